Context: an optimization exercise on an open-source flow, tuned for a short achievable clock period and few clock cycles. The choices shown serve that exercise and are no tape-out recipe.
Where RTL was checked, it was by simulation tests only, not by an equivalence proof against the original.
The runs stand in the order in which they began. Some may have run side by side, so a run need not build on the results above it, and the first need not be the original design.
The series may have gaps, and a smaller design here may also do less where the tests do not look.
Function not checked in run 2: the RTL went through the layout flow alone.
No activity file was given, so power comes from the tool's default toggle rates.

**flow/config.mk**
```make
export PLATFORM = sky130hd
export DESIGN_NAME = core
export DESIGN_NICKNAME = core
export VERILOG_FILES = /design/flow/design.v
export SDC_FILE = /design/flow/constraint.sdc
export NUM_CORES = 4
export LEC_CHECK = 0
export CAP_MARGIN = 20
export CORE_MARGIN = 2
export CORE_UTILIZATION = 40
export PLACE_DENSITY = 0.6
export SLEW_MARGIN = 20
```
**flow/constraint.sdc**
```tcl
create_clock -name core_clock -period 7.0 [get_ports {clk}]
set_input_delay 1.4000 -clock core_clock [delete_from_list [all_inputs] [get_ports {clk}]]
set_output_delay 1.4000 -clock core_clock [all_outputs]
set_load 0.01 [all_outputs]
```
**flow/design.v**
```verilog
module if_pp(
	input                            clk      ,
	input                            _rst     ,
	input                            jump_en  ,
	input     [32-1:0] jump_addr,
	output reg[32-1:0] inst_addr,
	input     [32-1:0]      inst_in  ,
	output    [32-1:0]      inst_out ,
	output    [32-1:0] pc       ,
	input                            stall    
);	
	always @(posedge clk) begin
		if (!_rst) begin
			inst_addr <= 32'b0;
		end
		else if (!stall) begin
			inst_addr <= jump_en ? jump_addr : (inst_addr + 32'h4);
		end
	end
	assign inst_out    = inst_in                                                ;
	assign pc          = inst_addr                                              ;
endmodule
module id_pp(
	input                                clk        ,
	input                                _rst       ,
	input [32-1:0]              inst_in    ,
	input [32-1:0]              pc         ,
	output [5-1:0]    rs1_addr   ,
	output [5-1:0]    rs2_addr   ,
	input [32-1:0]              rs1_in     ,
	input [32-1:0]              rs2_in     ,
	output reg[32-1:0]          opd1       ,
	output reg[32-1:0]          opd2       ,
	output reg[32-1:0]          base       ,
	output reg[32-1:0]          offset     ,
	output reg[4:0]                      op         ,
	output reg                           sel_to_me  ,
	output reg                           sel_to_if  ,
	output reg                           sel_mem_res,
	output reg                           jump       ,
	output reg                           cond_jump  ,
	output reg                           reg_w_en   ,
	output    [5-1:0] rd_addr    ,
	output reg                           mem_r_en   ,
	output reg                           mem_w_en   ,
	output reg[2:0]                      mem_sign   ,
	output reg[2:0]                      mem_whb    ,
	output reg[32-1:0]          mem_data   ,	
	input                                flush      ,
	input                                ex_mem_r_en,                           
	input                                ex_reg_w_en,
	input     [5-1:0] ex_rd_addr ,
	input     [32-1:0]          ex_reg_data,
	input                                me_reg_w_en,
	input     [5-1:0] me_rd_addr ,
	input     [32-1:0]          me_reg_data,
	input                                wb_reg_w_en,
	input     [5-1:0] wb_rd_addr ,
	input     [32-1:0]          wb_reg_data,
	output                               insert_nop
);
	reg [32-1:0] inst_q;
	reg [32-1:0] pc_q  ;
	always @(posedge clk) begin
		if (!_rst || flush) begin
			inst_q <= 32'b110011; 
			pc_q   <= 32'b0     ;
		end
		else if (!insert_nop) begin
			inst_q <= inst_in;
			pc_q   <= pc     ;
		end
	end
	wire[6:0] opcode       ;
	wire[2:0] func3        ;
	wire[6:0] func7        ; 
	wire      haz_rs1_ex_rd;
	wire      haz_rs2_ex_rd;
	reg                   opd1_sel   ;
	reg [1:0]             opd2_sel   ;
	reg [1:0]             base_sel   ;
	reg [1:0]             off_sel    ;
	reg [32-1:0] rs1_y      ;
	reg [32-1:0] rs2_y      ;
	reg                   mem_data_en;
	reg                   insert_nop1;
	reg                   insert_nop2;
	reg                   insert_nop3;
	assign opcode        = inst_q[6:0]                            ;
	assign func3         = inst_q[14:12]                          ;
	assign func7         = inst_q[31:25]                          ;
	assign rs1_addr      = inst_q[19:15]                          ;
	assign rs2_addr      = inst_q[24:20]                          ;
	assign rd_addr       = inst_q[11:7]                           ;
	assign insert_nop    = insert_nop1 | insert_nop2 | insert_nop3;
	assign haz_rs1_ex_rd = rs1_addr == ex_rd_addr && ex_reg_w_en  ;
	assign haz_rs2_ex_rd = rs2_addr == ex_rd_addr && ex_reg_w_en  ;
	always @(*) begin
		insert_nop1 = 1'b0;
		case(opd1_sel)
			1'h0:begin
				insert_nop1 = ex_mem_r_en && haz_rs1_ex_rd;
				opd1        = rs1_y                       ;
			end
			1'h1 :opd1 = pc_q  ;
		endcase
	end
	always @(*) begin
		insert_nop2 = 1'b0;
		case(opd2_sel)
			2'h0  :begin
				insert_nop2 = ex_mem_r_en && haz_rs2_ex_rd;
				opd2        = rs2_y                       ;
			end
			2'h1:opd2 = {{20{inst_q[31]}},inst_q[31:25],inst_q[11:7]}                            ;
			2'h2:opd2 = {{11{inst_q[31]}},inst_q[31],inst_q[19:12],inst_q[20],inst_q[30:21],1'b0};
			2'h3:opd2 = {{20{inst_q[31]}},inst_q[31:20]}                                         ;
		endcase
	end
	always @(*) begin
		insert_nop3 = mem_data_en && ex_mem_r_en && haz_rs2_ex_rd;
		mem_data    = rs2_y;
	end
	always @(*) begin
		if (haz_rs1_ex_rd) begin
			rs1_y = ex_reg_data;
		end
		else if (rs1_addr == me_rd_addr && me_reg_w_en ) begin
			rs1_y = me_reg_data;
		end
		else if (rs1_addr == wb_rd_addr && wb_reg_w_en) begin
			rs1_y = wb_reg_data;
		end 
		else begin
			rs1_y = rs1_in;
		end
	end
	always @(*) begin
		if (haz_rs2_ex_rd ) begin
			rs2_y = ex_reg_data;
		end
		else if (rs2_addr == me_rd_addr && me_reg_w_en ) begin
			rs2_y = me_reg_data;
		end
		else if (rs2_addr == wb_rd_addr && wb_reg_w_en ) begin
			rs2_y = wb_reg_data;
		end
		else begin
			rs2_y = rs2_in;
		end
	end
	always @(*) begin
		case(base_sel)
			1'h0: base = pc_q          ;
			1'h1 : base = 32'b0;
			default     : base = 32'b0;
		endcase
	end
	always @(*) begin
		case(off_sel)
			2'h0    : offset = 32'h4                                                         ;
			2'h1: offset = {{19{inst_q[31]}},inst_q[31],inst_q[7],inst_q[30:25],inst_q[11:8],1'b0};
			2'h2: offset = {inst_q[31:12],12'b0}                                                  ;
			default       : offset = 32'h4                                                         ;
		endcase
	end
	always @(*) begin
		op          = 5'h00       ;
		sel_to_me   = 1'b0          ;
		sel_to_if   = 1'b0          ;
		sel_mem_res = 1'b0          ;
		jump        = 1'b0          ;
		cond_jump   = 1'b0          ;
		reg_w_en    = 1'b0          ;
		mem_data_en = 1'b0          ;
		mem_r_en    = 1'b0          ;
		mem_w_en    = 1'b0          ;
		mem_sign    = 3'b000        ;
		mem_whb     = 3'b000        ;
		opd1_sel    = 1'h0 ;
		opd2_sel    = 2'h0 ;
		base_sel    = 1'h0  ;
		off_sel     = 2'h0    ;
		case(opcode)
			7'b0110011:begin
				reg_w_en = 1'b1;
				case(func3)
					3'h0:begin
						case(func7)
							7'h00:op = 5'h00;
							7'h20:op = 5'h01; 
						endcase
					end
					3'h4:op = 5'h02;
					3'h6:op = 5'h03 ;
					3'h7:op = 5'h04;
					3'h1:op = 5'h05;
					3'h5:begin
						case(func7)
							7'h00:op = 5'h06;
							7'h20:op = 5'h07;
						endcase
					end
					3'h2:op = 5'h08 ;
					3'h3:op = 5'h09; 
				endcase
			end
			7'b1100011:begin        
				off_sel   = 2'h1;                           
				cond_jump = 1'b1          ;
				case(func3)
					3'h0:op = 5'h11 ;
					3'h1:op = 5'h12 ;
					3'h4:op = 5'h13 ;
					3'h5:op = 5'h14 ;
					3'h6:op = 5'h15;
					3'h7:op = 5'h16;
				endcase
			end
			7'b0010011:begin
				opd2_sel = 2'h3;
				reg_w_en = 1'b1           ;
				case(func3)
					3'h0: op = 5'h00;
					3'h4: op = 5'h02;
					3'h6: op = 5'h03 ;
					3'h7: op = 5'h04;
					3'h1: op = 5'h05;
					3'h5: begin
						case(inst_q[31:25])
							7'h00:op = 5'h06;
							7'h20:op = 5'h07;
						endcase
					end
					3'h2: op = 5'h08 ;
					3'h3: op = 5'h09;
				endcase
			end
			7'b0000011:begin                       
				opd2_sel    = 2'h3;
				mem_r_en    = 1'b1           ;
				reg_w_en    = 1'b1           ;
				sel_mem_res = 1'b1           ;
				case(func3)
					3'h0,3'h4:mem_whb = 3'b001;
					3'h1,3'h5:mem_whb = 3'b010;
					3'h2:     mem_whb = 3'b100;
				endcase
				case(func3)
					3'h0:          mem_sign = 3'b001;
					3'h1:          mem_sign = 3'b010;
					3'h2,3'h4,3'h5:mem_sign = 3'b100;
				endcase
			end
			7'b1100111:begin                         
				opd2_sel    = 2'h3;
				jump        = 1'b1           ;
				reg_w_en    = 1'b1           ;
				sel_to_me   = 1'b1           ;
				sel_to_if   = 1'b1           ;
			end
			7'b1110011:begin
				case(inst_q[31:20])
					12'h0:op = 5'h1B ;
					12'h1:op = 5'h1C;
				endcase
			end
			7'b0100011:begin
				opd2_sel    = 2'h1;
				mem_w_en    = 1'b1           ;
				mem_data_en = 1'b1           ;
				case(func3)
					3'h0,3'h4:mem_whb = 3'b001;
					3'h1,3'h5:mem_whb = 3'b010;
					3'h2:     mem_whb = 3'b100;
				endcase
			end
			7'b0110111:begin
				base_sel  = 1'h1   ;
				off_sel   = 2'h2;
				reg_w_en  = 1'b1          ; 
				sel_to_me = 1'b1          ;
			end
			7'b0010111:begin
				off_sel   = 2'h2;
				reg_w_en  = 1'b1          ;
				sel_to_me = 1'b1          ; 
			end
			7'b1101111:begin
				opd1_sel    = 1'h1   ;
				opd2_sel    = 2'h2;
				jump        = 1'b1           ;
				reg_w_en    = 1'b1           ;
				sel_to_me   = 1'b1           ;
				sel_to_if   = 1'b1           ;
			end
		endcase
		if(rd_addr == 5'b0) begin
			reg_w_en = 1'b0;
		end
	end
endmodule
module ex_pp(
	input                                clk            ,
	input                                _rst           ,
	input     [32-1:0]          opd1           ,
	input     [32-1:0]          opd2           ,
	input     [32-1:0]          base           ,
	input     [32-1:0]          offset         ,
	input     [4:0]                      op             ,
	input                                sel_to_me      ,
	input                                sel_to_if      ,
	input                                sel_mem_res_in ,
	input                                jump           ,
	input                                cond_jump      ,
	input                                reg_w_en_in    ,
	input     [5-1:0] rd_addr_in     ,
	input                                mem_r_en_in    ,
	input                                mem_w_en_in    ,
	input     [2:0]                      mem_sign_in    ,
	input     [2:0]                      mem_whb_in     ,
	input     [32-1:0]          mem_data_in    ,	
	output reg                           reg_w_en_out   ,
	output reg[5-1:0] rd_addr_out    ,
	output reg                           mem_r_en_out   ,
	output reg                           mem_w_en_out   ,
	output reg[2:0]                      mem_sign_out   ,
	output reg[2:0]                      mem_whb_out    , 
	output reg[32-1:0]          mem_data_out   ,	
	output reg                           sel_mem_res_out,   
	output    [32-1:0]          res            ,
	output                               jump_en        ,
	output    [32-1:0]          jump_addr      ,
	input                                flush          ,
	output                               pb_mem_r_en    ,
	output                               pb_reg_w_en    ,
	output    [5-1:0] pb_rd_addr     ,
	output    [32-1:0]          pb_reg_data     
);
	reg [32-1:0]          opd1_q     ;
	reg [32-1:0]          opd2_q     ;
	reg [32-1:0]          base_q     ;
	reg [32-1:0]          offset_q   ;
	reg [32-1:0]          mem_data_q ;
	reg [4:0]                      op_q       ; 
	reg [2:0]                      sel_to_me_q;
	reg                            sel_to_if_q;
	reg                            jump_q     ;
	reg                            cond_jump_q;
	always @(posedge clk) begin
		if (!_rst || flush || jump_en) begin
			opd1_q          <= 32'b0         ; 
			opd2_q          <= 32'b0         ; 
			base_q          <= 32'b0         ; 
			offset_q        <= 32'b0         ; 
			mem_data_out    <= 32'b0         ; 
			rd_addr_out     <= 5'b0;
			op_q            <= 5'h00                ;
			sel_to_me_q     <= 2'h0                   ;
			sel_to_if_q     <= 1'b0                   ;
			sel_mem_res_out <= 1'b0                   ;
			jump_q          <= 1'b0                   ;
			cond_jump_q     <= 1'b0                   ;
			reg_w_en_out    <= 1'b0                   ;
			mem_r_en_out    <= 1'b0                   ;
			mem_w_en_out    <= 1'b0                   ;
			mem_sign_out    <= 3'b0                   ;
			mem_whb_out     <= 3'b0                   ;
		end
		else begin
			opd1_q          <= opd1                   ; 
			opd2_q          <= opd2                   ; 
			base_q          <= base                   ; 
			offset_q        <= offset                 ; 
			mem_data_out    <= mem_data_in            ;
			rd_addr_out     <= rd_addr_in             ;
			op_q            <= op                     ;
			sel_to_me_q     <= sel_to_me              ;
			sel_to_if_q     <= sel_to_if              ;
			sel_mem_res_out <= sel_mem_res_in         ;
			jump_q          <= jump                   ;
			cond_jump_q     <= cond_jump              ;
			reg_w_en_out    <= reg_w_en_in            ;
			mem_r_en_out    <= mem_r_en_in            ;
			mem_w_en_out    <= mem_w_en_in            ;
			mem_sign_out    <= mem_sign_in            ;
			mem_whb_out     <= mem_whb_in             ;
		end
	end
	wire[32-1:0] deputy_res;
	reg [32-1:0] main_res  ;
	reg                   cond      ;
	assign jump_en     = jump_q || cond && cond_jump_q      ;
	assign jump_addr   = sel_to_if_q ? main_res : deputy_res;
	assign res         = sel_to_me_q ? deputy_res: main_res ; 
	assign pb_mem_r_en = mem_r_en_out                       ;
	assign pb_reg_w_en = reg_w_en_out                       ;
	assign pb_rd_addr  = rd_addr_out                        ;
	assign pb_reg_data = res                                ;
	assign deputy_res = base_q + offset_q; 
	always @(*) begin
		main_res = 32'b0;
		cond     = 1'b0          ;
		case(op_q)
			5'h00  :main_res = opd1_q +  opd2_q                                  ;
			5'h01  :main_res = opd1_q -  opd2_q                                  ;
			5'h02  :main_res = opd1_q ^  opd2_q                                  ; 
			5'h03   :main_res = opd1_q |  opd2_q                                  ; 
			5'h04  :main_res = opd1_q &  opd2_q                                  ; 
			5'h05  :main_res = opd1_q << opd2_q[4:0]                             ; 
			5'h06  :main_res = opd1_q >> opd2_q[4:0]                             ;
			5'h07  :main_res = $signed(opd1_q) >>> opd2_q[4:0]                   ;
			5'h08  :main_res = ($signed(opd1_q) < $signed(opd2_q))  ?32'b1 :32'b0;
			5'h09 :main_res = (opd1_q <  opd2_q)                   ?32'b1 :32'b0;
			5'h11  :cond     = (opd1_q == opd2_q)                   ? 1'b1 : 1'b0;
			5'h12  :cond     = (opd1_q != opd2_q)                   ? 1'b1 : 1'b0;
			5'h13  :cond     = ($signed(opd1_q) <  $signed(opd2_q)) ? 1'b1 : 1'b0;
			5'h14  :cond     = ($signed(opd1_q) >= $signed(opd2_q)) ? 1'b1 : 1'b0;
			5'h15 :cond     = (opd1_q <  opd2_q)                   ? 1'b1 : 1'b0;
			5'h16 :cond     = (opd1_q >= opd2_q)                   ? 1'b1 : 1'b0;
		endcase
	end
endmodule
module d_in_ctrl(
	input      [3:0]  sel  ,
	input      [1:0]  addr ,
	input      [31:0] d_in ,
	output  reg[31:0] d_out
	);
	wire[31:0] d;
	assign d = {{8{sel[3]}},{8{sel[2]}},{8{sel[1]}},{8{sel[0]}}} & d_in;
	always @(*) begin
		d_out = 32'b0;
		case(addr)
			2'b00:
				d_out = d;
			2'b01:
				d_out[7:0] = d[15:8];
			2'b10:
				d_out[15:0] = d[31:16];
			2'b11:
				d_out[7:0] = d[31:24];
		endcase
	end	
endmodule
module d_out_ctrl(
	input      [3:0]  sel  ,
	input      [1:0]  addr ,
	input      [31:0] d_in ,
	output     [31:0] d_out
	);
	reg [31:0] d;
	assign d_out = {{8{sel[3]}},{8{sel[2]}},{8{sel[1]}},{8{sel[0]}}} & d;
	always @(*) begin
		d = 32'b0;
		case(addr)
			2'b00:
				d = d_in;
			2'b01:
				d[15:8] = d_in[7:0];
			2'b10:
				d[31:16] = d_in[15:0];
			2'b11:
				d[31:24] = d_in[7:0];
		endcase
	end
endmodule
module me_pp(
	input                                clk           ,
	input                                _rst          ,
	input                                reg_w_en_in   ,
	input    [5-1:0]  rd_addr_in    ,
	input                                mem_r_en_in   ,
	input                                mem_w_en_in   ,
	input    [2:0]                       mem_sign      ,
	input    [2:0]                       mem_whb       ,
	input    [32-1:0]           mem_data_in   ,
	input                                sel_mem_res   ,   
	input    [32-1:0]           res           ,
	output reg                           reg_w_en_out  ,
	output reg[5-1:0] rd_addr_out   ,
	output    [32-1:0]          reg_data      ,   
	output reg                           mem_r_en_out  ,  
	output reg                           mem_w_en_out  ,
	output reg [3:0]                     mem_sel       ,
	output     [32-1:0]    mem_addr_out  ,
	output     [32-1:0]    data_out  ,
	input     [32-1:0]          data_in   ,
	output                               pb_reg_w_en   ,
	output    [5-1:0] pb_rd_addr    ,
	output    [32-1:0]          pb_reg_data     
	);
	reg [2:0]                  mem_sign_q   ;
	reg [2:0]                  mem_whb_q    ;
	reg                        sel_mem_res_q;
	reg [32-1:0]      mem_data_q   ;
	reg [32-1:0]      res_q        ;
	always @(posedge clk) begin
		if (!_rst) begin
			res_q         <= 32'b0    ;
			rd_addr_out   <= 5'b0;
			reg_w_en_out  <= 1'b0                   ;
			mem_r_en_out  <= 1'b0                   ;
			mem_w_en_out  <= 1'b0                   ;
			mem_sign_q    <= 3'b0                   ;
			mem_whb_q     <= 3'b0                   ;
			mem_data_q    <= 32'b0         ;
			sel_mem_res_q <= 1'b0                   ;
		end
		else begin
			res_q         <= res        ;
			rd_addr_out   <= rd_addr_in ;
			reg_w_en_out  <= reg_w_en_in;
			mem_r_en_out  <= mem_r_en_in;
			mem_w_en_out  <= mem_w_en_in;
			mem_sign_q    <= mem_sign   ;
			mem_whb_q     <= mem_whb    ;
			mem_data_q    <= mem_data_in;
			sel_mem_res_q <= sel_mem_res;
		end
	end
	wire [32-1:0] dic_y     ;
	reg  [32-1:0] extend_y  ;
	d_in_ctrl  dic(mem_sel,res_q[1:0],data_in   ,dic_y   );
	d_out_ctrl doc(mem_sel,res_q[1:0],mem_data_q,data_out);
	assign reg_data     = sel_mem_res_q ? extend_y : res_q;
	assign mem_addr_out = res_q                           ;
	assign pb_reg_w_en  = reg_w_en_out                    ;
	assign pb_rd_addr   = rd_addr_out                     ;
	assign pb_reg_data  = reg_data                        ;
 	always @(*) begin
 		mem_sel = 4'b0000;
 		case(mem_whb_q)
 			3'b001:begin
 				case(mem_addr_out[1:0])
 					2'b00:mem_sel = 4'b0001;
 					2'b01:mem_sel = 4'b0010;
 					2'b10:mem_sel = 4'b0100;
 					2'b11:mem_sel = 4'b1000;
 				endcase
 			end
			3'b010:begin
				case(mem_addr_out[1])
					1'b0:mem_sel = 4'b0011;
					1'b1:mem_sel = 4'b1100;
				endcase
			end
			3'b100:begin
				mem_sel = 4'b1111;
			end
 		endcase
 	end 
	always @(*) begin
		extend_y = dic_y;
		case(mem_sign_q)
			3'b001:extend_y = {{24{dic_y[7]}},dic_y[7:0]}  ;
			3'b010:extend_y = {{16{dic_y[15]}},dic_y[15:0]};
			3'b100:extend_y = dic_y                        ;
		endcase
	end	
endmodule
module wb_pp(
	input                                clk           , 
	input                                _rst          , 
	input                                reg_w_en_in   ,
	input    [5-1:0]  rd_addr_in    , 
	input    [32-1:0]           reg_data_in   ,   
	output reg                           reg_w_en_out  ,
	output reg[5-1:0] rd_addr_out   ,
	output reg[32-1:0]          reg_data_out  ,
	output                               pb_reg_w_en   ,
	output    [5-1:0] pb_rd_addr    ,
	output    [32-1:0]          pb_reg_data     
);
	always @(posedge clk) begin
		if (!_rst) begin
			reg_data_out   <= 32'b0         ;
			rd_addr_out    <= 5'b0;
			reg_w_en_out   <= 1'b0                   ;
		end
		else begin
			reg_data_out   <= reg_data_in            ;
			rd_addr_out    <= rd_addr_in             ;
			reg_w_en_out   <= reg_w_en_in            ;
		end
	end
	assign pb_reg_w_en = reg_w_en_out;
	assign pb_rd_addr  = rd_addr_out ;
	assign pb_reg_data = reg_data_out;
endmodule
module reg_file(
	input                                 clk     ,
	input                                 _rst    , 
	input      [5-1:0] rs1_addr,
	input      [5-1:0] rs2_addr,
	output reg [32-1:0]          rs1     ,
	output reg [32-1:0]          rs2     ,
	input                                 w_en    ,
	input      [5-1:0] rd_addr , 
	input      [32-1:0]          w_in    
);
	integer i;
	reg[32-1:0] regs[1:32-1];
	always @(*) begin
		if (rs1_addr == 5'b0) begin
			rs1 = 32'b0;
		end
		else begin
			rs1 = regs[rs1_addr];
		end
	end
	always @(*) begin
		if (rs2_addr == 5'b0) begin
			rs2 = 32'b0;
		end
		else begin
			rs2 = regs[rs2_addr];
		end
	end
	always @(posedge clk ) begin
		if (_rst == 1'b0)begin 
			for(i = 1;i<32;i = i+1)begin
				regs[i] <= 32'b0;
			end	
		end
		else if (w_en && rd_addr != 5'b0) begin
			regs[rd_addr] <= w_in;
		end
	end
endmodule
module core(
	input                            clk      ,
	input                            _rst     ,
	output    [32-1:0] inst_addr,
	input     [32-1:0]      inst     ,
	output                           data_w_en,
	output                           data_r_en,
	output    [3:0]                  data_sel ,
	output    [32-1:0] data_addr,
	output    [32-1:0]      data_out ,
	input     [32-1:0]      data_in
);
	wire [32-1:0]          if_inst     ;
	wire [32-1:0]     if_pc       ;
	wire [5-1:0] id_rs1_addr   ;
	wire [5-1:0] id_rs2_addr   ;
	wire [32-1:0]          id_opd1       ;
	wire [32-1:0]          id_opd2       ;
	wire [32-1:0]          id_base       ;
	wire [32-1:0]          id_offset     ;
	wire [4:0]                      id_op         ;
	wire                            id_sel_to_me  ;
	wire                            id_sel_to_if  ;
	wire                            id_sel_mem_res;
	wire                            id_jump       ;
	wire                            id_cond_jump  ;
	wire [5-1:0] id_rd_addr    ;
	wire                            id_reg_w_en   ;
	wire                            id_mem_r_en   ;
	wire                            id_mem_w_en   ;
	wire [2:0]                      id_mem_sign   ;
	wire [2:0]                      id_mem_whb    ;
	wire [32-1:0]          id_mem_data   ;	
	wire                            id_insert_nop ;
	wire                            ex_reg_w_en   ;
	wire [5-1:0] ex_rd_addr    ;
	wire                            ex_mem_r_en   ;
	wire                            ex_mem_w_en   ;
	wire [2:0]                      ex_mem_sign   ;
	wire [2:0]                      ex_mem_whb    ; 
	wire [32-1:0]          ex_mem_data   ;
	wire                            ex_sel_mem_res;   
	wire [32-1:0]          ex_res        ;
	wire                            ex_pb_mem_r_en;
	wire                            ex_pb_reg_w_en;
	wire [5-1:0] ex_pb_rd_addr ;
	wire [32-1:0]          ex_pb_reg_data;
	wire                            ex_jump_en    ;
	wire [32-1:0]          ex_jump_addr  ;
	wire                            me_reg_w_en    ;
	wire [5-1:0] me_rd_addr     ;
	wire [32-1:0]          me_reg_data    ;   
	wire                            me_mem_r_en    ;  
	wire                            me_mem_w_en    ;
	wire [3:0]                      me_mem_sel     ;
	wire [32-1:0]     me_mem_addr    ;
	wire [32-1:0]     me_mem_data    ;
	wire                            me_pb_reg_w_en ;
	wire [5-1:0] me_pb_rd_addr  ;
	wire [32-1:0]          me_pb_reg_data ;  
	wire                            wb_reg_w_en    ;
	wire [5-1:0] wb_rd_addr     ;
	wire [32-1:0]          wb_reg_data    ;
	wire                            wb_pb_reg_w_en ;
	wire [5-1:0] wb_pb_rd_addr  ;
	wire [32-1:0]          wb_pb_reg_data ;
	wire [32-1:0]          rf_rs1;
	wire [32-1:0]          rf_rs2;
	if_pp if_pp_o(
		.clk      (clk          ),
		._rst     (_rst         ),
		.jump_en  (ex_jump_en   ),
		.jump_addr(ex_jump_addr ),
		.inst_addr(inst_addr ),
		.inst_in  (inst         ),
		.inst_out (if_inst      ),
		.pc       (if_pc        ),
		.stall    (id_insert_nop)
		);
	id_pp id_pp_o(
		.clk        (clk           ),
		._rst       (_rst          ),
		.inst_in    (if_inst       ),
		.pc         (if_pc         ),
		.rs1_addr   (id_rs1_addr   ),
		.rs2_addr   (id_rs2_addr   ),
		.rs1_in     (rf_rs1        ),
		.rs2_in     (rf_rs2        ),
		.opd1       (id_opd1       ),
		.opd2       (id_opd2       ),
		.base       (id_base       ),
		.offset     (id_offset     ),
		.op         (id_op         ),
		.sel_to_me  (id_sel_to_me  ),
		.sel_to_if  (id_sel_to_if  ),
		.sel_mem_res(id_sel_mem_res),
		.jump       (id_jump       ),
		.cond_jump  (id_cond_jump  ),
		.rd_addr    (id_rd_addr    ),
		.reg_w_en   (id_reg_w_en   ),
		.mem_r_en   (id_mem_r_en   ),
		.mem_w_en   (id_mem_w_en   ),
		.mem_sign   (id_mem_sign   ),
		.mem_whb    (id_mem_whb    ),
		.mem_data   (id_mem_data   ),	
		.flush      (ex_jump_en    ),
		.ex_mem_r_en(ex_pb_mem_r_en),                    
		.ex_reg_w_en(ex_pb_reg_w_en),
		.ex_rd_addr (ex_pb_rd_addr ),
		.ex_reg_data(ex_pb_reg_data),
		.me_reg_w_en(me_pb_reg_w_en),
		.me_rd_addr (me_pb_rd_addr ),
		.me_reg_data(me_pb_reg_data),
		.wb_reg_w_en(wb_pb_reg_w_en),
		.wb_rd_addr (wb_pb_rd_addr ),
		.wb_reg_data(wb_pb_reg_data),
		.insert_nop (id_insert_nop )
		);
	ex_pp ex_pp_o(
		.clk            (clk           ),
		._rst           (_rst          ),
		.opd1           (id_opd1       ),
		.opd2           (id_opd2       ),
		.base           (id_base       ),
		.offset         (id_offset     ),
		.op             (id_op         ),
		.sel_to_me      (id_sel_to_me  ),
		.sel_to_if      (id_sel_to_if  ),
		.sel_mem_res_in (id_sel_mem_res),
		.jump           (id_jump       ),
		.cond_jump      (id_cond_jump  ),
		.reg_w_en_in    (id_reg_w_en   ),
		.rd_addr_in     (id_rd_addr    ),
		.mem_r_en_in    (id_mem_r_en   ),
		.mem_w_en_in    (id_mem_w_en   ),
		.mem_sign_in    (id_mem_sign   ),
		.mem_whb_in     (id_mem_whb    ),
		.mem_data_in    (id_mem_data   ),	
		.reg_w_en_out   (ex_reg_w_en   ),
		.rd_addr_out    (ex_rd_addr    ),
		.mem_r_en_out   (ex_mem_r_en   ),
		.mem_w_en_out   (ex_mem_w_en   ),
		.mem_sign_out   (ex_mem_sign   ),
		.mem_whb_out    (ex_mem_whb    ), 
		.mem_data_out   (ex_mem_data   ),
		.sel_mem_res_out(ex_sel_mem_res),   
		.res            (ex_res        ),
		.flush          (id_insert_nop ),
		.pb_mem_r_en    (ex_pb_mem_r_en),
		.pb_reg_w_en    (ex_pb_reg_w_en),
		.pb_rd_addr     (ex_pb_rd_addr ),
		.pb_reg_data    (ex_pb_reg_data),
		.jump_en        (ex_jump_en    ),
		.jump_addr      (ex_jump_addr  )
		);
	me_pp me_pp_o(
		.clk           (clk           ),
		._rst          (_rst          ),
		.reg_w_en_in   (ex_reg_w_en   ),
		.rd_addr_in    (ex_rd_addr    ),
		.mem_r_en_in   (ex_mem_r_en   ),
		.mem_w_en_in   (ex_mem_w_en   ),
		.mem_sign      (ex_mem_sign   ),
		.mem_whb       (ex_mem_whb    ),
		.mem_data_in   (ex_mem_data   ),
		.sel_mem_res   (ex_sel_mem_res),   
		.res           (ex_res        ),
		.reg_w_en_out  (me_reg_w_en   ),
		.rd_addr_out   (me_rd_addr    ),
		.reg_data      (me_reg_data   ),   
		.mem_r_en_out  (data_r_en     ),  
		.mem_w_en_out  (data_w_en     ),
		.mem_sel       (data_sel      ),
		.mem_addr_out  (data_addr     ),
		.data_out      (data_out      ),
		.data_in       (data_in       ),
		.pb_reg_w_en   (me_pb_reg_w_en),
		.pb_rd_addr    (me_pb_rd_addr ),
		.pb_reg_data   (me_pb_reg_data) 
		);
	wb_pp wb_pp_o(
		.clk           (clk           ), 
		._rst          (_rst          ), 
		.reg_w_en_in   (me_reg_w_en   ),
		.rd_addr_in    (me_rd_addr    ), 
		.reg_data_in   (me_reg_data   ),   
		.reg_w_en_out  (wb_reg_w_en   ),
		.rd_addr_out   (wb_rd_addr    ),
		.reg_data_out  (wb_reg_data   ),
		.pb_reg_w_en   (wb_pb_reg_w_en),
		.pb_rd_addr    (wb_pb_rd_addr ),
		.pb_reg_data   (wb_pb_reg_data)  
		);
	reg_file rf(
		.clk     (clk ),
		._rst    (_rst), 
		.rs1_addr(id_rs1_addr),
		.rs2_addr(id_rs2_addr),
		.rs1     (rf_rs1),
		.rs2     (rf_rs2),
		.w_en    (wb_reg_w_en),
		.rd_addr (wb_rd_addr ), 
		.w_in    (wb_reg_data)
		);
endmodule
```
**flow/run.sh**
```bash
#!/bin/bash
# synth_recipe.tcl (not shown) runs the flow's synth.tcl, then flattens the netlist and writes it again
# the make line also repeats each setting of config.mk as NAME=value (left out here)
make -C /OpenROAD-flow-scripts/flow DESIGN_CONFIG=/design/flow/config.mk WORK_HOME=/design/flow/orfs CLKGATE_MAP_FILE= SYNTH_SCRIPT=/design/flow/synth_recipe.tcl finish
```
==> results of run 1 <==
-- kinds of logic (layout without fill, tap and decap cells) --
| group | count (synthesis) | after routing |
|---|---|---|
| xor gates and xnor gates | 69 | 69 |
| other | 1 | 38 |
| and+or+nand+nor | 2373 | 2373 |
| buffers and inverters | 787 | 807 |
| AOI/OAI and AO/OA | 1211 | 1211 |
| adders and majority gates | 133 | 133 |
| muxes | 863 | 863 |
| DFF | 1427 | 1427 |
-- per-stage QoR --
step,cells,util
2_1_floorplan,6895,-
3_3_place_gp,9301,0.427
3_5_place_dp,9305,0.427
4_1_cts,9602,0.453
5_1_grt,9604,0.453
6_report,9609,0.453
-- metal layers --
metal / share of wire / vias up / wire (um) / track usage
li1: - / 25691 / - / -
met1: 0.37 / 31589 / 123000 / 0.389
met2: 0.48 / 3625 / 159000 / 0.511
met3: 0.083 / 874 / 27900 / 0.0562
met4: 0.072 / 10 / 24000 / 0.190
met5: 0.00018 / - / 60 / 0
-- worst paths after layout --
check / endpoint / slack, ns / cells after the start
max: ex_pp_o.opd2_q[31] / 1.42 / 14
min: me_pp_o.mem_whb_q[0] / 0.44 / 1
max reg2reg: ex_pp_o.opd2_q[31] / 1.42 / 14
min reg2reg: me_pp_o.mem_whb_q[0] / 0.44 / 1
-- state kept, by name (all words and copies together), names as in the netlist, 31 cells and up, named ones only --
name	cells
me_pp_o.mem_data_q	32
if_pp_o.inst_addr	32
ex_pp_o.opd2_q	32
id_pp_o.pc_q	32
ex_pp_o.mem_data_out	32
ex_pp_o.base_q	32
rf.regs	1024
me_pp_o.res_q	32
ex_pp_o.opd1_q	32
id_pp_o.inst_q	32
ex_pp_o.offset_q	31
wb_pp_o.reg_data_out	32
-- area by class of cell --
| cell class | count | area, um2 | share of cell area |
|---|---|---|---|
| multi-input combinational | 4681 | 41300 | 0.446 |
| clock buffer | 215 | 4420 | 0.0477 |
| timing repair buffer | 369 | 3400 | 0.0367 |
| sequential | 1427 | 38900 | 0.419 |
| inverter | 141 | 529 | 0.00571 |
| tap | 2688 | 3360 | 0.0363 |
| clock inverter | 82 | 793 | 0.00855 |
| antenna | 6 | 15.0 | 0.000162 |
-- Yosys cell counts (all sizes together) (23+ instances only) --
cell type | number | area (um2)
a22oi | 23 | 173
a21oi | 369 | 1850
mux4 | 706 | 15900
nand2 | 402 | 1510
nand4 | 32 | 200
nor3 | 62 | 315
and2 | 1153 | 7210
and3 | 52 | 325
o21ai | 232 | 1160
nor2 | 433 | 1630
o22ai | 33 | 206
xnor2 | 32 | 280
xor2 | 37 | 324
clkbuf | 524 | 1970
dfxtp | 403 | 8070
edfxtp | 1024 | 30700
nand3 | 72 | 360
o211ai | 65 | 488
buf | 122 | 537
inv | 139 | 522
a31oi | 60 | 375
nor4 | 30 | 188
a221oi | 55 | 482
a211oi | 75 | 568
ha | 130 | 1630
mux2 | 55 | 619
a21o | 29 | 218
o21a | 27 | 203
mux2i | 102 | 1020
-- worst max-delay path, stage by stage (launching register included) --
cell	delay [ns]
dfxtp_1	0.58
inv_1	0.09
ha_1	0.42
nand2b_1	0.24
a221oi_1	0.71
o211ai_1	0.26
buf_4	0.22
a21o_1	0.27
a21oi_1	0.28
or4_1	0.20
o2111ai_2	0.34
a211oi_4	0.65
buf_4	0.47
o21ai_1	0.41
a31oi_1	0.28
-- power groups by stage --
stage / Combinational [W] / Sequential [W] / Clock, W
floorplan: 0.00230 / 0.00974 / 0
global placement: 0.00364 / 0.0101 / 0
detailed placement: 0.00363 / 0.0101 / 0
CTS: 0.00364 / 0.00990 / 0.00859
global route: 0.00386 / 0.00995 / 0.00894
finish: 0.00375 / 0.00992 / 0.00852
==> results.yml, run 1 <==
status:
  outcome: "timing/DRC/antenna clean"
sta:
  rsz0062_at_grt: "no"
  tns_ns: 0
  period_minus_slack_ns: 5.58
  relSlewSlack: 0.202
  fmax_mhz: 179
  final.period_utilization: 0.798
  worst_pin_slew_ns: 1.19
  report.final.slew_viol_count: 0
  setup_viol: 0
  finalHoldViolations: 0
  hold_ws_ns: 0.442
  fin_skew_ns: 0.0344
  setup_ws_ns: 1.42
layout:
  area_growth_pct: 12.7
  num-fill-cells: 18531
  final_cell_mix: "and2_1, edfxtp_1, mux4_2"
  post_route_cells_drive_above_1_share: 0.197
  nNetsFinal: 6980
  design_area_um2: 92700
  final_common_cell: "and2_1"
logic_synthesis:
  synthCells: 6864
  synth_edf_count: 1024
  synth_xor_xnor_area_share: 0.00734
  synth_top_family_by_area: "multiplexers"
  syn_area_um2: 82300
  yosys.area_share.simple: 0.154
  synth_seq_area_share: 0.472
  synth.distinct_cells: 94
  synth_compound_area_frac: 0.0961
  syn_area_per_cell_um2: 12.0
  synth-main-ff-cell: "edfxtp_1"
  synthMuxAreaShare: 0.213
  ys_warn_count: 8
  synthArstFlopShare: 0
  synthAdderAreaFrac: 0.0205
  synth-seq-cells: 1427
floorplan:
  num_rows: 166
  initial_core_util: 0.402
  die_width_um: 458
  dieArea_um2: 209000
  io_pins: 168
  die_h_um: 458
  core_um2: 205000
global_routing:
  antenna_found_initial: 18
  grt_pass1_vias: 60449
  grt_pass1_wl_mm: 469
  grt.total_usage: 0.314
  grt-ovfl-total: 0
  grt_max_degree: 91
place:
  dp_slack_ns: 1.63
  hpwlAfterDp_mm: 232
  place_congestion: 1.03
  port_buffers: 167
  placed_area_um2: 87400
drt:
  drtIter0Drc: 8366
  wl_per_cell_um: 34.8
  vias: 61789
  vias_per_cell: 6.43
  route.detailed.drc: 0
  drt_wl_total_mm: 334
  ant_nets: 0
  firstDrtPassIters: 8
critical_path:
  startpoint: "ex_pp_o.opd1_q[2]"
  regToRegStartpoint: "ex_pp_o.opd1_q[2]"
  worstSetupEndpointType: "flop"
  cp_data_arrival_time_ns: 6.29
  start_kind: "flop"
  worstSetupPathType: "reg -> reg"
  path_max_fanout: 27
  required_ns: 7.71
cts:
  post_cts_buffers: 0
  cts_resized: 0
  holdBufCountCts: 0
  clockRootBuffer: "clkbuf_16"
  clock-sinks: 1427
  cts_buffers: 161
  cts_tree: "done"
  path_clk_slew_ns: 0.06
  cts.path.max_buffers: 3
  clk-insertion-delay-late_ns: 0.82
  htree_levels: 4
power_and_ir_drop:
  finalPower_w: 0.0222
  cellPowerDensity_nw_per_um2: 239
  power_switching_w: 0.00651
  combPwrFrac: 0.169
  seqPwrFrac: 0.447
  switching_share: 0.294
  peakVddDrop_mv: 0.260
  pwr-share-clk: 0.384
  p_leak_nw: 32.4
  power.internal_w: 0.0157
flow_run:
  cap_viol_max_count: 0
min_path:
  hold_class: "reg -> reg"
  worst_hold_startpoint: "ex_pp_o.mem_whb_out[0]"
==> run 2: changes to the inputs <==
==> flow/design.v (replaced) <==
module core(
	input             clk      ,
	input             _rst     ,
	output     [31:0] inst_addr,
	input      [31:0] inst     ,
	output            data_w_en,
	output            data_r_en,
	output     [3:0]  data_sel ,
	output     [31:0] data_addr,
	output     [31:0] data_out ,
	input      [31:0] data_in
);
	reg  [31:0] pc_a, pc_b;
	reg         pc_sel;
	wire [31:0] pc = pc_sel ? pc_b : pc_a;
	reg         x_valid, x_luse;
	reg  [31:0] x_pc, x_cval, x_off, x_op1, x_op2, x_rs2v;
	reg         x_fa_m, x_fb_m, x_fs_m;
	reg  [4:0]  x_rd;
	reg         x_we, x_load, x_store, x_br, x_jal, x_jalr, x_pred;
	reg  [2:0]  x_f3;
	reg         x_c_eq, x_c_ne, x_c_lt, x_c_ge, x_c_ltu, x_c_geu, x_c_jalr;
	reg         x_r_add, x_r_sub, x_r_xor, x_r_or, x_r_and, x_r_sll, x_r_srl, x_r_sra,
	            x_r_slt, x_r_sltu, x_r_pci, x_r_cval;
	reg         m_valid, m_we, m_load;
	reg  [4:0]  m_rd;
	reg  [31:0] m_res;
	reg  [2:0]  m_f3;
	reg  [1:0]  m_a;
	reg         m_w_en, m_r_en;
	reg  [3:0]  m_sel;
	reg  [31:0] m_addr, m_wdata;
	reg  [31:0] rf [1:31];
	reg  [31:0] ld;
	wire [7:0]  ld_b = m_a[1] ? (m_a[0] ? data_in[31:24] : data_in[23:16])
	                          : (m_a[0] ? data_in[15:8]  : data_in[7:0]);
	wire [15:0] ld_h = m_a[1] ? data_in[31:16] : data_in[15:0];
	always @(*) begin
		case (m_f3)
			3'd0:    ld = {{24{ld_b[7]}}, ld_b};
			3'd1:    ld = {{16{ld_h[15]}}, ld_h};
			3'd4:    ld = {24'd0, ld_b};
			3'd5:    ld = {16'd0, ld_h};
			default: ld = data_in;
		endcase
	end
	wire [31:0] wval = m_load ? ld : m_res;
	assign inst_addr = pc;
	wire [4:0] opc = inst[6:2];
	wire [4:0] rd  = inst[11:7];
	wire [2:0] f3  = inst[14:12];
	wire [4:0] rs1 = inst[19:15];
	wire [4:0] rs2 = inst[24:20];
	wire d_lui   = opc == 5'b01101;
	wire d_auipc = opc == 5'b00101;
	wire d_jal   = opc == 5'b11011;
	wire d_jalr  = opc == 5'b11001;
	wire d_br    = opc == 5'b11000;
	wire d_load  = opc == 5'b00000;
	wire d_store = opc == 5'b01000;
	wire d_opi   = opc == 5'b00100;
	wire d_opr   = opc == 5'b01100;
	wire d_alu   = d_opi | d_opr;
	wire d_we    = (d_lui | d_auipc | d_jal | d_jalr | d_load | d_alu) & (rd != 5'd0);
	wire d_use1  = ~(d_lui | d_auipc | d_jal);
	wire d_use2  = d_br | d_store | d_opr;
	wire [31:0] imm_i = {{20{inst[31]}}, inst[31:20]};
	wire [31:0] imm_s = {{20{inst[31]}}, inst[31:25], inst[11:7]};
	wire [31:0] imm_b = {{19{inst[31]}}, inst[31], inst[7], inst[30:25], inst[11:8], 1'b0};
	wire [31:0] imm_u = {inst[31:12], 12'b0};
	wire [31:0] imm_j = {{11{inst[31]}}, inst[31], inst[19:12], inst[20], inst[30:21], 1'b0};
	wire [31:0] pc4 = pc + 32'd4;
	wire        d_pred = d_jal | (d_br & inst[31]);
	wire [31:0] pt_b   = pc + imm_b;
	wire [31:0] pt_j   = pc + imm_j;
	wire [31:0] ptgt   = d_jal ? pt_j : pt_b;
	wire [31:0] rs1v = (rs1 == 5'd0) ? 32'd0 : rf[rs1];
	wire [31:0] rs2v = (rs2 == 5'd0) ? 32'd0 : rf[rs2];
	wire d_b_imm = ~(d_opr | d_br);
	wire d_fa_m = x_valid & x_we & (x_rd == rs1);
	wire d_fa_w = m_valid & m_we & (m_rd == rs1);
	wire d_fb_m = x_valid & x_we & (x_rd == rs2);
	wire d_fb_w = m_valid & m_we & (m_rd == rs2);
	wire d_luse = x_valid & x_load & ((d_fa_m & d_use1) | (d_fb_m & d_use2));
	wire sub_or_sra = inst[30] & d_opr;    
	wire d_r_add  = d_load | d_store | (d_alu & f3 == 3'd0 & ~(inst[30] & d_opr));
	wire d_r_sub  = d_opr & f3 == 3'd0 & inst[30];
	wire d_r_sll  = d_alu & f3 == 3'd1;
	wire d_r_slt  = d_alu & f3 == 3'd2;
	wire d_r_sltu = d_alu & f3 == 3'd3;
	wire d_r_xor  = d_alu & f3 == 3'd4;
	wire d_r_srl  = d_alu & f3 == 3'd5 & ~inst[30];
	wire d_r_sra  = d_alu & f3 == 3'd5 &  inst[30];
	wire d_r_or   = d_alu & f3 == 3'd6;
	wire d_r_and  = d_alu & f3 == 3'd7;
	wire [31:0] ea = x_op1;
	wire [31:0] ob = x_op2;
	wire [31:0] eb = x_rs2v;
	wire [31:0] s_add = ea + ob;
	wire [31:0] s_sub = ~(~ea + ob);           
	wire [31:0] s_pci = x_pc + x_off;
	wire [4:0]  sh    = ob[4:0];
	wire [31:0] s_sll = ea << sh;
	wire [31:0] s_srl = ea >> sh;
	wire [31:0] s_sra = $signed(ea) >>> sh;
	wire [32:0] s_cmp = {1'b0, ob} + {1'b0, ~ea};
	wire        s_ltu = s_cmp[32];
	wire        s_lt  = (ea[31] ^ ob[31]) ? ea[31] : s_ltu;
	wire [31:0] res =
		({32{x_r_add }} & s_add) |
		({32{x_r_sub }} & s_sub) |
		({32{x_r_xor }} & (ea ^ ob)) |
		({32{x_r_or  }} & (ea | ob)) |
		({32{x_r_and }} & (ea & ob)) |
		({32{x_r_sll }} & s_sll) |
		({32{x_r_srl }} & s_srl) |
		({32{x_r_sra }} & s_sra) |
		({32{x_r_slt }} & {31'd0, s_lt }) |
		({32{x_r_sltu}} & {31'd0, s_ltu}) |
		({32{x_r_pci }} & s_pci) |
		({32{x_r_cval}} & x_cval);
	wire b_eq  = ea == ob;
	wire b_lt  = s_lt;
	wire b_ltu = s_ltu;
	wire        hold     = x_valid & x_luse;
	wire        mispred  = x_c_jalr |
	                       (x_c_eq  &  b_eq ) | (x_c_ne  & ~b_eq ) |
	                       (x_c_lt  &  b_lt ) | (x_c_ge  & ~b_lt ) |
	                       (x_c_ltu &  b_ltu) | (x_c_geu & ~b_ltu);
	wire        redirect = x_valid & ~x_luse & mispred;
	wire [31:0] target   = x_jalr ? {s_add[31:1], 1'b0} : x_pred ? x_cval : s_pci;
	assign data_w_en = m_w_en;
	assign data_r_en = m_r_en;
	assign data_sel  = m_sel;
	assign data_addr = m_addr;
	assign data_out  = m_wdata;
	always @(posedge clk) begin
		if (!_rst) begin
			pc_sel <= 1'b0;
			pc_a   <= 32'd0;
		end else begin
			pc_sel <= redirect;
			pc_a   <= hold ? pc : d_pred ? ptgt : pc4;
		end
		pc_b <= target;
	end
	always @(posedge clk) begin
		if (!_rst) begin
			x_valid <= 1'b0;
			x_luse  <= 1'b0;
		end else if (redirect) begin
			x_valid <= 1'b0;
			x_luse  <= 1'b0;
		end else if (hold) begin
			x_luse  <= 1'b0;
		end else begin
			x_valid <= 1'b1;
			x_luse  <= d_luse;
		end
	end
	always @(posedge clk) begin
		if (hold) begin
			if (x_fa_m) x_op1  <= wval;
			if (x_fb_m) x_op2  <= wval;
			if (x_fs_m) x_rs2v <= wval;
			x_fa_m <= 1'b0;
			x_fb_m <= 1'b0;
			x_fs_m <= 1'b0;
		end else begin
			x_pc     <= pc;
			x_cval   <= d_lui ? imm_u : pc4;
			x_off    <= d_br ? imm_b : d_jal ? imm_j : imm_u;
			x_op1    <= d_fa_m ? res : d_fa_w ? wval : rs1v;
			x_op2    <= d_b_imm ? (d_store ? imm_s : imm_i) : d_fb_m ? res : d_fb_w ? wval : rs2v;
			x_rs2v   <= d_fb_m ? res : d_fb_w ? wval : rs2v;
			x_fa_m   <= d_fa_m;
			x_fb_m   <= d_fb_m & ~d_b_imm;
			x_fs_m   <= d_fb_m;
			x_rd     <= rd;
			x_we     <= d_we;
			x_load   <= d_load;
			x_store  <= d_store;
			x_br     <= d_br;
			x_jal    <= d_jal;
			x_jalr   <= d_jalr;
			x_pred   <= d_pred;
			x_f3     <= f3;
			x_c_eq   <= d_br & (d_pred ? f3 == 3'd1 : f3 == 3'd0);
			x_c_ne   <= d_br & (d_pred ? f3 == 3'd0 : f3 == 3'd1);
			x_c_lt   <= d_br & (d_pred ? f3 == 3'd5 : f3 == 3'd4);
			x_c_ge   <= d_br & (d_pred ? f3 == 3'd4 : f3 == 3'd5);
			x_c_ltu  <= d_br & (d_pred ? f3 == 3'd7 : f3 == 3'd6);
			x_c_geu  <= d_br & (d_pred ? f3 == 3'd6 : f3 == 3'd7);
			x_c_jalr <= d_jalr;
			x_r_add  <= d_r_add;
			x_r_sub  <= d_r_sub;
			x_r_xor  <= d_r_xor;
			x_r_or   <= d_r_or;
			x_r_and  <= d_r_and;
			x_r_sll  <= d_r_sll;
			x_r_srl  <= d_r_srl;
			x_r_sra  <= d_r_sra;
			x_r_slt  <= d_r_slt;
			x_r_sltu <= d_r_sltu;
			x_r_pci  <= d_auipc;
			x_r_cval <= d_lui | d_jal | d_jalr;
		end
	end
	wire x_go = x_valid & ~x_luse;
	always @(posedge clk) begin
		if (!_rst) begin
			m_valid <= 1'b0;
			m_w_en  <= 1'b0;
			m_r_en  <= 1'b0;
		end else begin
			m_valid <= x_go;
			m_w_en  <= x_go & x_store;
			m_r_en  <= x_go & x_load;
		end
	end
	always @(posedge clk) begin
		m_we    <= x_we;
		m_load  <= x_load;
		m_rd    <= x_rd;
		m_res   <= res;
		m_f3    <= x_f3;
		m_a     <= s_add[1:0];
		m_addr  <= s_add;
		case (x_f3[1:0])
			2'd0: begin
				m_sel   <= 4'b0001 << s_add[1:0];
				m_wdata <= {4{eb[7:0]}};
			end
			2'd1: begin
				m_sel   <= s_add[1] ? 4'b1100 : 4'b0011;
				m_wdata <= {2{eb[15:0]}};
			end
			default: begin
				m_sel   <= 4'b1111;
				m_wdata <= eb;
			end
		endcase
	end
	integer i;
	always @(posedge clk) begin
		if (!_rst) begin
			for (i = 1; i < 32; i = i + 1) rf[i] <= 32'd0;
		end else if (m_valid & m_we) begin
			rf[m_rd] <= wval;
		end
	end
endmodule
--- a/flow/config.mk
+++ b/flow/config.mk
@@ -7,2 +7,3 @@
 export LEC_CHECK = 0
+export ABC_CLOCK_PERIOD_IN_PS = 3000
 export CAP_MARGIN = 20
@@ -11,2 +12,4 @@
 export PLACE_DENSITY = 0.6
+export SETUP_SLACK_MARGIN = 3.2
 export SLEW_MARGIN = 20
+export TNS_END_PERCENT = 50
==> results.yml, run 2 <==
status:
  outcome: "timing/DRC/antenna clean"
logic_synthesis:
  yosysTopAreaCell: "edfxtp_1"
  synth_top_area_share: 0.458
  synthCells: 6674
  synth_most_common_cell: "nor2_1"
  synth.area.top_cells: "edfxtp_1, mux4_2, nor2_1"
  syn_area_per_cell_um2: 12.2
  synth_commonest_cells: "nor2_1, edfxtp_1, mux4_2"
  synth-seq-cells: 1429
  synth.distinct_cells: 109
  synth_edf_count: 1246
  synthArstFlopShare: 0
  syn_area_um2: 81700
  ys_warn_count: 1
  synth_seq_area_share: 0.503
  synth-main-ff-cell: "edfxtp_1"
drt:
  ant_nets: 0
  vias: 62716
  drtIter0Drc: 8837
  route.detailed.drc: 0
  wl_per_cell_um: 35.2
  firstDrtPassIters: 6
  vias_per_cell: 6.52
  drt_wl_total_mm: 338
flow_run:
  cap_viol_max_count: 0
floorplan:
  initial_core_util: 0.404
  die_width_um: 456
  die_h_um: 456
  core_um2: 203000
  io_pins: 168
  num_rows: 165
  dieArea_um2: 208000
layout:
  largest_reg_flops: 1024
  nNetsFinal: 7041
  largest_register: "rf"
  num-fill-cells: 17898
  final_cells: 9616
  area_growth_pct: 17.8
  final_common_cell: "nor2_1"
  final_cell_mix: "nor2_1, edfxtp_1, mux4_2"
  post_route_cells_drive_above_1_share: 0.265
sta:
  finalHoldViolations: 0
  worst_pin_slew_ns: 1.35
  fmax_mhz: 247
  fin_skew_ns: 0.0603
  setup_ws_ns: 2.96
  rsz0062_at_grt: "yes"
  period_minus_slack_ns: 4.04
  report.final.slew_viol_count: 0
  relSlewSlack: 0.0963
  hold_ws_ns: 0.389
  final.period_utilization: 0.577
  tns_ns: 0
  setup_viol: 0
cts:
  path_clk_slew_ns: 0.06
  clock-sinks: 1429
  cts_tree: "done"
  clockRootBuffer: "clkbuf_16"
  htree_levels: 4
  cts.path.max_buffers: 3
  clk-insertion-delay-late_ns: 0.82
  cts_buffers: 156
global_routing:
  grt_pass1_vias: 60907
  grt_max_degree: 89
  grt.total_usage: 0.316
  grt-ovfl-total: 0
  antenna_found_initial: 8
  grt_pass1_wl_mm: 466
place:
  dp.cells: 9116
  hpwlAfterDp_mm: 220
  port_buffers: 165
  place_congestion: 0.992
  dp_slack_ns: 0.778
min_path:
  min_path_cells: 0
  worst_hold_startpoint: "x_load"
  hold_class: "reg -> reg"
critical_path:
  cp_cell_sequence: "buf_12 -> buf_4 -> buf_12 -> buf_4 -> nor2_1 -> o2111ai_1 -> a31oi_1 -> o211ai_1 -> a221oi_2 -> a21boi_4 -> a221oi_1"
  startpoint: "x_op2[3]"
  worstSetupEndpointType: "flop"
  path_max_fanout: 39
  slowest_delay_ns: 0.58
  regToRegStartpoint: "x_op2[3]"
  start_kind: "flop"
  required_ns: 7.52
  worstSetupPathType: "reg -> reg"
  cp_data_arrival_time_ns: 4.56
  cp_slowest_cell: "a31oi_1"
  rrSetupSlack_ns: 2.96
  reg2reg_depth: 11
power_and_ir_drop:
  p_leak_nw: 34.9
  cellPowerDensity_nw_per_um2: 248
  peakVddDrop_mv: 0.323
run 2: metrics by stage:
step	area [um2]	utilization	power [W]
after global routing	96200	0.475	0.0245
after detailed placement	86500	0.427	0.0149
after floorplan	81700	-	0.0128
after CTS	94600	0.467	0.0235
after global placement	86500	0.427	0.0149
final	96300	0.475	0.0239
run 2: timing repair:
item | CTS | global route
cloned | 20 | 5
hold buffers | 0 | 0
buffers inserted | 129 | 54
pin swaps | 80 | 99
setup endpoints to repair | 255 | 288
resized for setup | 406 | 221
run 2: cell type report:
cell class              instances  area [um2]  area share
clock buffers                 209        4260      0.0442
well taps                    2672        3340      0.0347
inverters                     212         832     0.00864
repair buffers                567        5750      0.0597
multi-input cells            4447       40200       0.418
clock inverters                74         764     0.00794
diodes                          6        15.0    0.000156
flip-flops and latches       1429       41100       0.427
run 2: kinds of logic after synthesis:
kind of cell,synth area share
buffers and inverters,0.0389
DFF,0.503
adders and majority gates,0.0251
AOI/OAI and AO/OA,0.0948
xor gates and xnor gates,0.0148
and+or+nand+nor,0.104
muxes,0.220
run 2: power breakdown:
| part | internal (W) | switching (W) |
|---|---|---|
| registers | 0.00975 | 0.000342 |
| clock network | 0.00464 | 0.00361 |
| logic | 0.00213 | 0.00341 |
| total | 0.0165 | 0.00736 |
run 2: path summary, 6_finish.rpt:
check / end
setup / recovery: x_rs2v[24]
hold / removal: m_load
setup reg to reg: x_rs2v[24]
hold reg to reg: m_load
run 2: worst max-delay path, delay by kind of cell, from the launching register on:
| kind | cells | cell delay [ns] |
|---|---|---|
| flops | 1 | 0.56 |
| simple gates | 1 | 0.38 |
| buf+inv | 4 | 0.72 |
| compound gates | 6 | 2.04 |
run 2: metal layers:
| metal | share of wire | up-vias | GRT usage |
|---|---|---|---|
| met5 | 0.00014 | - | 0 |
| met3 | 0.10 | 940 | 0.0699 |
| met2 | 0.47 | 4167 | 0.504 |
| li1 | - | 25604 | - |
| met1 | 0.36 | 31999 | 0.393 |
| met4 | 0.071 | 6 | 0.190 |
==> run 3: changes to the inputs <==
==> flow/design.v (replaced) <==
module core(
	input             clk      ,
	input             _rst     ,
	output     [31:0] inst_addr,
	input      [31:0] inst     ,
	output            data_w_en,
	output            data_r_en,
	output     [3:0]  data_sel ,
	output     [31:0] data_addr,
	output     [31:0] data_out ,
	input      [31:0] data_in
);
	reg  [31:0] pc_a, pc_b;
	reg         pc_sel;
	reg         x_valid;
	reg  [31:0] x_pc, x_cval, x_off, x_op1, x_op2, x_rs2v;
	reg  [4:0]  x_shamt;
	reg  [4:0]  x_rd;
	reg         x_we, x_load, x_store;
	reg  [2:0]  x_f3;
	reg         x_c_eq, x_c_ne, x_c_lt, x_c_ge, x_c_ltu, x_c_geu, x_c_jalr, x_pred;
	reg         x_r_add, x_r_sub, x_r_xor, x_r_or, x_r_and, x_r_sll, x_r_sr,
	            x_r_slt, x_r_sltu, x_r_pci, x_r_cval;
	reg         x_sra;
	reg         m_valid, m_we, m_load;
	reg  [4:0]  m_rd;
	reg  [31:0] m_res;
	reg  [2:0]  m_f3;
	reg  [1:0]  m_a;
	reg         m_w_en, m_r_en;
	reg  [3:0]  m_sel;
	reg  [31:0] m_addr, m_wdata;
	reg  [31:0] rf [1:31];
	reg         rst_q;
	reg  [31:0] ld;
	wire [7:0]  ld_b = m_a[1] ? (m_a[0] ? data_in[31:24] : data_in[23:16])
	                          : (m_a[0] ? data_in[15:8]  : data_in[7:0]);
	wire [15:0] ld_h = m_a[1] ? data_in[31:16] : data_in[15:0];
	always @(*) begin
		case (m_f3)
			3'd0:    ld = {{24{ld_b[7]}}, ld_b};
			3'd1:    ld = {{16{ld_h[15]}}, ld_h};
			3'd4:    ld = {24'd0, ld_b};
			3'd5:    ld = {16'd0, ld_h};
			default: ld = data_in;
		endcase
	end
	wire [31:0] wval = m_load ? ld : m_res;
	wire        m_wr = m_valid & m_we;
	assign data_w_en = m_w_en;
	assign data_r_en = m_r_en;
	assign data_sel  = m_sel;
	assign data_addr = m_addr;
	assign data_out  = m_wdata;
	wire [31:0] pc = pc_sel ? pc_b : pc_a;
	assign inst_addr = pc;
	wire [4:0] opc = inst[6:2];
	wire [4:0] rd  = inst[11:7];
	wire [2:0] f3  = inst[14:12];
	wire [4:0] rs1 = inst[19:15];
	wire [4:0] rs2 = inst[24:20];
	wire d_lui   = opc == 5'b01101;
	wire d_auipc = opc == 5'b00101;
	wire d_jal   = opc == 5'b11011;
	wire d_jalr  = opc == 5'b11001;
	wire d_br    = opc == 5'b11000;
	wire d_load  = opc == 5'b00000;
	wire d_store = opc == 5'b01000;
	wire d_opi   = opc == 5'b00100;
	wire d_opr   = opc == 5'b01100;
	wire d_alu   = d_opi | d_opr;
	wire d_we    = (d_lui | d_auipc | d_jal | d_jalr | d_load | d_alu) & (rd != 5'd0);
	wire d_use1  = ~(d_lui | d_auipc | d_jal);
	wire d_use2  = d_br | d_store | d_opr;
	wire d_b_imm = ~(d_opr | d_br);
	wire [31:0] imm_i = {{20{inst[31]}}, inst[31:20]};
	wire [31:0] imm_s = {{20{inst[31]}}, inst[31:25], inst[11:7]};
	wire [31:0] imm_b = {{19{inst[31]}}, inst[31], inst[7], inst[30:25], inst[11:8], 1'b0};
	wire [31:0] imm_u = {inst[31:12], 12'b0};
	wire [31:0] imm_j = {{11{inst[31]}}, inst[31], inst[19:12], inst[20], inst[30:21], 1'b0};
	wire [31:0] pc4 = pc + 32'd4;
	wire        d_pred = d_jal | (d_br & inst[31]);
	wire [31:0] pt_b   = pc + imm_b;
	wire [31:0] pt_j   = pc + imm_j;
	wire [31:0] ptgt   = d_jal ? pt_j : pt_b;
	wire [31:0] rs1v = (rs1 == 5'd0) ? 32'd0 : rf[rs1];
	wire [31:0] rs2v = (rs2 == 5'd0) ? 32'd0 : rf[rs2];
	wire d_fa_m = x_valid & x_we & (x_rd == rs1);
	wire d_fa_w = m_wr & (m_rd == rs1);
	wire d_fb_m = x_valid & x_we & (x_rd == rs2);
	wire d_fb_w = m_wr & (m_rd == rs2);
	wire d_luse = x_valid & x_load & ((d_fa_m & d_use1) | (d_fb_m & d_use2));
	wire d_r_add  = d_load | d_store | (d_alu & f3 == 3'd0 & ~(inst[30] & d_opr));
	wire d_r_sub  = d_opr & f3 == 3'd0 & inst[30];
	wire d_r_sll  = d_alu & f3 == 3'd1;
	wire d_r_slt  = d_alu & f3 == 3'd2;
	wire d_r_sltu = d_alu & f3 == 3'd3;
	wire d_r_xor  = d_alu & f3 == 3'd4;
	wire d_r_sr   = d_alu & f3 == 3'd5;
	wire d_r_or   = d_alu & f3 == 3'd6;
	wire d_r_and  = d_alu & f3 == 3'd7;
	wire [31:0] ea = x_op1;
	wire [31:0] ob = x_op2;
	wire [31:0] eb = x_rs2v;
	wire [31:0] s_add = ea + ob;
	wire [31:0] s_sub = ~(~ea + ob);           
	wire [31:0] s_pci = x_pc + x_off;
	wire [31:0] s_sll = ea << x_shamt;
	wire [32:0] s_sr  = $signed({x_sra & ea[31], ea}) >>> x_shamt;
	wire [32:0] s_cmp = {1'b0, ob} + {1'b0, ~ea};
	wire        s_ltu = s_cmp[32];
	wire        s_lt  = (ea[31] ^ ob[31]) ? ea[31] : s_ltu;
	wire        s_eq  = ea == ob;
	wire [31:0] res =
		({32{x_r_add }} & s_add) |
		({32{x_r_sub }} & s_sub) |
		({32{x_r_xor }} & (ea ^ ob)) |
		({32{x_r_or  }} & (ea | ob)) |
		({32{x_r_and }} & (ea & ob)) |
		({32{x_r_sll }} & s_sll) |
		({32{x_r_sr  }} & s_sr[31:0]) |
		({32{x_r_slt }} & {31'd0, s_lt }) |
		({32{x_r_sltu}} & {31'd0, s_ltu}) |
		({32{x_r_pci }} & s_pci) |
		({32{x_r_cval}} & x_cval);
	wire        mispred  = x_c_jalr |
	                       (x_c_eq  &  s_eq ) | (x_c_ne  & ~s_eq ) |
	                       (x_c_lt  &  s_lt ) | (x_c_ge  & ~s_lt ) |
	                       (x_c_ltu &  s_ltu) | (x_c_geu & ~s_ltu);
	wire        redirect = x_valid & mispred;
	wire [31:0] target   = x_c_jalr ? {s_add[31:1], 1'b0} : x_pred ? x_cval : s_pci;
	always @(posedge clk) begin
		if (!_rst) begin
			pc_sel <= 1'b0;
			pc_a   <= 32'd0;
		end else begin
			pc_sel <= redirect;
			pc_a   <= d_luse ? pc : d_pred ? ptgt : pc4;
		end
		pc_b <= target;
	end
	always @(posedge clk) begin
		if (!_rst) begin
			x_valid <= 1'b0;
		end else begin
			x_valid <= ~redirect & ~d_luse;
		end
	end
	always @(posedge clk) begin
		x_pc     <= pc;
		x_cval   <= d_lui ? imm_u : pc4;
		x_off    <= d_br ? imm_b : d_jal ? imm_j : imm_u;
		x_op1    <= d_fa_m ? res : d_fa_w ? wval : rs1v;
		x_op2    <= d_b_imm ? (d_store ? imm_s : imm_i) : d_fb_m ? res : d_fb_w ? wval : rs2v;
		x_rs2v   <= d_fb_m ? res : d_fb_w ? wval : rs2v;
		x_shamt  <= d_opr ? (d_fb_m ? res[4:0] : d_fb_w ? wval[4:0] : rs2v[4:0]) : inst[24:20];
		x_sra    <= inst[30];
		x_rd     <= rd;
		x_we     <= d_we;
		x_load   <= d_load;
		x_store  <= d_store;
		x_pred   <= d_pred;
		x_f3     <= f3;
		x_c_eq   <= d_br & (d_pred ? f3 == 3'd1 : f3 == 3'd0);
		x_c_ne   <= d_br & (d_pred ? f3 == 3'd0 : f3 == 3'd1);
		x_c_lt   <= d_br & (d_pred ? f3 == 3'd5 : f3 == 3'd4);
		x_c_ge   <= d_br & (d_pred ? f3 == 3'd4 : f3 == 3'd5);
		x_c_ltu  <= d_br & (d_pred ? f3 == 3'd7 : f3 == 3'd6);
		x_c_geu  <= d_br & (d_pred ? f3 == 3'd6 : f3 == 3'd7);
		x_c_jalr <= d_jalr;
		x_r_add  <= d_r_add;
		x_r_sub  <= d_r_sub;
		x_r_xor  <= d_r_xor;
		x_r_or   <= d_r_or;
		x_r_and  <= d_r_and;
		x_r_sll  <= d_r_sll;
		x_r_sr   <= d_r_sr;
		x_r_slt  <= d_r_slt;
		x_r_sltu <= d_r_sltu;
		x_r_pci  <= d_auipc;
		x_r_cval <= d_lui | d_jal | d_jalr;
	end
	always @(posedge clk) begin
		if (!_rst) begin
			m_valid <= 1'b0;
			m_w_en  <= 1'b0;
			m_r_en  <= 1'b0;
		end else begin
			m_valid <= x_valid;
			m_w_en  <= x_valid & x_store;
			m_r_en  <= x_valid & x_load;
		end
	end
	always @(posedge clk) begin
		m_we    <= x_we;
		m_load  <= x_load;
		m_rd    <= x_rd;
		m_res   <= res;
		m_f3    <= x_f3;
		m_a     <= s_add[1:0];
		m_addr  <= s_add;
		case (x_f3[1:0])
			2'd0: begin
				m_sel   <= 4'b0001 << s_add[1:0];
				m_wdata <= {4{eb[7:0]}};
			end
			2'd1: begin
				m_sel   <= s_add[1] ? 4'b1100 : 4'b0011;
				m_wdata <= {2{eb[15:0]}};
			end
			default: begin
				m_sel   <= 4'b1111;
				m_wdata <= eb;
			end
		endcase
	end
	integer i;
	always @(posedge clk) begin
		rst_q <= _rst;
		if (!rst_q) begin
			for (i = 1; i < 32; i = i + 1) rf[i] <= 32'd0;
		end else if (m_wr) begin
			rf[m_rd] <= wval;
		end
	end
endmodule
--- a/flow/config.mk
+++ b/flow/config.mk
@@ -12,3 +12,3 @@
 export PLACE_DENSITY = 0.6
-export SETUP_SLACK_MARGIN = 3.2
+export SETUP_SLACK_MARGIN = 3.6
 export SLEW_MARGIN = 20
==> results.yml, run 3 <==
logic_synthesis:
  synth_commonest_cells: "nor2_1, edfxtp_1, mux4_2"
  syn_area_per_cell_um2: 12.0
  syn_area_um2: 80200
  synth-seq-cells: 1431
  synth_top_area_share: 0.384
  ys_warn_count: 1
  synth_edf_count: 1024
  yosysTopAreaCell: "edfxtp_1"
  synth.area.top_cells: "edfxtp_1, mux4_2, dfxtp_1"
  synthCells: 6662
  synthArstFlopShare: 0
  synthMuxAreaShare: 0.231
  synth_seq_area_share: 0.485
  yosys.area_share.simple: 0.110
  synthAdderAreaFrac: 0.0254
  synth_xor_xnor_area_share: 0.0144
  synth_most_common_cell: "nor2_1"
  synth.distinct_cells: 104
  synth_compound_area_frac: 0.0936
  synth_top_family_by_area: "multiplexers"
  synth-main-ff-cell: "edfxtp_1"
power_and_ir_drop:
  p_leak_nw: 35.5
  finalPower_w: 0.0240
  peakVddDrop_mv: 0.240
  cellPowerDensity_nw_per_um2: 246
layout:
  post_route_cells_drive_above_1_share: 0.312
  final_cells: 9753
  final_cell_mix: "nor2_1, edfxtp_1, mux4_2"
  final_common_cell: "nor2_1"
  largest_reg_flops: 1024
  area_growth_pct: 21.8
  nNetsFinal: 7192
  largest_register: "rf"
min_path:
  hold_class: "reg -> reg"
  min_path_cells: 0
  worst_hold_startpoint: "x_load"
  min_to: "m_load"
floorplan:
  core_um2: 199000
  dieArea_um2: 204000
  num_rows: 164
  initial_core_util: 0.402
  io_pins: 168
  die_width_um: 452
  die_h_um: 452
cts:
  clockRootBuffer: "clkbuf_16"
  clock-sinks: 1431
  path_clk_slew_ns: 0.06
  htree_levels: 4
  cts.path.max_buffers: 3
  cts_buffers: 150
  cts_tree: "done"
  clk-insertion-delay-late_ns: 0.84
sta:
  finalHoldViolations: 0
  tns_ns: 0
  period_minus_slack_ns: 4.06
  fmax_mhz: 247
  final.period_utilization: 0.579
  worst_pin_slew_ns: 1.22
  hold_ws_ns: 0.358
  rsz0062_at_grt: "yes"
  setup_viol: 0
  report.final.slew_viol_count: 0
  fin_skew_ns: 0.0984
  relSlewSlack: 0.181
drt:
  vias: 63024
  drtIter0Drc: 8605
  vias_per_cell: 6.46
  ant_nets: 0
  drt_wl_total_mm: 331
  wl_per_cell_um: 33.9
  route.detailed.drc: 0
  firstDrtPassIters: 6
flow_run:
  cap_viol_max_count: 0
place:
  port_buffers: 165
  hpwlAfterDp_mm: 207
  dp.cells: 9085
  place_congestion: 1.01
status:
  outcome: "timing/DRC/antenna clean"
critical_path:
  worstSetupEndpointType: "flop"
  start_kind: "primary input"
  regToRegStartpoint: "pc_sel"
  required_ns: 7.75
  worstSetupPathType: "in -> reg"
  reg2reg_depth: 23
  rrSetupSlack_ns: 3.19
  path_max_fanout: 5
  cp_data_arrival_time_ns: 4.81
  r2r_end: "pc_a[22]"
global_routing:
  antenna_found_initial: 14
  grt_pass1_vias: 61247
  grt_pass1_wl_mm: 455
  grt-ovfl-total: 0
  grt_max_degree: 69
  grt.total_usage: 0.314
[run 3: what timing repair did]
item	CTS	global route
hold buffers	0	0
resized for setup	789	278
cloned	24	8
hold endpoints to repair	0	0
buffers inserted	202	150
pin swaps	117	117
endpoints found under the setup margin	966	384
[run 3: per-layer routing]
metal	global-route usage	vias up	wire, um
li1	-	25778	-
met1	0.380	31958	115000
met2	0.501	4295	154000
met3	0.0802	983	37500
met4	0.197	10	24300
met5	0	-	57
[run 3: layout make-up]
class | instances | area, um2
diodes | 12 | 30.0
clock buffers | 197 | 4070
clock inverters | 75 | 996
fillers | 17465 | 102000
inverters | 205 | 830
multi-input cells | 4432 | 41500
flip-flops and latches | 1431 | 39000
well taps | 2656 | 3320
repair buffers | 745 | 7870
[run 3: worst max path at each step]
stage                        from  cells after the start  slack (ns)       end
after CTS                 inst[6]                     18        3.06  pc_a[28]
final                     inst[4]                     22        2.94  pc_a[22]
after detailed placement  inst[5]                     15        0.93  pc_a[28]
after global routing      inst[6]                     18        2.88  pc_a[28]
after floorplan           inst[6]                     16        2.33  pc_a[31]
after global placement    inst[5]                     15        0.94  pc_a[28]
[run 3: critical path, cell delays in order]
cell and delay, ns:
buf_8 0.10, nor2b_4 0.11, and2_4 0.14, and3_4 0.24, buf_12 0.12, buf_12 0.10
nor2_4 0.05, buf_6 0.13, a21o_1 0.18, ha_4 0.29, and4_4 0.25, buf_12 0.11
nand3_4 0.10, a21oi_4 0.16, a211oi_4 0.08, buf_4 0.16, buf_6 0.11, o21ba_4 0.18
or3_1 0.38, a21oi_2 0.16, o21ai_1 0.09, a21oi_1 0.16
[run 3: logic make-up after synthesis]
group | Yosys count
multiplexers | 958
XOR/XNOR | 132
flip-flops | 1431
AO/OA/AOI/OAI | 1108
buffers and inverters | 802
AND/OR/NAND/NOR | 2070
adder cells (fa/ha/maj) | 161
[run 3: power breakdown]
group / switching (W) / total [W] / leakage, nW / internal [W]
Sequential: 0.000397 / 0.00994 / 13.9 / 0.00955
Combinational: 0.00335 / 0.00576 / 19.2 / 0.00240
Clock: 0.00369 / 0.00828 / 2.46 / 0.00459
Total: 0.00744 / 0.0240 / 35.5 / 0.0165
[run 3: through the flow]
step	cell area (um2)	worst slack [ns]	util
floorplan	81000	2.33	-
global placement	84800	0.941	0.425
detailed placement	84800	0.927	0.425
CTS	95100	3.06	0.477
global route	97600	2.88	0.489
finish	97600	2.94	0.490
Testbench counts for the RTL of run 3, summed over its fixed seeds: cycles 56,739.
==> run 4: changes to the inputs <==
--- a/flow/design.v
+++ b/flow/design.v
@@ -32,2 +32,5 @@
 	reg  [31:0] m_addr, m_wdata;
+	reg         w_wr;
+	reg  [4:0]  w_rd;
+	reg  [31:0] w_val;
 	reg  [31:0] rf [1:31];
@@ -82,5 +85,15 @@
 	wire        d_pred = d_jal | (d_br & inst[31]);
-	wire [31:0] pt_b   = pc + imm_b;
-	wire [31:0] pt_j   = pc + imm_j;
-	wire [31:0] ptgt   = d_jal ? pt_j : pt_b;
+	wire [13:0] pb_lo  = {1'b0, pc[12:0]} + {1'b0, imm_b[12:0]};
+	wire [21:0] pj_lo  = {1'b0, pc[20:0]} + {1'b0, imm_j[20:0]};
+	wire [18:0] pb_hi0 = pc[31:13];
+	wire [18:0] pb_hip = pc[31:13] + 19'd1;
+	wire [18:0] pb_him = pc[31:13] - 19'd1;
+	wire [10:0] pj_hi0 = pc[31:21];
+	wire [10:0] pj_hip = pc[31:21] + 11'd1;
+	wire [10:0] pj_him = pc[31:21] - 11'd1;
+	wire [18:0] pb_hi  = (pb_lo[13] ^ inst[31]) ? (inst[31] ? pb_him : pb_hip) : pb_hi0;
+	wire [10:0] pj_hi  = (pj_lo[21] ^ inst[31]) ? (inst[31] ? pj_him : pj_hip) : pj_hi0;
+	wire [31:0] pt_b   = {pb_hi, pb_lo[12:0]};
+	wire [31:0] pt_j   = {pj_hi, pj_lo[20:0]};
+	wire [31:0] ptgt   = ({32{inst[3]}} & pt_j) | ({32{~inst[3]}} & pt_b);
 	wire [31:0] rs1v = (rs1 == 5'd0) ? 32'd0 : rf[rs1];
@@ -89,4 +102,8 @@
 	wire d_fa_w = m_wr & (m_rd == rs1);
+	wire d_fa_v = w_wr & (w_rd == rs1);
 	wire d_fb_m = x_valid & x_we & (x_rd == rs2);
 	wire d_fb_w = m_wr & (m_rd == rs2);
+	wire d_fb_v = w_wr & (w_rd == rs2);
+	wire [31:0] d_rs1v = d_fa_v ? w_val : rs1v;
+	wire [31:0] d_rs2v = d_fb_v ? w_val : rs2v;
 	wire d_luse = x_valid & x_load & ((d_fa_m & d_use1) | (d_fb_m & d_use2));
@@ -152,6 +169,6 @@
 		x_off    <= d_br ? imm_b : d_jal ? imm_j : imm_u;
-		x_op1    <= d_fa_m ? res : d_fa_w ? wval : rs1v;
-		x_op2    <= d_b_imm ? (d_store ? imm_s : imm_i) : d_fb_m ? res : d_fb_w ? wval : rs2v;
-		x_rs2v   <= d_fb_m ? res : d_fb_w ? wval : rs2v;
-		x_shamt  <= d_opr ? (d_fb_m ? res[4:0] : d_fb_w ? wval[4:0] : rs2v[4:0]) : inst[24:20];
+		x_op1    <= d_fa_m ? res : d_fa_w ? wval : d_rs1v;
+		x_op2    <= d_b_imm ? (d_store ? imm_s : imm_i) : d_fb_m ? res : d_fb_w ? wval : d_rs2v;
+		x_rs2v   <= d_fb_m ? res : d_fb_w ? wval : d_rs2v;
+		x_shamt  <= d_opr ? (d_fb_m ? res[4:0] : d_fb_w ? wval[4:0] : d_rs2v[4:0]) : inst[24:20];
 		x_sra    <= inst[30];
@@ -216,2 +233,11 @@
 	end
+	always @(posedge clk) begin
+		if (!_rst) begin
+			w_wr <= 1'b0;
+		end else begin
+			w_wr <= m_wr;
+		end
+		w_rd  <= m_rd;
+		w_val <= wval;
+	end
 	integer i;
@@ -221,4 +247,4 @@
 			for (i = 1; i < 32; i = i + 1) rf[i] <= 32'd0;
-		end else if (m_wr) begin
-			rf[m_rd] <= wval;
+		end else if (w_wr) begin
+			rf[w_rd] <= w_val;
 		end
==> results.yml, run 4 <==
status:
  outcome: "timing/DRC/antenna clean"
critical_path:
  reg2reg_depth: 8
  start_kind: "flop"
  startpoint: "x_r_sll"
  path_buf_inv: 2
  cp_cell_sequence: "nand2_1 -> nor2_2 -> nand2_1 -> nand4_1 -> a21oi_2 -> o22ai_4 -> buf_4 -> buf_4"
  slowest_delay_ns: 0.82
  critPathTopFamily: "simple AND/OR/NAND/NOR gates"
  cp.depth: 8
  path_max_fanout: 13
  regToRegStartpoint: "x_r_sll"
  worstSetupEndpointType: "flop"
  cp_data_arrival_time_ns: 4.44
  required_ns: 7.75
  cp_slowest_cell: "dfxtp_1"
  worstSetupPathType: "reg -> reg"
floorplan:
  num_rows: 168
  dieArea_um2: 215000
  initial_core_util: 0.403
  core_um2: 210000
  die_h_um: 463
  die_width_um: 463
  io_pins: 168
logic_synthesis:
  synth_seq_area_share: 0.470
  yosysTopAreaCell: "edfxtp_1"
  synth.distinct_cells: 103
  synth_edf_count: 1024
  synth.area.top_cells: "edfxtp_1, mux4_2, dfxtp_1"
  synth_top_family_by_area: "multiplexers"
  synth_compound_area_frac: 0.112
  synthCells: 7161
  syn_area_per_cell_um2: 11.8
  yosys.area_share.simple: 0.135
  synth-main-ff-cell: "edfxtp_1"
  synth-seq-cells: 1469
  synthAdderAreaFrac: 0.0266
  ys_warn_count: 1
  synth_xor_xnor_area_share: 0.0181
  synthMuxAreaShare: 0.200
  synthArstFlopShare: 0
  synth_most_common_cell: "edfxtp_1"
  synth_top_area_share: 0.364
  synth_commonest_cells: "edfxtp_1, and2_1, mux4_2"
  syn_area_um2: 84400
layout:
  multi_input_area_um2: 45500
  nNetsFinal: 7705
  area_growth_pct: 22.4
  final_common_cell: "edfxtp_1"
  num-fill-cells: 18355
  largest_reg_flops: 1024
  final_cell_mix: "edfxtp_1, and2_1, mux4_2"
  post_route_cells_drive_above_1_share: 0.287
  seq_area_um2: 39800
  largest_register: "rf"
sta:
  tns_ns: 0
  final.period_utilization: 0.528
  finalHoldViolations: 0
  hold_ws_ns: 0.385
  period_minus_slack_ns: 3.70
  worst_pin_slew_ns: 1.18
  report.final.slew_viol_count: 0
  fin_skew_ns: 0.0577
  relSlewSlack: 0.213
  rsz0062_at_grt: "yes"
  fmax_mhz: 271
  setup_viol: 0
global_routing:
  grt-ovfl-total: 0
  grt_pass1_wl_mm: 482
  grt.total_usage: 0.313
  grt_pass1_vias: 63830
  antenna_found_initial: 18
  grt_max_degree: 66
power_and_ir_drop:
  peakVddDrop_mv: 0.271
  switching_share: 0.311
  seqPwrFrac: 0.419
  power_switching_w: 0.00765
  power.internal_w: 0.0169
  p_leak_nw: 38.7
  combPwrFrac: 0.232
  pwr-share-clk: 0.349
  finalPower_w: 0.0246
  cellPowerDensity_nw_per_um2: 238
cts:
  cts_tree: "done"
  cts.path.max_buffers: 3
  clockRootBuffer: "clkbuf_16"
  path_clk_slew_ns: 0.08
  clock-sinks: 1469
  clk-insertion-delay-late_ns: 0.83
  htree_levels: 4
  cts_buffers: 159
drt:
  ant_nets: 0
  vias_per_cell: 6.36
  firstDrtPassIters: 7
  route.detailed.drc: 0
  drt_wl_total_mm: 350
  vias: 66189
  wl_per_cell_um: 33.7
  drtIter0Drc: 8893
min_path:
  min_path_cells: 0
  worst_hold_startpoint: "x_rs2v[5]"
  hold_class: "reg -> reg"
place:
  place_congestion: 0.998
  hpwlAfterDp_mm: 217
  port_buffers: 165
flow_run:
  cap_viol_max_count: 0
run 4: cells by family (layout without fill, tap and decap cells):
logic type	after synthesis	in the layout
simple gates	2150	2151
flops	1469	1469
compound gates	1433	1433
mux	962	962
buf+inv	797	1228
fa+ha+maj	176	176
xor+xnor	174	176
other cells	0	8
run 4: final cells by class:
type	count	share of cell area
Antenna cell	8	0.000194
Inverter	165	0.00686
Timing Repair Buffer	770	0.0824
Clock inverter	82	0.00856
Tap cell	2805	0.0340
Sequential cell	1469	0.385
Clock buffer	211	0.0422
Multi-Input combinational cell	4898	0.441
run 4: what timing repair did:
action	in CTS	in global routing
pin swaps	97	137
buffers inserted	240	127
endpoints found under the hold margin	0	0
cloned	24	14
setup endpoints to repair	284	285
resized for setup	755	337
hold buffers	0	0
run 4: per-stage QoR:
step | cells | instance area, um2 | setup WS [ns] | utilization
floorplan | 7161 | 85200 | 3.06 | -
global placement | 9699 | 89500 | 1.55 | 0.427
detailed placement | 9701 | 89600 | 1.59 | 0.427
CTS | 10258 | 100000 | 3.38 | 0.479
global route | 10403 | 103000 | 3.31 | 0.493
finish | 10408 | 103000 | 3.30 | 0.493
run 4: worst reg2reg max path, delay by kind of cell (launching register included):
family,cells,cell delay (ns)
and+or+nand+nor,4,2.06
DFF,1,0.82
AOI/OAI and AO/OA,2,0.50
buffers and inverters,2,0.27
run 4: power groups by stage:
stage / Combinational, W / Sequential (W) / Clock (W)
after global routing: 0.00586 / 0.0103 / 0.00897
final: 0.00569 / 0.0103 / 0.00858
after floorplan: 0.00271 / 0.0102 / 0
after global placement: 0.00444 / 0.0104 / 0
after CTS: 0.00517 / 0.0103 / 0.00864
after detailed placement: 0.00446 / 0.0105 / 0
run 4: routing by layer:
layer	global-route usage	vias up	wire (um)	part of all wire
li1	-	27430	-	-
met1	0.403	33508	130000	0.37
met2	0.486	4237	158000	0.45
met3	0.0725	1000	38200	0.11
met4	0.180	14	24300	0.069
met5	0	-	87	0.00025
run 4: worst paths after layout:
path	to	slack (ns)
hold / removal	m_wdata[5]	0.39
setup / recovery	x_rs2v[4]	3.30
hold reg to reg	m_wdata[5]	0.39
setup reg to reg	x_rs2v[4]	3.30
Testbench counts for the RTL of run 4, summed over its fixed seeds: cycles 56,739.
==> run 5: changes to the inputs <==
--- a/flow/design.v
+++ b/flow/design.v
@@ -35,2 +35,8 @@
 	reg  [31:0] w_val;
+	reg  [63:0]  bht;
+	reg         x_fwd;
+	reg         u_en, u_val;
+	reg  [5:0]  u_idx;
+	reg  [31:0] x_aval;
+	reg         x_auipc;
 	reg  [31:0] rf [1:31];
@@ -83,17 +89,23 @@
 	wire [31:0] imm_j = {{11{inst[31]}}, inst[31], inst[19:12], inst[20], inst[30:21], 1'b0};
-	wire [31:0] pc4 = pc + 32'd4;
-	wire        d_pred = d_jal | (d_br & inst[31]);
-	wire [13:0] pb_lo  = {1'b0, pc[12:0]} + {1'b0, imm_b[12:0]};
-	wire [21:0] pj_lo  = {1'b0, pc[20:0]} + {1'b0, imm_j[20:0]};
-	wire [18:0] pb_hi0 = pc[31:13];
-	wire [18:0] pb_hip = pc[31:13] + 19'd1;
-	wire [18:0] pb_him = pc[31:13] - 19'd1;
-	wire [10:0] pj_hi0 = pc[31:21];
-	wire [10:0] pj_hip = pc[31:21] + 11'd1;
-	wire [10:0] pj_him = pc[31:21] - 11'd1;
-	wire [18:0] pb_hi  = (pb_lo[13] ^ inst[31]) ? (inst[31] ? pb_him : pb_hip) : pb_hi0;
-	wire [10:0] pj_hi  = (pj_lo[21] ^ inst[31]) ? (inst[31] ? pj_him : pj_hip) : pj_hi0;
-	wire [31:0] pt_b   = {pb_hi, pb_lo[12:0]};
-	wire [31:0] pt_j   = {pj_hi, pj_lo[20:0]};
-	wire [31:0] ptgt   = ({32{inst[3]}} & pt_j) | ({32{~inst[3]}} & pt_b);
+	wire [31:0] pc4_a, pc4_b, pt_b_a, pt_b_b, pt_j_a, pt_j_b;
+	wire [19:0] av_a, av_b;
+	fetch_calc fc_a(.pc(pc_a), .inst(inst), .pc4(pc4_a), .pt_b(pt_b_a), .pt_j(pt_j_a), .aval_hi(av_a));
+	fetch_calc fc_b(.pc(pc_b), .inst(inst), .pc4(pc4_b), .pt_b(pt_b_b), .pt_j(pt_j_b), .aval_hi(av_b));
+	wire [31:0] pc4       = pc_sel ? pc4_b  : pc4_a;
+	wire [31:0] pt_b      = pc_sel ? pt_b_b : pt_b_a;
+	wire [31:0] pt_j      = pc_sel ? pt_j_b : pt_j_a;
+	wire [19:0] d_aval_hi = pc_sel ? av_b   : av_a;
+	wire        d_fuse;
+	wire        d_spred = d_jal | (d_br & inst[31]) | d_fuse;
+	wire        bht_t   = pc_sel ? bht[pc_b[7:2]] : bht[pc_a[7:2]];
+	wire        d_bpred = d_br & ~inst[31] & bht_t;
+	wire        d_pred  = d_spred | d_bpred;
+	wire [12:0] pr_lo  = {1'b0, x_aval[11:0]} + {1'b0, imm_i[11:0]};
+	wire [19:0] pr_hi0 = x_aval[31:12];
+	wire [19:0] pr_hip = x_aval[31:12] + 20'd1;
+	wire [19:0] pr_him = x_aval[31:12] - 20'd1;
+	wire [19:0] pr_hi  = (pr_lo[12] ^ inst[31]) ? (inst[31] ? pr_him : pr_hip) : pr_hi0;
+	wire [31:0] pt_r   = {pr_hi, pr_lo[11:1], 1'b0};
+	wire [31:0] ptgt   = ({32{inst[3]}} & pt_j) | ({32{~inst[3] & inst[2]}} & pt_r) |
+	                     ({32{~inst[3] & ~inst[2]}} & pt_b);
 	wire [31:0] rs1v = (rs1 == 5'd0) ? 32'd0 : rf[rs1];
@@ -101,2 +113,4 @@
 	wire d_fa_m = x_valid & x_we & (x_rd == rs1);
+	assign d_fuse = d_jalr & d_fa_m & x_auipc;
+	wire d_fb_m2 = d_fb_m & ~d_b_imm;
 	wire d_fa_w = m_wr & (m_rd == rs1);
@@ -130,5 +144,3 @@
 	wire        s_eq  = ea == ob;
-	wire [31:0] res =
-		({32{x_r_add }} & s_add) |
-		({32{x_r_sub }} & s_sub) |
+	wire [31:0] res_o =
 		({32{x_r_xor }} & (ea ^ ob)) |
@@ -140,4 +152,5 @@
 		({32{x_r_sltu}} & {31'd0, s_ltu}) |
-		({32{x_r_pci }} & s_pci) |
+		({32{x_r_pci }} & x_aval) |
 		({32{x_r_cval}} & x_cval);
+	wire [31:0] res = ({32{x_r_add}} & s_add) | ({32{x_r_sub}} & s_sub) | res_o;
 	wire        mispred  = x_c_jalr |
@@ -154,3 +167,3 @@
 			pc_sel <= redirect;
-			pc_a   <= d_luse ? pc : d_pred ? ptgt : pc4;
+			pc_a   <= (d_bpred & ~d_luse) ? pt_b : d_luse ? pc : d_spred ? ptgt : pc4;
 		end
@@ -169,5 +182,9 @@
 		x_off    <= d_br ? imm_b : d_jal ? imm_j : imm_u;
-		x_op1    <= d_fa_m ? res : d_fa_w ? wval : d_rs1v;
-		x_op2    <= d_b_imm ? (d_store ? imm_s : imm_i) : d_fb_m ? res : d_fb_w ? wval : d_rs2v;
-		x_rs2v   <= d_fb_m ? res : d_fb_w ? wval : d_rs2v;
+		x_op1    <= ({32{d_fa_m & x_r_add}} & s_add) | ({32{d_fa_m & x_r_sub}} & s_sub) |
+		            ({32{d_fa_m}} & res_o) | ({32{~d_fa_m}} & (d_fa_w ? wval : d_rs1v));
+		x_op2    <= ({32{d_fb_m2 & x_r_add}} & s_add) | ({32{d_fb_m2 & x_r_sub}} & s_sub) |
+		            ({32{d_fb_m2}} & res_o) |
+		            ({32{~d_fb_m2}} & (d_b_imm ? (d_store ? imm_s : imm_i) : d_fb_w ? wval : d_rs2v));
+		x_rs2v   <= ({32{d_fb_m & x_r_add}} & s_add) | ({32{d_fb_m & x_r_sub}} & s_sub) |
+		            ({32{d_fb_m}} & res_o) | ({32{~d_fb_m}} & (d_fb_w ? wval : d_rs2v));
 		x_shamt  <= d_opr ? (d_fb_m ? res[4:0] : d_fb_w ? wval[4:0] : d_rs2v[4:0]) : inst[24:20];
@@ -179,2 +196,3 @@
 		x_pred   <= d_pred;
+		x_fwd    <= d_br & ~inst[31];
 		x_f3     <= f3;
@@ -186,3 +204,5 @@
 		x_c_geu  <= d_br & (d_pred ? f3 == 3'd6 : f3 == 3'd7);
-		x_c_jalr <= d_jalr;
+		x_c_jalr <= d_jalr & ~d_fuse;
+		x_aval   <= {d_aval_hi, pc[11:0]};
+		x_auipc  <= d_auipc;
 		x_r_add  <= d_r_add;
@@ -242,2 +262,19 @@
 	end
+	always @(posedge clk) begin
+		u_en  <= x_valid & x_fwd;
+		u_idx <= x_pc[7:2];
+		u_val <= x_pred ^ mispred;
+	end
+	genvar gb;
+	generate
+		for (gb = 0; gb < 64; gb = gb + 1) begin : g_bht
+			always @(posedge clk) begin
+				if (!rst_q) begin
+					bht[gb] <= 1'b0;
+				end else if (u_en && u_idx == gb) begin
+					bht[gb] <= u_val;
+				end
+			end
+		end
+	endgenerate
 	integer i;
@@ -252 +289,24 @@
 endmodule
+module fetch_calc(
+	input      [31:0] pc,
+	input      [31:0] inst,
+	output     [31:0] pc4,
+	output     [31:0] pt_b,
+	output     [31:0] pt_j,
+	output     [19:0] aval_hi
+);
+	wire [31:0] imm_b = {{19{inst[31]}}, inst[31], inst[7], inst[30:25], inst[11:8], 1'b0};
+	wire [31:0] imm_j = {{11{inst[31]}}, inst[31], inst[19:12], inst[20], inst[30:21], 1'b0};
+	assign pc4 = pc + 32'd4;
+	wire [13:0] pb_lo  = {1'b0, pc[12:0]} + {1'b0, imm_b[12:0]};
+	wire [21:0] pj_lo  = {1'b0, pc[20:0]} + {1'b0, imm_j[20:0]};
+	wire [18:0] pb_hip = pc[31:13] + 19'd1;
+	wire [18:0] pb_him = pc[31:13] - 19'd1;
+	wire [10:0] pj_hip = pc[31:21] + 11'd1;
+	wire [10:0] pj_him = pc[31:21] - 11'd1;
+	wire [18:0] pb_hi  = (pb_lo[13] ^ inst[31]) ? (inst[31] ? pb_him : pb_hip) : pc[31:13];
+	wire [10:0] pj_hi  = (pj_lo[21] ^ inst[31]) ? (inst[31] ? pj_him : pj_hip) : pc[31:21];
+	assign pt_b = {pb_hi, pb_lo[12:0]};
+	assign pt_j = {pj_hi, pj_lo[20:0]};
+	assign aval_hi = pc[31:12] + inst[31:12];
+endmodule
==> results.yml, run 5 <==
logic_synthesis:
  synth_commonest_cells: "edfxtp_1, and2_1, mux4_2"
  synth_edf_count: 1024
  synthCells: 8066
  syn_area_per_cell_um2: 11.6
  synth_top_area_share: 0.330
  synth.area.top_cells: "edfxtp_1, mux4_2, dfxtp_1"
  syn_area_um2: 93300
  synth.distinct_cells: 99
  synth_seq_area_share: 0.445
  yosysTopAreaCell: "edfxtp_1"
  synth-main-ff-cell: "edfxtp_1"
  ys_warn_count: 1
  synth-seq-cells: 1562
  synth_most_common_cell: "edfxtp_1"
  synthArstFlopShare: 0
sta:
  finalHoldViolations: 0
  fmax_mhz: 274
  period_minus_slack_ns: 3.65
  setup_ws_ns: 3.35
  worst_pin_slew_ns: 1.16
  setup_viol: 0
  tns_ns: 0
  fin_skew_ns: 0.103
  relSlewSlack: 0.227
  report.final.slew_viol_count: 0
  rsz0062_at_grt: "yes"
  final.period_utilization: 0.522
cts:
  htree_levels: 4
  clockRootBuffer: "clkbuf_16"
  clock-sinks: 1562
  cts_buffers: 174
  cts_tree: "done"
  path_clk_slew_ns: 0.07
  clk-insertion-delay-late_ns: 0.91
  cts.path.max_buffers: 3
place:
  dp_slack_ns: 0.915
  hpwlAfterDp_mm: 237
  place_congestion: 0.985
  port_buffers: 165
layout:
  post_route_cells_drive_above_1_share: 0.294
  largest_reg_flops: 1024
  num-fill-cells: 20123
  area_growth_pct: 22.1
  final_common_cell: "edfxtp_1"
  largestRegisters: "rf (1024), bht (64)"
  multi_input_area_um2: 53000
  largest_register: "rf"
  seq_area_um2: 41700
  nNetsFinal: 8693
  final_cell_mix: "edfxtp_1, and2_1, mux4_2"
drt:
  vias: 73684
  wl_met3_mm: 40.1
  drtIter0Drc: 9711
  drt_wl_total_mm: 381
  drt-met1-wl_mm: 139
  wl_met2_mm: 176
  wl_per_cell_um: 33.0
  firstDrtPassIters: 6
  ant_nets: 0
  route.detailed.drc: 0
  vias_per_cell: 6.38
  routed.top_layer: "met5"
floorplan:
  core_um2: 232000
  dieArea_um2: 237000
  io_pins: 168
  die_width_um: 487
  num_rows: 177
  initial_core_util: 0.401
  die_h_um: 487
global_routing:
  grt.total_usage: 0.310
  grt_pass1_wl_mm: 528
  grt-ovfl-total: 0
  grt_pass1_vias: 71236
  grt_max_degree: 85
  antenna_found_initial: 16
critical_path:
  rrSetupSlack_ns: 3.37
  path_max_fanout: 7
  startpoint: "pc_sel"
  reg2reg_depth: 16
  worstSetupEndpointType: "output port"
  regToRegStartpoint: "x_op1[0]"
  required_ns: 5.60
  start_kind: "flop"
  worstSetupPathType: "reg -> out"
  r2r_end: "pc_sel"
  cp_data_arrival_time_ns: 2.25
power_and_ir_drop:
  cellPowerDensity_nw_per_um2: 239
  p_leak_nw: 42.3
  peakVddDrop_mv: 0.233
min_path:
  hold_class: "reg -> reg"
  worst_hold_startpoint: "x_we"
  min_path_cells: 0
  min_to: "m_we"
status:
  outcome: "timing/DRC/antenna clean"
flow_run:
  cap_viol_max_count: 0
==> run 5: final cells by class <==
| type | instances | area share |
|---|---|---|
| repair inverters | 3 | 0.000198 |
| well taps | 3043 | 0.0334 |
| repair buffers | 771 | 0.0734 |
| clock buffers | 217 | 0.0406 |
| multi-input cells | 5593 | 0.465 |
| inverters | 249 | 0.00915 |
| flip-flops and latches | 1562 | 0.366 |
| clock inverters | 101 | 0.0113 |
| diodes | 8 | 0.000176 |
==> run 5: layer usage <==
layer / GRT usage / vias to the layer above
met2: 0.494 / 4546
met1: 0.386 / 37232
met5: 0 / -
met4: 0.183 / 8
li1: - / 30742
met3: 0.0723 / 1156
==> run 5: worst max-delay path: stages, from the launching register on <==
cell	delay, ns
dfxtp_4	0.48
buf_6	0.14
buf_12	0.09
buf_16	0.14
mux2i_4	0.30
inv_4	0.09
buf_6	0.13
==> run 5: stage by stage <==
| stage | hold WS (ns) | total power, W | area, um2 | util | instances |
|---|---|---|---|---|---|
| 2_1_floorplan | 0.310 | 0.0142 | 94400 | - | 8066 |
| 3_3_place_gp | 0.368 | 0.0165 | 98800 | 0.425 | 10794 |
| 3_5_place_dp | 0.357 | 0.0165 | 98800 | 0.425 | 10796 |
| 4_1_cts | 0.377 | 0.0268 | 111000 | 0.480 | 11429 |
| 5_1_grt | 0.380 | 0.0280 | 114000 | 0.490 | 11540 |
| 6_report | 0.375 | 0.0273 | 114000 | 0.490 | 11547 |
==> run 5: worst max-delay path by stage <==
stage                    end  slack [ns]
6_report       inst_addr[16]        3.35
5_1_grt             pc_a[28]        3.29
4_1_cts        inst_addr[16]        3.33
3_5_place_dp        pc_a[20]        0.91
3_3_place_gp        pc_a[15]        0.91
2_1_floorplan       pc_a[14]        2.56
==> run 5: kinds of logic (layout without fill, tap and decap cells) <==
| kind of cell | Yosys count | after routing | share of synthesized area |
|---|---|---|---|
| mux | 1007 | 1007 | 0.206 |
| simple gates | 2466 | 2468 | 0.138 |
| flops | 1562 | 1562 | 0.445 |
| buf+inv | 915 | 1341 | 0.0383 |
| fa+ha+maj | 273 | 273 | 0.0378 |
| xor+xnor | 267 | 269 | 0.0251 |
| other cells | 0 | 8 | 0 |
| compound gates | 1576 | 1576 | 0.110 |
==> run 5: timing repair <==
action | 4_1_cts | 5_1_grt
hold endpoints to repair | 0 | 0
buffers inserted | 274 | 98
hold buffers | 0 | 0
resized for setup | 1003 | 312
pin swaps | 163 | 150
setup endpoints to repair | 297 | 193
gates cloned | 41 | 12
==> run 5: power by group <==
| part | switching (W) | internal, W |
|---|---|---|
| sequential | 0.000709 | 0.0103 |
| clock | 0.00421 | 0.00538 |
| combinational | 0.00378 | 0.00283 |
Testbench counts for the RTL of run 5, summed over its fixed seeds: cycles 54,821.
==> run 6: changes to the inputs <==
--- a/flow/config.mk
+++ b/flow/config.mk
@@ -10,4 +10,4 @@
 export CORE_MARGIN = 2
-export CORE_UTILIZATION = 40
-export PLACE_DENSITY = 0.6
+export CORE_UTILIZATION = 33
+export PLACE_DENSITY = 0.5
 export SETUP_SLACK_MARGIN = 3.6
==> results.yml, run 6 <==
critical_path:
  reg2reg_depth: 15
  regToRegStartpoint: "x_op1[0]"
  cp_slowest_cell: "dfxtp_4"
  rrSetupSlack_ns: 3.39
  path_common_cell: "buf_6"
  cp_cell_sequence: "buf_16 -> buf_6 -> mux2i_4 -> clkinvlp_4 -> buf_6 -> buf_6"
  worstSetupEndpointType: "output port"
  worstSetupPathType: "reg -> out"
  start_kind: "flop"
  path_max_fanout: 6
  startpoint: "pc_sel"
  cp_data_arrival_time_ns: 2.28
  r2r_end: "pc_sel"
  required_ns: 5.60
  path_buf_inv: 5
  cp.depth: 6
  cp-endpoint: "inst_addr[13]"
  critPathTopFamily: "buffers and inverters"
  slowest_delay_ns: 0.45
cts:
  cts_buffers: 187
  htree_levels: 4
  holdBufCountCts: 0
  path_clk_slew_ns: 0.06
  cts_tree: "done"
  clock-sinks: 1562
  clk-insertion-delay-late_ns: 0.92
  cts.path.max_buffers: 4
  clockRootBuffer: "clkbuf_16"
place:
  dp.cells: 11524
  place_congestion: 0.956
  dp_slack_ns: 1.18
  port_buffers: 165
  hpwlAfterDp_mm: 258
logic_synthesis:
  synth_commonest_cells: "edfxtp_1, and2_1, mux4_2"
  yosysTopAreaCell: "edfxtp_1"
  synth_seq_area_share: 0.445
  synth.distinct_cells: 99
  synth_xor_xnor_area_share: 0.0251
  syn_area_um2: 93300
  synthAdderAreaFrac: 0.0378
  yosys.area_share.simple: 0.138
  synthCells: 8066
  synth-main-ff-cell: "edfxtp_1"
  synth.area.top_cells: "edfxtp_1, mux4_2, dfxtp_1"
  syn_area_per_cell_um2: 11.6
  synth-seq-cells: 1562
  synth_top_family_by_area: "multiplexers"
  synth_top_area_share: 0.330
  synthArstFlopShare: 0
  synth_most_common_cell: "edfxtp_1"
  synth_edf_count: 1024
  synth_compound_area_frac: 0.110
  synthMuxAreaShare: 0.206
  ys_warn_count: 1
min_path:
  hold_class: "reg -> reg"
layout:
  final_cells: 12357
  num-fill-cells: 26432
  final_cell_mix: "edfxtp_1, and2_1, mux4_2"
  largestRegisters: "rf (1024), bht (64)"
  finish.utilization: 0.413
  largest_register: "rf"
  post_route_cells_drive_above_1_share: 0.306
  final_common_cell: "edfxtp_1"
  area_growth_pct: 24.7
  largest_reg_flops: 1024
  nNetsFinal: 8804
floorplan:
  initial_core_util: 0.331
  core_um2: 282000
  dieArea_um2: 287000
  die_width_um: 536
  num_rows: 195
  die_h_um: 536
  io_pins: 168
global_routing:
  grt_max_degree: 69
  grt_pass1_wl_mm: 554
  grt_pass1_vias: 71671
  antenna_found_initial: 22
  grt.total_usage: 0.271
  grt-ovfl-total: 0
power_and_ir_drop:
  pwr-share-clk: 0.357
  peakVddDrop_mv: 0.183
  switching_share: 0.317
  seqPwrFrac: 0.398
  combPwrFrac: 0.245
  finalPower_w: 0.0277
  power_switching_w: 0.00878
  p_leak_nw: 43.1
  power.internal_w: 0.0189
  cellPowerDensity_nw_per_um2: 238
sta:
  fmax_mhz: 272
  finalHoldViolations: 0
  fin_skew_ns: 0.0876
  worst_pin_slew_ns: 1.08
  relSlewSlack: 0.277
  period_minus_slack_ns: 3.68
  report.final.slew_viol_count: 0
  setup_ws_ns: 3.32
  tns_ns: 0
  setup_viol: 0
  rsz0062_at_grt: "yes"
  final.period_utilization: 0.525
drt:
  vias_per_cell: 5.91
  route.detailed.drc: 0
  drt_wl_total_mm: 404
  drtIter0Drc: 8678
  firstDrtPassIters: 7
  ant_nets: 0
  vias: 72988
  wl_per_cell_um: 32.7
flow_run:
  cap_viol_max_count: 0
status:
  outcome: "timing/DRC/antenna clean"
-- run 6: cell counts after synthesis --
No cell type changed its count.
-- run 6: worst reg2reg max path: cells and delay by family (launching register included) --
kind | cells | cell delay [ns]
AOI/OAI and AO/OA | 7 | 1.80
adders and majority gates | 2 | 0.52
buffers and inverters | 3 | 0.34
DFF | 1 | 0.38
and+or+nand+nor | 3 | 0.41
-- run 6: how the worst min path moves through the flow --
stage                   start         end  slack (ns)  cells past startpoint
floorplan             x_f3[2]     m_f3[2]        0.31                      0
global placement         x_we        m_we        0.36                      0
detailed placement       x_we        m_we        0.36                      0
CTS                 x_rs2v[3]  m_wdata[3]        0.34                      0
global route        x_rs2v[5]  m_wdata[5]        0.36                      0
finish              x_rs2v[3]  m_wdata[3]        0.34                      0
-- run 6: logic make-up after synthesis --
family	Yosys count
multiplexers	1007
AO/OA/AOI/OAI	1576
XOR/XNOR	267
adder cells (fa/ha/maj)	273
AND/OR/NAND/NOR	2466
buffers and inverters	915
flip-flops	1562
-- run 6: area by class of cell --
type                    count  area [um2]  share of cell area
multi-input cells        5591       53000               0.456
flip-flops and latches   1562       41700               0.359
repair buffers            872        9770              0.0840
clock buffers             238        5070              0.0436
well taps                3743        4680              0.0403
inverters                 249        1060             0.00915
clock inverters            92         965             0.00829
diodes                      8        20.0            0.000172
repair inverters            2        16.3            0.000140
-- run 6: routing by layer --
metal / up-vias / global-route usage / wire length (um) / share of wire
met4: 10 / 0.131 / 22300 / 0.055
met1: 37513 / 0.340 / 157000 / 0.39
met2: 3598 / 0.448 / 191000 / 0.47
li1: 31021 / - / - / -
met5: - / 0.00333 / 184 / 0.00046
met3: 846 / 0.0520 / 32800 / 0.081
-- run 6: through the flow --
step                      hold slack [ns]  instance area [um2]
final                               0.341               116000
after detailed placement            0.359                99900
after CTS                           0.342               112000
after global routing                0.363               116000
after floorplan                     0.310                94400
after global placement              0.364                99800
-- run 6: power groups by stage --
| stage | sequential, W | combinational (W) | clock [W] |
|---|---|---|---|
| floorplan | 0.0108 | 0.00340 | 0 |
| global placement | 0.0112 | 0.00535 | 0 |
| detailed placement | 0.0112 | 0.00538 | 0 |
| CTS | 0.0110 | 0.00625 | 0.0100 |
| global route | 0.0111 | 0.00709 | 0.0103 |
| finish | 0.0110 | 0.00680 | 0.00989 |
-- run 6: repair_timing --
item	in CTS	in global routing
pin swaps	148	210
setup endpoints to repair	286	241
gates cloned	41	19
setup buffers	236	199
gates resized for setup	976	426
==> run 7: changes to the inputs <==
--- a/flow/design.v
+++ b/flow/design.v
@@ -37,3 +37,3 @@
 	reg         x_fwd;
-	reg         u_en, u_val;
+	reg         u_en, u_pred;
 	reg  [5:0]  u_idx;
@@ -93,9 +93,9 @@
 	fetch_calc fc_b(.pc(pc_b), .inst(inst), .pc4(pc4_b), .pt_b(pt_b_b), .pt_j(pt_j_b), .aval_hi(av_b));
-	wire [31:0] pc4       = pc_sel ? pc4_b  : pc4_a;
-	wire [31:0] pt_b      = pc_sel ? pt_b_b : pt_b_a;
-	wire [31:0] pt_j      = pc_sel ? pt_j_b : pt_j_a;
-	wire [19:0] d_aval_hi = pc_sel ? av_b   : av_a;
+	wire [31:0] pc4       = ({32{pc_sel}} & pc4_b ) | ({32{~pc_sel}} & pc4_a );
+	wire [31:0] pt_b      = ({32{pc_sel}} & pt_b_b) | ({32{~pc_sel}} & pt_b_a);
+	wire [31:0] pt_j      = ({32{pc_sel}} & pt_j_b) | ({32{~pc_sel}} & pt_j_a);
+	wire [19:0] d_aval_hi = ({20{pc_sel}} & av_b  ) | ({20{~pc_sel}} & av_a  );
 	wire        d_fuse;
 	wire        d_spred = d_jal | (d_br & inst[31]) | d_fuse;
-	wire        bht_t   = pc_sel ? bht[pc_b[7:2]] : bht[pc_a[7:2]];
+	wire        bht_t   = (pc_sel & bht[pc_b[7:2]]) | (~pc_sel & bht[pc_a[7:2]]);
 	wire        d_bpred = d_br & ~inst[31] & bht_t;
@@ -265,3 +265,3 @@
 		u_idx <= x_pc[7:2];
-		u_val <= x_pred ^ mispred;
+		u_pred <= x_pred;
 	end
@@ -274,3 +274,3 @@
 				end else if (u_en && u_idx == gb) begin
-					bht[gb] <= u_val;
+					bht[gb] <= u_pred ^ pc_sel;
 				end
--- a/flow/config.mk
+++ b/flow/config.mk
@@ -10,4 +10,4 @@
 export CORE_MARGIN = 2
-export CORE_UTILIZATION = 33
-export PLACE_DENSITY = 0.5
+export CORE_UTILIZATION = 40
+export PLACE_DENSITY = 0.6
 export SETUP_SLACK_MARGIN = 3.6
==> results.yml, run 7 <==
logic_synthesis:
  synth.distinct_cells: 98
  yosysTopAreaCell: "edfxtp_1"
  synth_top_area_share: 0.324
  synthAdderAreaFrac: 0.0378
  syn_area_per_cell_um2: 11.7
  synthArstFlopShare: 0
  synth_compound_area_frac: 0.115
  ys_warn_count: 1
  synth.area.top_cells: "edfxtp_1, mux4_2, dfxtp_1"
  yosys.area_share.simple: 0.133
  synth_edf_count: 1024
  synth-main-ff-cell: "edfxtp_1"
  synth_seq_area_share: 0.438
  synth_top_family_by_area: "multiplexers"
  synth-seq-cells: 1562
  synthCells: 8093
  synth_commonest_cells: "edfxtp_1, and2_1, mux4_2"
  synth_xor_xnor_area_share: 0.0288
  synth_most_common_cell: "edfxtp_1"
  syn_area_um2: 94900
  synthMuxAreaShare: 0.210
sta:
  relSlewSlack: 0.165
  report.final.slew_viol_count: 0
  finalHoldViolations: 0
  period_minus_slack_ns: 3.78
  fmax_mhz: 264
  hold_ws_ns: 0.335
  final.period_utilization: 0.541
  setup_viol: 0
  worst_pin_slew_ns: 1.24
  rsz0062_at_grt: "yes"
  setup_ws_ns: 3.22
  tns_ns: 0
  fin_skew_ns: 0.0739
status:
  outcome: "timing/DRC/antenna clean"
global_routing:
  met2_usage: 0.496
  grt_max_degree: 69
  antenna_found_initial: 15
  met3_usage: 0.0757
  top_usage_layer: "met2"
  grt.total_usage: 0.319
  grt_pass1_vias: 72951
  grt_pass1_wl_mm: 553
  met1_usage: 0.400
  grt-ovfl-total: 0
cts:
  path_clk_slew_ns: 0.06
  htree_levels: 4
  cts.path.max_buffers: 3
  clk-insertion-delay-late_ns: 0.88
  clockRootBuffer: "clkbuf_16"
  cts_tree: "done"
  cts_buffers: 171
  clock-sinks: 1562
critical_path:
  startpoint: "x_op1[0]"
  slowest_delay_ns: 0.44
  required_ns: 7.69
  cp_data_arrival_time_ns: 4.47
  cp_slowest_cell: "a221o_2"
  start_kind: "flop"
  cp_cell_sequence: "buf_6 -> inv_4 -> ha_4 -> fa_2 -> nor2b_4 -> o211ai_1 -> buf_4 -> a311oi_4 -> o21ai_1 -> buf_4 -> a21oi_4 -> a211o_4 -> mux2_4 -> a221o_2 -> a21oi_4 -> inv_2"
  regToRegStartpoint: "x_op1[0]"
  worstSetupEndpointType: "flop"
  path_max_fanout: 5
  worstSetupPathType: "reg -> reg"
drt:
  route.detailed.drc: 0
  vias_per_cell: 6.47
  wl_per_cell_um: 34.2
  firstDrtPassIters: 6
  ant_nets: 0
  drtIter0Drc: 10600
  vias: 75168
  drt_wl_total_mm: 397
power_and_ir_drop:
  cellPowerDensity_nw_per_um2: 240
  peakVddDrop_mv: 0.222
  p_leak_nw: 42.6
  finalPower_w: 0.0275
place:
  place_congestion: 0.974
  port_buffers: 165
  hpwlAfterDp_mm: 251
  dp_slack_ns: 1.17
floorplan:
  dieArea_um2: 241000
  num_rows: 178
  die_width_um: 491
  io_pins: 168
  die_h_um: 491
  initial_core_util: 0.403
  core_um2: 236000
layout:
  seq_area_um2: 41700
  post_route_cells_drive_above_1_share: 0.290
  final_cell_mix: "edfxtp_1, and2_1, mux4_2"
  num-fill-cells: 20661
  largest_register: "rf"
  final_common_cell: "edfxtp_1"
  largest_reg_flops: 1024
  largestRegisters: "rf (1024), bht (64)"
  nNetsFinal: 8666
  multi_input_area_um2: 54100
  area_growth_pct: 21.1
min_path:
  worst_hold_startpoint: "x_f3[2]"
  hold_class: "reg -> reg"
flow_run:
  cap_viol_max_count: 0
run 7: cell families after synthesis:
kind of cell	Yosys count
AO/OA/AOI/OAI	1653
XOR/XNOR	311
adder cells (fa/ha/maj)	278
buffers and inverters	921
flip-flops	1562
multiplexers	1022
AND/OR/NAND/NOR	2346
run 7: timing repair:
action	CTS	global route
resized for setup	900	283
hold buffers	0	0
pin swaps	137	99
setup buffers	218	83
gates cloned	50	6
setup endpoints to repair	303	207
run 7: critical path, delay by kind of cell (launching register included):
kind / cells / cell delay [ns]
AOI/OAI and AO/OA: 7 / 1.62
adders and majority gates: 2 / 0.54
buffers and inverters: 5 / 0.59
DFF: 1 / 0.39
muxes: 1 / 0.32
and+or+nand+nor: 1 / 0.14
run 7: layout make-up:
cell class,instances,area share
inverter,215,0.00742
sequential,1562,0.363
timing repair buffer,758,0.0746
clock buffer,232,0.0415
clock inverter,81,0.00861
tap,3150,0.0343
multi-input combinational,5614,0.471
antenna,12,0.000261
run 7: through the flow:
step | area [um2] | cells | util
2_1_floorplan | 96100 | 8093 | -
5_1_grt | 115000 | 11614 | 0.488
3_5_place_dp | 101000 | 10942 | 0.428
6_report | 115000 | 11624 | 0.488
4_1_cts | 113000 | 11523 | 0.479
3_3_place_gp | 101000 | 10937 | 0.427
run 7: routing by layer:
layer | part of all wire | wire length (um)
met1 | 0.36 | 144000
met2 | 0.45 | 180000
met3 | 0.11 | 42200
met4 | 0.077 | 30600
met5 | 0 | 0
run 7: report_power, final:
part	switching [W]	total, W	internal, W
Combinational	0.00420	0.00719	0.00299
Clock	0.00417	0.00938	0.00521
Sequential	0.000591	0.0110	0.0104
run 7: final timing paths:
kind               end  slack (ns)  cells after the start
max          x_rs2v[0]        3.22                     16
min            m_f3[2]        0.34                      0
max reg2reg  x_rs2v[0]        3.22                     16
min reg2reg    m_f3[2]        0.34                      0
Testbench counts for the RTL of run 7, summed over its fixed seeds: cycles 54,821.
==> run 8: changes to the inputs <==
--- a/flow/design.v
+++ b/flow/design.v
@@ -14,3 +14,4 @@
 	reg         pc_sel;
-	reg         x_valid;
+	reg         x_vraw;
+	wire        x_valid;
 	reg  [31:0] x_pc, x_cval, x_off, x_op1, x_op2, x_rs2v;
@@ -64,2 +65,3 @@
 	wire [31:0] pc = pc_sel ? pc_b : pc_a;
+	assign x_valid = x_vraw & ~pc_sel;
 	assign inst_addr = pc;
@@ -173,5 +175,5 @@
 		if (!_rst) begin
-			x_valid <= 1'b0;
+			x_vraw  <= 1'b0;
 		end else begin
-			x_valid <= ~redirect & ~d_luse;
+			x_vraw  <= ~d_luse;
 		end
==> results.yml, run 8 <==
sta:
  relSlewSlack: 0.178
  fmax_mhz: 273
  fin_skew_ns: 0.0708
  setup_viol: 0
  finalHoldViolations: 0
  period_minus_slack_ns: 3.67
  rsz0062_at_grt: "yes"
  worst_pin_slew_ns: 1.23
  tns_ns: 0
  final.period_utilization: 0.524
  report.final.slew_viol_count: 0
logic_synthesis:
  synth_top_area_share: 0.323
  synth.area.top_cells: "edfxtp_1, mux4_2, dfxtp_1"
  synth_edf_count: 1024
  synth_seq_area_share: 0.436
  synth-main-ff-cell: "edfxtp_1"
  ys_warn_count: 1
  syn_area_per_cell_um2: 11.6
  synthArstFlopShare: 0
  synth_commonest_cells: "edfxtp_1, and2_1, mux4_2"
  synth.distinct_cells: 91
  yosysTopAreaCell: "edfxtp_1"
  syn_area_um2: 95100
  synth_most_common_cell: "edfxtp_1"
  synthCells: 8210
  synth-seq-cells: 1562
cts:
  htree_levels: 4
  clock-sinks: 1562
  cts_buffers: 172
  holdBufCountCts: 0
  cts.path.max_buffers: 3
  clk-insertion-delay-late_ns: 0.86
  path_clk_slew_ns: 0.06
  clockRootBuffer: "clkbuf_16"
  cts_tree: "done"
layout:
  nNetsFinal: 8805
  final_cells: 11783
  largest_register: "rf"
  multi_input_area_um2: 54100
  largestRegisters: "rf (1024), bht (64)"
  area_growth_pct: 21.5
  num-fill-cells: 20801
  final_cell_mix: "edfxtp_1, and2_1, mux4_2"
  final_common_cell: "edfxtp_1"
  seq_area_um2: 41700
  post_route_cells_drive_above_1_share: 0.287
  largest_reg_flops: 1024
place:
  port_buffers: 165
  place_congestion: 1.01
  hpwlAfterDp_mm: 260
  dp.cells: 11044
critical_path:
  worstSetupPathType: "in -> reg"
  path_max_fanout: 8
  worstSetupEndpointType: "flop"
  cp_data_arrival_time_ns: 4.37
  start_kind: "primary input"
  rrSetupSlack_ns: 3.37
  required_ns: 7.70
floorplan:
  dieArea_um2: 242000
  initial_core_util: 0.401
  io_pins: 168
  die_width_um: 492
  die_h_um: 492
  num_rows: 179
  core_um2: 237000
drt:
  route.detailed.drc: 0
  vias_per_cell: 6.46
  drtIter0Drc: 9917
  wl_per_cell_um: 34.2
  drt_wl_total_mm: 402
  firstDrtPassIters: 8
  ant_nets: 0
  vias: 76072
global_routing:
  grt_pass1_vias: 73938
  antenna_found_initial: 24
  grt-ovfl-total: 0
  grt_max_degree: 65
  grt.total_usage: 0.321
  grt_pass1_wl_mm: 557
flow_run:
  cap_viol_max_count: 0
power_and_ir_drop:
  cellPowerDensity_nw_per_um2: 240
  peakVddDrop_mv: 0.256
  finalPower_w: 0.0278
  p_leak_nw: 43.0
min_path:
  hold_class: "reg -> reg"
status:
  outcome: "timing/DRC/antenna clean"
[run 8: cell types whose count changed in the layout (fill, tap and decap cells not counted), sizes merged, moves of 16 or more]
| cell | change |
|---|---|
| a221oi | -29 |
| xnor2 | +16 |
| nand2 | +64 |
| o211ai | +21 |
| buf | +38 |
| a21oi | -42 |
| mux2i | +32 |
| a22oi | +40 |
| nor2b | +28 |
| xor2 | -24 |
| mux4 | -20 |
[run 8: final cells by class]
class	count	area share
Sequential cell	1562	0.361
Inverter	218	0.00730
Clock inverter	94	0.00917
Antenna cell	11	0.000238
Tap cell	3167	0.0343
Clock buffer	224	0.0411
Timing Repair Buffer	791	0.0791
Multi-Input combinational cell	5716	0.468
[run 8: critical path, cell delays in order]
cell	delay (ns)
buf_16	0.16
buf_6	0.13
buf_8	0.11
buf_16	0.14
mux4_2	0.54
mux4_2	0.56
mux2_2	0.36
a22oi_1	0.18
nand2_1	0.08
o211ai_1	0.14
o21ai_2	0.13
mux2_4	0.37
[run 8: cells by family after synthesis]
group	count (synthesis)	share of synthesized area
xor gates and xnor gates	303	0.0281
muxes	1037	0.208
adders and majority gates	278	0.0377
DFF	1562	0.436
AOI/OAI and AO/OA	1665	0.116
buffers and inverters	934	0.0379
and+or+nand+nor	2431	0.136
[run 8: report_power, final]
group	total (W)	internal [W]	leakage (nW)	switching [W]
clock	0.00948	0.00535	2.81	0.00413
sequential	0.0111	0.0104	15.0	0.000775
combinational	0.00716	0.00308	25.1	0.00407
[run 8: final timing paths]
kind                                 from         end  depth (start not counted)
worst max-delay path             inst[20]  x_shamt[0]                         12
worst min-delay path            x_rs2v[2]  m_wdata[2]                          0
worst max register to register   x_op1[0]  x_shamt[0]                         18
worst min register to register  x_rs2v[2]  m_wdata[2]                          0
[run 8: through the flow]
step           hold slack (ns)  setup WS (ns)  utilization  area (um2)
2_1_floorplan            0.310           2.60            -       96500
3_3_place_gp             0.377           1.08        0.425      101000
3_5_place_dp             0.359           1.18        0.426      101000
4_1_cts                  0.379           3.31        0.477      113000
5_1_grt                  0.394           3.26        0.487      116000
6_report                 0.387           3.33        0.487      116000
[run 8: repair_timing]
item / CTS / global route
pin swaps: 133 / 130
buffers inserted: 254 / 92
hold endpoints to repair: 0 / 0
setup endpoints to repair: 285 / 295
cloned: 45 / 18
resized for setup: 924 / 269
[run 8: per-layer routing]
| metal | routed length [um] | vias to the layer above | share of wire | GRT usage |
|---|---|---|---|---|
| met5 | 55 | - | 0.00014 | 0 |
| met4 | 28700 | 8 | 0.071 | 0.188 |
| met3 | 41700 | 1250 | 0.10 | 0.0726 |
| met2 | 185000 | 4812 | 0.46 | 0.509 |
| met1 | 147000 | 38488 | 0.37 | 0.401 |
| li1 | - | 31514 | - | - |
Testbench counts for the RTL of run 8, summed over its fixed seeds: cycles 54,821.

afterwards: timing with drivers on the ports:
Ports are ideal in the flow. The routed layouts listed here were re-timed in OpenROAD.
Step 1: set_driving_cell puts a clkbuf_16 on clk and a buf_2 on each other input, an assumption about the parent block.
Step 2 times the ports against the registers' clock, not the clock port: input delays grow and output delays shrink by t, the midpoint of the rising clock arrivals with the driver on.
Three values: ideal ports, drivers, drivers and shift; two values: the first two.
| run | t, ns | slack for setup (ns) | hold slack, ns |
|---|---|---|---|
| run 1 | 0.887 | 1.417 / 1.417 / 1.417 | 0.442 / 0.442 / 0.442 |
| run 2 | 0.878 | 2.959 / 2.945 / 2.179 | 0.389 / 0.389 / 0.389 |
| run 3 | 0.891 | 2.944 / 2.914 / 2.023 | 0.358 / 0.358 / 0.358 |
| run 4 | 0.889 | 3.305 / 3.105 / 2.216 | 0.385 / 0.385 / 0.385 |
| run 5 | 0.944 | 3.346 / 3.067 / 2.123 | 0.375 / 0.375 / 0.375 |
| run 6 | 0.974 | 3.325 / 3.025 / 2.051 | 0.341 / 0.341 / 0.341 |
| run 7 | 0.936 | 3.216 / 2.959 / 2.023 | 0.335 / 0.335 / 0.335 |
| run 8 | 0.918 | 3.334 / 2.878 / 1.960 | 0.387 / 0.387 / 0.387 |
After both steps every run listed still meets setup and hold. The setup slack of run 8, which loses most, moves by -0.456 ns with the drivers and by -1.374 ns with both steps.
